This is an optimization exercise on Yosys and OpenROAD, whose aim is small area, not a production implementation. Function was checked by simulation only, so behaviour that the tests miss may differ from the original. Order is by start time. A run may have started before the one above it ended, and the first run may already hold edits. Not every run is shown, and edits may drop behaviour that the tests do not exercise. Power figures rest on the tool's default switching activity, not on a simulated workload.

===== flow/design.v =====
`timescale 1ps/1ps
module LUT6 #(parameter [63:0] INIT = 64'h0) (
  output O,
  input  I0, I1, I2, I3, I4, I5
);
  assign O = INIT[{I5, I4, I3, I2, I1, I0}];
endmodule
module LUT6_2 #(parameter [63:0] INIT = 64'h0) (
  output O6,
  output O5,
  input  I0, I1, I2, I3, I4, I5
);
  assign O6 = INIT[{I5, I4, I3, I2, I1, I0}];
  assign O5 = INIT[{1'b0, I4, I3, I2, I1, I0}];
endmodule
module FD #(parameter [0:0] INIT = 1'b0) (
  output reg Q,
  input  C, D
);
  always @(posedge C) Q <= D;
endmodule
module FDR #(parameter [0:0] INIT = 1'b0) (
  output reg Q,
  input  C, D, R
);
  always @(posedge C)
    if (R) Q <= 1'b0;
    else   Q <= D;
endmodule
module FDS #(parameter [0:0] INIT = 1'b1) (
  output reg Q,
  input  C, D, S
);
  always @(posedge C)
    if (S) Q <= 1'b1;
    else   Q <= D;
endmodule
module FDRE #(parameter [0:0] INIT = 1'b0) (
  output reg Q,
  input  C, CE, D, R
);
  always @(posedge C)
    if (R)       Q <= 1'b0;
    else if (CE) Q <= D;
endmodule
module MUXCY (
  output O,
  input  CI, DI, S
);
  assign O = S ? CI : DI;
endmodule
module XORCY (
  output O,
  input  CI, LI
);
  assign O = CI ^ LI;
endmodule
module RAM32M #(
  parameter [63:0] INIT_A = 64'h0,
  parameter [63:0] INIT_B = 64'h0,
  parameter [63:0] INIT_C = 64'h0,
  parameter [63:0] INIT_D = 64'h0
) (
  output [1:0] DOA, DOB, DOC, DOD,
  input  [4:0] ADDRA, ADDRB, ADDRC, ADDRD,
  input  [1:0] DIA, DIB, DIC, DID,
  input        WE, WCLK
);
  reg [1:0] mem_a [0:31];
  reg [1:0] mem_b [0:31];
  reg [1:0] mem_c [0:31];
  reg [1:0] mem_d [0:31];
  always @(posedge WCLK)
    if (WE) begin
      mem_a[ADDRD] <= DIA;
      mem_b[ADDRD] <= DIB;
      mem_c[ADDRD] <= DIC;
      mem_d[ADDRD] <= DID;
    end
  assign DOA = mem_a[ADDRA];
  assign DOB = mem_b[ADDRB];
  assign DOC = mem_c[ADDRC];
  assign DOD = mem_d[ADDRD];
endmodule
module RAM64M #(
  parameter [63:0] INIT_A = 64'h0,
  parameter [63:0] INIT_B = 64'h0,
  parameter [63:0] INIT_C = 64'h0,
  parameter [63:0] INIT_D = 64'h0
) (
  output       DOA, DOB, DOC, DOD,
  input  [5:0] ADDRA, ADDRB, ADDRC, ADDRD,
  input        DIA, DIB, DIC, DID,
  input        WE, WCLK
);
  reg mem_a [0:63];
  reg mem_b [0:63];
  reg mem_c [0:63];
  reg mem_d [0:63];
  always @(posedge WCLK)
    if (WE) begin
      mem_a[ADDRD] <= DIA;
      mem_b[ADDRD] <= DIB;
      mem_c[ADDRD] <= DIC;
      mem_d[ADDRD] <= DID;
    end
  assign DOA = mem_a[ADDRA];
  assign DOB = mem_b[ADDRB];
  assign DOC = mem_c[ADDRC];
  assign DOD = mem_d[ADDRD];
endmodule
module RAM128X1S #(parameter [127:0] INIT = 128'h0) (
  output O,
  input  A0, A1, A2, A3, A4, A5, A6,
  input  D, WE, WCLK
);
  reg mem [0:127];
  wire [6:0] a = {A6, A5, A4, A3, A2, A1, A0};
  always @(posedge WCLK)
    if (WE) mem[a] <= D;
  assign O = mem[a];
endmodule
module RAM256X1S #(parameter [255:0] INIT = 256'h0) (
  output       O,
  input  [7:0] A,
  input        D, WE, WCLK
);
  reg mem [0:255];
  always @(posedge WCLK)
    if (WE) mem[A] <= D;
  assign O = mem[A];
endmodule
`timescale 1ps/1ps
module kcpsm6 (address, instruction, bram_enable, in_port, out_port, port_id, write_strobe, k_write_strobe, read_strobe, interrupt, interrupt_ack, sleep, reset, clk) ;
parameter [7:0] 	hwbuild = 8'h00 ;
parameter [11:0] 	interrupt_vector = 12'h3FF ;
parameter integer scratch_pad_memory_size = 64 ;   
output [11:0]	address ;
input	 [17:0]    	instruction ;
output		bram_enable ;
input	 [7:0]	in_port ;
output [7:0]	out_port ;
output [7:0]	port_id ;
output		write_strobe ;
output		k_write_strobe ;
output		read_strobe ;
input			interrupt ;
output		interrupt_ack ;
input			sleep ;
input			reset ;
input			clk ;
wire	[2:1]		t_state_value ;
wire	[2:1]		t_state ;
wire 			run_value ;
wire              run ;
wire  		internal_reset_value ;
wire 			internal_reset ;
wire 			sync_sleep ;
wire 			int_enable_type ;
wire 			interrupt_enable_value ;
wire			interrupt_enable ;
wire			sync_interrupt ;
wire 			active_interrupt_value ;
wire 			active_interrupt ;
wire	[2:0]		arith_logical_sel ;
wire			arith_carry_in ;
wire			arith_carry_value ;
wire			arith_carry ;
wire 	[7:0]		half_arith_logical ;
wire 	[7:0]		logical_carry_mask ;
wire 	[7:0]		carry_arith_logical ;
wire 	[7:0]		arith_logical_value ;
wire 	[7:0]		arith_logical_result ;
wire 	[7:0]		shift_rotate_value ;
wire 	[7:0]		shift_rotate_result ;
wire			shift_in_bit ;
wire 	[7:0]		alu_result ;
wire 	[1:0]		alu_mux_sel_value ;
wire 	[1:0]		alu_mux_sel ;
wire			strobe_type ;
wire 			write_strobe_value ;
wire 			k_write_strobe_value ;
wire			read_strobe_value ;
wire			flag_enable_type ;
wire			flag_enable_value ;
wire			flag_enable ; 
wire			lower_parity ;
wire			lower_parity_sel ;
wire			carry_lower_parity ;
wire 			upper_parity ;
wire			parity ;
wire			shift_carry_value ;
wire			shift_carry ;
wire			carry_flag_value ;
wire			carry_flag ;
wire 			use_zero_flag_value ;
wire			use_zero_flag ;
wire 			drive_carry_in_zero ;
wire          	carry_in_zero ;
wire             	lower_zero ;
wire         	lower_zero_sel ;
wire       		carry_lower_zero ;
wire           	middle_zero ;
wire        	middle_zero_sel ;
wire      		carry_middle_zero ;
wire         	upper_zero_sel ;
wire        	zero_flag_value ;
wire              zero_flag ;
wire       		spm_enable_value ;
wire             	spm_enable ;
wire 	[7:0]		spm_ram_data ;
wire 	[7:0]		spm_data  ;
wire           	regbank_type ;
wire             	bank_value ;
wire              bank ;
wire          	loadstar_type ;
wire         	sx_addr4_value ;
wire   		register_enable_type ;
wire  		register_enable_value ;
wire        	register_enable ;
wire 	[4:0]		sx_addr ;
wire 	[4:0]		sy_addr ;
wire 	[7:0]		sx ;
wire 	[7:0]		sy ;
wire 	[7:0]		sy_or_kk ;
wire       		pc_move_is_valid ;
wire              move_type ;
wire           	returni_type ;
wire 	[2:0]		pc_mode ;
wire 	[11:0]	register_vector ;
wire 	[11:0]	half_pc ;
wire 	[10:0]	carry_pc ;
wire 	[11:0]	pc_value ;
wire 	[11:0]	pc ;
wire 	[11:0]	pc_vector ;
wire             	push_stack ;
wire              pop_stack ;
wire 	[11:0]	stack_memory ;
wire 	[11:0]	return_vector ;
wire       		stack_carry_flag ;
wire      		shadow_carry_flag ;
wire        	stack_zero_flag ;
wire      		shadow_zero_value ;
wire       		shadow_zero_flag ;
wire             	stack_bank ;
wire            	shadow_bank ;
wire              stack_bit ;
wire            	special_bit ;
wire 	[4:0]		half_pointer_value ;
wire 	[4:0]		feed_pointer_value ;
wire 	[4:0]		stack_pointer_carry ;
wire 	[4:0]		stack_pointer_value ;
wire 	[4:0]		stack_pointer ;
LUT6_2 #(
	.INIT	(64'hFFFFF55500000EEE))
reset_lut( 
	.I0 	(run),
	.I1 	(internal_reset),
	.I2 	(stack_pointer_carry[4]),
	.I3 	(t_state[2]),
	.I4 	(reset),
	.I5 	(1'b1),
	.O5 	(run_value),
	.O6 	(internal_reset_value));
FD run_flop (  
	.D 	(run_value),
	.Q 	(run),
	.C 	(clk));
FD internal_reset_flop(
	.D	(internal_reset_value),
	.Q	(internal_reset),
	.C	(clk));
FD sync_sleep_flop(
	.D 	(sleep),
	.Q 	(sync_sleep),
	.C 	(clk));
LUT6_2 #(
	.INIT    (64'h0083000B00C4004C))
t_state_lut( 
	.I0     (t_state[1]),
	.I1     (t_state[2]),
	.I2     (sync_sleep),
	.I3     (internal_reset),
	.I4     (special_bit),
	.I5     (1'b1),
	.O5     (t_state_value[1]),
	.O6     (t_state_value[2]));
FD t_state1_flop (  
	.D      (t_state_value[1]),
	.Q      (t_state[1]),
	.C      (clk));
FD t_state2_flop (  
	.D      (t_state_value[2]),
	.Q      (t_state[2]),
	.C      (clk));
LUT6_2 #(
	.INIT	(64'h0010000000000800))
int_enable_type_lut( 
	.I0     (instruction[13]),
	.I1     (instruction[14]),
	.I2     (instruction[15]),
	.I3     (instruction[16]),
	.I4     (instruction[17]),
	.I5     (1'b1),
	.O5     (loadstar_type),
	.O6     (int_enable_type)) ;
LUT6 #(
	.INIT    (64'h000000000000CAAA))
interrupt_enable_lut( 
	.I0     (interrupt_enable),
	.I1     (instruction[0]),
	.I2     (int_enable_type),
	.I3     (t_state[1]),
	.I4     (active_interrupt),
	.I5     (internal_reset),
	.O      (interrupt_enable_value));                     
FD interrupt_enable_flop (  
	.D      (interrupt_enable_value),
	.Q      (interrupt_enable),
	.C      (clk));
FD sync_interrupt_flop (  
	.D      (interrupt),
	.Q      (sync_interrupt),
	.C      (clk));
LUT6_2 # (
	.INIT    (64'hCC33FF0080808080))
active_interrupt_lut( 
	.I0     (interrupt_enable),
	.I1     (t_state[2]),
	.I2     (sync_interrupt),
	.I3     (bank),
	.I4     (loadstar_type),
	.I5     (1'b1),
	.O5     (active_interrupt_value), 
	.O6     (sx_addr4_value));
FD active_interrupt_flop (  
	.D      (active_interrupt_value),
	.Q      (active_interrupt),
	.C      (clk));
FD interrupt_ack_flop (  
	.D      (active_interrupt),
	.Q      (interrupt_ack),
	.C      (clk));
LUT6 #(
	.INIT    (64'h5A3CFFFF00000000))
pc_move_is_valid_lut( 
	.I0     (carry_flag),
	.I1     (zero_flag),
	.I2     (instruction[14]),
	.I3     (instruction[15]),
	.I4     (instruction[16]),
	.I5     (instruction[17]),
	.O      (pc_move_is_valid)) ;
LUT6_2 # (
	.INIT    (64'h7777027700000200))
move_type_lut( 
	.I0     (instruction[12]),
	.I1     (instruction[13]),
	.I2     (instruction[14]),
	.I3     (instruction[15]),
	.I4     (instruction[16]),
	.I5     (1'b1),
	.O5     (returni_type),
	.O6     (move_type)) ;
LUT6_2 # (
	.INIT    (64'h0000F000000023FF))
pc_mode1_lut( 
	.I0     (instruction[12]),
	.I1     (returni_type),
	.I2     (move_type),
	.I3     (pc_move_is_valid),
	.I4     (active_interrupt),
	.I5     (1'b1),
	.O5     (pc_mode[0]),
	.O6     (pc_mode[1])) ;
LUT6 # (
	.INIT    (64'hFFFFFFFF00040000))
pc_mode2_lut( 
	.I0     (instruction[12]),
	.I1     (instruction[14]),
	.I2     (instruction[15]),
	.I3     (instruction[16]),
	.I4     (instruction[17]),
	.I5     (active_interrupt),
	.O      (pc_mode[2])) ;
LUT6_2 # (
	.INIT    (64'hFFFF100000002000))
push_pop_lut( 
	.I0     (instruction[12]),
	.I1     (instruction[13]),
	.I2     (move_type),
	.I3     (pc_move_is_valid),
	.I4     (active_interrupt),
	.I5     (1'b1),
	.O5     (pop_stack),
	.O6     (push_stack)) ;
LUT6_2 #(
	.INIT    (64'h03CA000004200000))
alu_decode0_lut( 
	.I0     (instruction[13]),
	.I1     (instruction[14]),
	.I2     (instruction[15]),
	.I3     (instruction[16]),
	.I4     (1'b1),
	.I5     (1'b1),
	.O5     (alu_mux_sel_value[0]),
	.O6     (arith_logical_sel[0])) ;
FD alu_mux_sel0_flop(  
	.D      (alu_mux_sel_value[0]),
	.Q      (alu_mux_sel[0]),
	.C      (clk)) ;
LUT6_2 #(
	.INIT    (64'h7708000000000F00))
alu_decode1_lut( 
	.I0     (carry_flag),
	.I1     (instruction[13]),
	.I2     (instruction[14]),
	.I3     (instruction[15]),
	.I4     (instruction[16]),
	.I5     (1'b1),
	.O5     (alu_mux_sel_value[1]),
	.O6     (arith_carry_in)) ;                     
FD alu_mux_sel1_flop (  
	.D      (alu_mux_sel_value[1]),
	.Q      (alu_mux_sel[1]),
	.C      (clk)) ;
LUT6_2 # (
	.INIT    (64'hD000000002000000))
alu_decode2_lut( 
	.I0     (instruction[14]),
	.I1     (instruction[15]),
	.I2     (instruction[16]),
	.I3     (1'b1),
	.I4     (1'b1),
	.I5     (1'b1),
	.O5     (arith_logical_sel[1]),
	.O6     (arith_logical_sel[2])) ;
LUT6_2 # (
	.INIT    (64'h00013F3F0010F7CE))
register_enable_type_lut( 
	.I0     (instruction[13]),
	.I1     (instruction[14]),
	.I2     (instruction[15]),
	.I3     (instruction[16]),
	.I4     (instruction[17]),
	.I5     (1'b1),
	.O5     (flag_enable_type),
	.O6     (register_enable_type)) ;
LUT6_2 # (
	.INIT    (64'hC0CC0000A0AA0000))
register_enable_lut( 
	.I0     (flag_enable_type),
	.I1     (register_enable_type),
	.I2     (instruction[12]),
	.I3     (instruction[17]),
	.I4     (t_state[1]),
	.I5     (1'b1),
	.O5     (flag_enable_value),
	.O6     (register_enable_value)) ;
FDR flag_enable_flop (  
	.D      (flag_enable_value),
	.Q      (flag_enable),
	.R      (active_interrupt),
	.C      (clk)) ;
FDR register_enable_flop (  
	.D      (register_enable_value),
	.Q      (register_enable),
	.R      (active_interrupt),
	.C      (clk)) ;
LUT6_2 # (
	.INIT    (64'h8000000020000000))
spm_enable_lut( 
	.I0     (instruction[13]),
	.I1     (instruction[14]),
	.I2     (instruction[17]),
	.I3     (strobe_type),
	.I4     (t_state[1]),
	.I5     (1'b1),
	.O5     (k_write_strobe_value),
	.O6     (spm_enable_value)) ;
FDR k_write_strobe_flop (  
	.D      (k_write_strobe_value),
	.Q      (k_write_strobe),
	.R      (active_interrupt),
	.C      (clk)) ;
FDR spm_enable_flop (  
	.D      (spm_enable_value),
	.Q      (spm_enable),
	.R      (active_interrupt),
	.C      (clk)) ;
LUT6_2 # (
	.INIT    (64'h4000000001000000))
read_strobe_lut( 
	.I0     (instruction[13]),
	.I1     (instruction[14]),
	.I2     (instruction[17]),
	.I3     (strobe_type),
	.I4     (t_state[1]),
	.I5     (1'b1),
	.O5     (read_strobe_value),
	.O6     (write_strobe_value)) ;
FDR write_strobe_flop (  
	.D      (write_strobe_value),
	.Q      (write_strobe),
	.R      (active_interrupt),
	.C      (clk)) ;
FDR read_strobe_flop (  
	.D      (read_strobe_value),
	.Q      (read_strobe),
	.R      (active_interrupt),
	.C      (clk)) ;
LUT6 # (
	.INIT    (64'h0080020000000000))
regbank_type_lut( 
	.I0     (instruction[12]),
	.I1     (instruction[13]),
	.I2     (instruction[14]),
	.I3     (instruction[15]),
	.I4     (instruction[16]),
	.I5     (instruction[17]),
	.O      (regbank_type)) ;
LUT6 # (
	.INIT    (64'hACACFF00FF00FF00))
bank_lut( 
	.I0     (instruction[0]),
	.I1     (shadow_bank),
	.I2     (instruction[16]),
	.I3     (bank),
	.I4     (regbank_type),
	.I5     (t_state[1]),
	.O      (bank_value)) ;                     
FDR bank_flop (  
	.D      (bank_value),
	.Q      (bank),
	.R      (internal_reset),
	.C      (clk)) ;
FD sx_addr4_flop (  
	.D      (sx_addr4_value),
	.Q      (sx_addr[4]),
	.C      (clk)) ;
assign sx_addr[3:0] = instruction[11:8] ;
assign sy_addr = {bank, instruction[7:4]} ;
XORCY arith_carry_xorcy ( 
	.LI 	(1'b0),
	.CI 	(carry_arith_logical[7]),
	.O      (arith_carry_value)) ;
FD arith_carry_flop (  
	.D      (arith_carry_value),
	.Q      (arith_carry),
	.C      (clk)) ;
LUT6_2 # (
	.INIT    (64'h0000000087780000))
lower_parity_lut( 
	.I0     (instruction[13]),
	.I1     (carry_flag),
	.I2     (arith_logical_result[0]),
	.I3     (arith_logical_result[1]),
	.I4     (1'b1),
	.I5     (1'b1),
	.O5     (lower_parity),
	.O6     (lower_parity_sel)) ;  
MUXCY parity_muxcy ( 
	.DI	(lower_parity),
	.CI	(1'b0),                     
	.S	(lower_parity_sel),
	.O      (carry_lower_parity)) ;
LUT6 #(
	.INIT    (64'h6996966996696996))
upper_parity_lut( 
	.I0     (arith_logical_result[2]),
	.I1     (arith_logical_result[3]),
	.I2     (arith_logical_result[4]),
	.I3     (arith_logical_result[5]),
	.I4     (arith_logical_result[6]),
	.I5     (arith_logical_result[7]),
	.O      (upper_parity)) ;                     
XORCY parity_xorcy( 
	.LI	(upper_parity),
        .CI	(carry_lower_parity),
	.O      (parity)) ;
LUT6 #(
	.INIT    (64'hFFFFAACCF0F0F0F0))
shift_carry_lut( 
	.I0     (sx[0]),
	.I1     (sx[7]),
	.I2     (shadow_carry_flag),
	.I3     (instruction[3]),
	.I4     (instruction[7]),
	.I5     (instruction[16]),
	.O      (shift_carry_value)) ;                     
FD shift_carry_flop(  
	.D      (shift_carry_value),
	.Q      (shift_carry),
	.C      (clk)) ;
LUT6_2 #(
	.INIT    (64'h3333AACCF0AA0000))
carry_flag_lut( 
	.I0     (shift_carry),
	.I1     (arith_carry),
	.I2     (parity),
	.I3     (instruction[14]),
	.I4     (instruction[15]),
	.I5     (instruction[16]),
	.O5     (drive_carry_in_zero),
	.O6     (carry_flag_value)) ;  
FDRE carry_flag_flop(  
	.D      (carry_flag_value),
	.Q      (carry_flag),
       	.CE     (flag_enable),
	.R      (internal_reset),
	.C      (clk)) ;
MUXCY init_zero_muxcy( 
	.DI	(drive_carry_in_zero),
	.CI	(1'b0),
	.S	(carry_flag_value),
	.O      (carry_in_zero)) ;
LUT6_2 # (
	.INIT    (64'hA280000000F000F0))
use_zero_flag_lut( 
	.I0     (instruction[13]),
	.I1     (instruction[14]),
	.I2     (instruction[15]),
	.I3     (instruction[16]),
	.I4     (1'b1),
	.I5     (1'b1),
	.O5     (strobe_type),
	.O6     (use_zero_flag_value)) ;                     
FD use_zero_flag_flop(  
	.D      (use_zero_flag_value),
	.Q      (use_zero_flag),
	.C      (clk)) ;
LUT6_2 #(
	.INIT    (64'h0000000000000001))
lower_zero_lut( 
	.I0     (alu_result[0]),
	.I1     (alu_result[1]),
	.I2     (alu_result[2]),
	.I3     (alu_result[3]),
	.I4     (alu_result[4]),
	.I5     (1'b1),
	.O5     (lower_zero),
	.O6     (lower_zero_sel)) ;                     
MUXCY lower_zero_muxcy( 
	.DI	(lower_zero),
	.CI	(carry_in_zero),
	.S	(lower_zero_sel),
	.O      (carry_lower_zero)) ;
LUT6_2 # (
	.INIT    (64'h0000000D00000000))
middle_zero_lut( 
	.I0     (use_zero_flag),
	.I1     (zero_flag),
	.I2     (alu_result[5]),
	.I3     (alu_result[6]),
	.I4     (alu_result[7]),
	.I5     (1'b1),
	.O5     (middle_zero),
	.O6     (middle_zero_sel)) ;                     
MUXCY middle_zero_muxcy( 
	.DI	(middle_zero),
	.CI	(carry_lower_zero),                     
	.S 	(middle_zero_sel),
  	.O      (carry_middle_zero)) ;
LUT6 #(
	.INIT    (64'hFBFF000000000000))
upper_zero_lut( 
	.I0     (instruction[14]),
	.I1     (instruction[15]),
	.I2     (instruction[16]),
	.I3     (1'b1),
	.I4     (1'b1),
	.I5     (1'b1),
	.O      (upper_zero_sel)) ;                     
MUXCY upper_zero_muxcy( 
	.DI	(shadow_zero_flag),
	.CI	(carry_middle_zero),                    
	.S	(upper_zero_sel),
	.O      (zero_flag_value)) ;
FDRE zero_flag_flop(  
	.D      (zero_flag_value),
	.Q      (zero_flag),
	.CE     (flag_enable),
	.R      (internal_reset),
	.C      (clk)) ;
assign register_vector = {sx[3:0], sy} ;
genvar i ;
generate
for (i = 0 ; i <= 11 ; i = i+1)
begin : address_loop
FD return_vector_flop(  
	.D      (stack_memory[i]),
	.Q      (return_vector[i]),
	.C      (clk));
if (i % 2 == 0) begin: output_data
LUT6_2 #(
	.INIT   (64'hFF00F0F0CCCCAAAA))
pc_vector_mux_lut( 
	.I0     (instruction[i]),
	.I1     (return_vector[i]),
	.I2     (instruction[i+1]),
	.I3     (return_vector[i+1]),
	.I4     (instruction[12]),
	.I5     (1'b1),
	.O5     (pc_vector[i]),
	.O6     (pc_vector[i+1]));
end  
FDRE pc_flop(  
	.D      (pc_value[i]),
	.Q      (pc[i]),
	.R      (internal_reset),
	.CE     (t_state[1]),
	.C      (clk));
if (i == 0) begin: lsb_pc
if (interrupt_vector[i] == 1'b0) begin: low_int_vector
LUT6 #(
	.INIT    (64'h00AA000033CC0F00))
pc_lut( 
	.I0     (register_vector[i]),
	.I1     (pc_vector[i]),
	.I2     (pc[i]),
	.I3     (pc_mode[0]),
	.I4     (pc_mode[1]),
	.I5     (pc_mode[2]), 
	.O      (half_pc[i]));
end  
if (interrupt_vector[i] == 1'b1) begin: high_int_vector
LUT6 #(
	.INIT    (64'h00AA00FF33CC0F00))
pc_lut( 
	.I0     (register_vector[i]),
	.I1     (pc_vector[i]),
	.I2     (pc[i]),
	.I3     (pc_mode[0]),
	.I4     (pc_mode[1]),
	.I5     (pc_mode[2]), 
	.O      (half_pc[i]));
end  
XORCY pc_xorcy( 
	.LI	(half_pc[i]),
	.CI	(1'b0),
	.O      (pc_value[i]));
MUXCY pc_muxcy( 
	.DI 	(pc_mode[0]),
	.CI 	(1'b0),
	.S	(half_pc[i]),
        .O      (carry_pc[i]));
end  
if (i > 0) begin : upper_pc
if (interrupt_vector[i] == 1'b0) begin: low_int_vector
LUT6 #(
	.INIT    (64'h00AA0000CCCCF000))
pc_lut( 
	.I0     (register_vector[i]),
	.I1     (pc_vector[i]),
	.I2     (pc[i]),
	.I3     (pc_mode[0]),
	.I4     (pc_mode[1]),
	.I5     (pc_mode[2]), 
	.O      (half_pc[i]));
end  
if (interrupt_vector[i] == 1'b1) begin: high_int_vector
LUT6 #(
	.INIT    (64'h00AA00FFCCCCF000))
pc_lut( 
	.I0     (register_vector[i]),
	.I1     (pc_vector[i]),
	.I2     (pc[i]),
	.I3     (pc_mode[0]),
	.I4     (pc_mode[1]),
	.I5     (pc_mode[2]), 
	.O      (half_pc[i]));
end  
XORCY pc_xorcy( 
	.LI	(half_pc[i]),
	.CI	(carry_pc[i-1]),
	.O      (pc_value[i]));
if (i < 11) begin: mid_pc
MUXCY pc_muxcy( 
	.DI 	(1'b0),
	.CI 	(carry_pc[i-1]),
	.S 	(half_pc[i]),
	.O     	(carry_pc[i]));
end  
end  
end  
endgenerate
FD shadow_carry_flag_flop(  
	.D      (stack_carry_flag),
	.Q      (shadow_carry_flag),
	.C      (clk)) ;
FD stack_zero_flop(  
	.D      (stack_zero_flag),
	.Q      (shadow_zero_value),
	.C      (clk)) ;
FD shadow_zero_flag_flop(  
	.D      (shadow_zero_value),
	.Q      (shadow_zero_flag),
	.C      (clk)) ;
FD shadow_bank_flop(  
	.D      (stack_bank),
	.Q      (shadow_bank),
	.C      (clk)) ;
FD stack_bit_flop(  
	.D      (stack_bit),
	.Q      (special_bit),
	.C      (clk)) ;
RAM32M #(
	.INIT_A	(64'h0000000000000000), 
	.INIT_B	(64'h0000000000000000), 
	.INIT_C (64'h0000000000000000), 
	.INIT_D (64'h0000000000000000)) 
stack_ram_low ( 
	.DOA	({stack_zero_flag, stack_carry_flag}), 
	.DOB	({stack_bit, stack_bank}),
	.DOC    (stack_memory[1:0]), 
	.DOD    (stack_memory[3:2]),
	.ADDRA	(stack_pointer[4:0]), 
	.ADDRB	(stack_pointer[4:0]), 
	.ADDRC  (stack_pointer[4:0]), 
	.ADDRD  (stack_pointer[4:0]),
	.DIA	({zero_flag, carry_flag}), 
	.DIB	({run, bank}),
	.DIC    (pc[1:0]),
	.DID    (pc[3:2]),
	.WE 	(t_state[1]), 
	.WCLK	(clk));
RAM32M #(
	.INIT_A	(64'h0000000000000000), 
	.INIT_B	(64'h0000000000000000), 
	.INIT_C	(64'h0000000000000000), 
	.INIT_D	(64'h0000000000000000)) 
stack_ram_high(    
	.DOA	(stack_memory[5:4]), 
	.DOB	(stack_memory[7:6]),
	.DOC   	(stack_memory[9:8]),
	.DOD   	(stack_memory[11:10]),
	.ADDRA 	(stack_pointer[4:0]), 
	.ADDRB 	(stack_pointer[4:0]), 
	.ADDRC  (stack_pointer[4:0]), 
	.ADDRD  (stack_pointer[4:0]),
	.DIA    (pc[5:4]),
	.DIB    (pc[7:6]),
	.DIC    (pc[9:8]),
	.DID    (pc[11:10]),
	.WE 	(t_state[1]),  
	.WCLK 	(clk));
generate
for (i = 0 ; i <= 4 ; i = i+1)
begin : stack_loop
if (i == 0) begin: lsb_stack
FDR pointer_flop(  
	.D      (stack_pointer_value[i]),
	.Q      (stack_pointer[i]),
	.R      (internal_reset),
	.C      (clk)) ;
LUT6_2 #(
	.INIT    (64'h001529AAAAAAAAAA))
stack_pointer_lut( 
	.I0     (stack_pointer[i]),
	.I1     (pop_stack),
	.I2     (push_stack),
	.I3     (t_state[1]),
	.I4     (t_state[2]),
	.I5     (1'b1), 
	.O5     (feed_pointer_value[i]),
	.O6     (half_pointer_value[i]));
XORCY stack_xorcy( 
	.LI 	(half_pointer_value[i]),
	.CI 	(1'b0),
	.O      (stack_pointer_value[i]));
MUXCY stack_muxcy( 
	.DI	(feed_pointer_value[i]),
	.CI	(1'b0),
	.S 	(half_pointer_value[i]),
	.O      (stack_pointer_carry[i]));
end  
if (i > 0) begin: upper_stack
FDR pointer_flop(  
	.D      (stack_pointer_value[i]),
	.Q      (stack_pointer[i]),
	.R      (internal_reset),
	.C      (clk)) ;
LUT6_2 #(
	.INIT    (64'h002A252AAAAAAAAA))
stack_pointer_lut( 
	.I0     (stack_pointer[i]),
	.I1     (pop_stack),
	.I2     (push_stack),
	.I3     (t_state[1]),
	.I4     (t_state[2]),
	.I5     (1'b1), 
	.O5     (feed_pointer_value[i]),
	.O6     (half_pointer_value[i]));
XORCY stack_xorcy( 
	.LI 	(half_pointer_value[i]),
	.CI 	(stack_pointer_carry[i-1]),
	.O      (stack_pointer_value[i]));
MUXCY stack_muxcy( 
	.DI 	(feed_pointer_value[i]),
	.CI 	(stack_pointer_carry[i-1]),
	.S 	(half_pointer_value[i]),
	.O      (stack_pointer_carry[i]));
end  
end  
endgenerate
generate
for (i = 0 ; i <= 7 ; i = i+1)
begin : data_path_loop
if (i % 2 == 0) begin: output_data
LUT6_2 #(
	.INIT    (64'hFF00F0F0CCCCAAAA))
sy_kk_mux_lut( 
	.I0     (sy[i]),
	.I1     (instruction[i]),
	.I2     (sy[i+1]),
	.I3     (instruction[i+1]),
	.I4     (instruction[12]),
	.I5     (1'b1),
	.O5     (sy_or_kk[i]),
	.O6     (sy_or_kk[i+1]));
end  
if (i % 2 == 0) begin: second_operand
LUT6_2 #(
	.INIT    (64'hFF00F0F0CCCCAAAA))
out_port_lut( 
	.I0     (sx[i]),
	.I1     (instruction[i+4]),
	.I2     (sx[i+1]),
	.I3     (instruction[i+5]),
	.I4     (instruction[13]),
	.I5     (1'b1),
	.O5     (out_port[i]),
	.O6     (out_port[i+1]));
end  
LUT6_2 #(
	.INIT    (64'h69696E8ACCCC0000))
arith_logical_lut( 
	.I0     (sy_or_kk[i]),
	.I1     (sx[i]),
	.I2     (arith_logical_sel[0]),
	.I3     (arith_logical_sel[1]),
	.I4     (arith_logical_sel[2]),
	.I5     (1'b1),
	.O5     (logical_carry_mask[i]),
	.O6     (half_arith_logical[i]));
FD arith_logical_flop( 
	.D      (arith_logical_value[i]),
	.Q      (arith_logical_result[i]),
	.C      (clk)) ;
if (i == 0) begin: lsb_arith_logical
MUXCY arith_logical_muxcy( 
	.DI 	(logical_carry_mask[i]),
	.CI 	(arith_carry_in),
	.S 	(half_arith_logical[i]),
	.O      (carry_arith_logical[i]));
XORCY arith_logical_xorcy( 
	.LI 	(half_arith_logical[i]),
	.CI 	(arith_carry_in),
	.O      (arith_logical_value[i]));
end  
if (i > 0) begin: upper_arith_logical
MUXCY arith_logical_muxcy( 
	.DI 	(logical_carry_mask[i]),
	.CI 	(carry_arith_logical[i-1]),
	.S 	(half_arith_logical[i]),
	.O      (carry_arith_logical[i]));
XORCY arith_logical_xorcy( 
	.LI 	(half_arith_logical[i]),
	.CI 	(carry_arith_logical[i-1]),
	.O      (arith_logical_value[i]));
end  
if (hwbuild[i] == 1'b0) begin: low_hwbuild 
FDR shift_rotate_flop( 
	.D      (shift_rotate_value[i]),
	.Q      (shift_rotate_result[i]),
	.R      (instruction[7]),
	.C      (clk)) ;
end  
if (hwbuild[i] == 1'b1) begin: high_hwbuild 
FDS shift_rotate_flop( 
	.D      (shift_rotate_value[i]),
	.Q      (shift_rotate_result[i]),
	.S 	(instruction[7]),
	.C      (clk)) ;
end  
if (i == 0) begin: lsb_shift_rotate
LUT6 #(
	.INIT    (64'hBFBC8F8CB3B08380))
shift_bit_lut( 
	.I0     (instruction[0]),
	.I1     (instruction[1]),
	.I2     (instruction[2]),
	.I3     (carry_flag),
	.I4     (sx[0]),
	.I5     (sx[7]),
	.O      (shift_in_bit));
LUT6_2 #(
	.INIT    (64'hFF00F0F0CCCCAAAA))
shift_rotate_lut( 
	.I0     (shift_in_bit),
	.I1     (sx[i+1]),
	.I2     (sx[i]),
	.I3     (sx[i+2]),
	.I4     (instruction[3]),
	.I5     (1'b1),
	.O5     (shift_rotate_value[i]),
	.O6     (shift_rotate_value[i+1]));
end  
if (i == 2 || i == 4) begin: mid_shift_rotate
LUT6_2 #(
	.INIT    (64'hFF00F0F0CCCCAAAA))
shift_rotate_lut( 
	.I0     (sx[i-1]),
	.I1     (sx[i+1]),
	.I2     (sx[i]),
	.I3     (sx[i+2]),
	.I4     (instruction[3]),
	.I5     (1'b1),
	.O5     (shift_rotate_value[i]),
	.O6     (shift_rotate_value[i+1]));
end  
if (i == 6) begin: msb_shift_rotate
LUT6_2 #(
	.INIT    (64'hFF00F0F0CCCCAAAA))
shift_rotate_lut( 
	.I0     (sx[i-1]),
	.I1     (sx[i+1]),
	.I2     (sx[i]),
	.I3     (shift_in_bit),
	.I4     (instruction[3]),
	.I5     (1'b1),
	.O5     (shift_rotate_value[i]),
	.O6     (shift_rotate_value[i+1]));
end  
LUT6 #(
	.INIT    (64'hFF00F0F0CCCCAAAA))
alu_mux_lut( 
	.I0     (arith_logical_result[i]),
	.I1     (shift_rotate_result[i]),
	.I2     (in_port[i]),
	.I3     (spm_data[i]),
	.I4     (alu_mux_sel[0]),
	.I5     (alu_mux_sel[1]),
	.O      (alu_result[i]));
if (scratch_pad_memory_size == 64) begin : small_spm
FD spm_flop( 
	.D      (spm_ram_data[i]),
	.Q      (spm_data[i]),
	.C      (clk)) ;
if (i == 0 || i == 4) begin: small_spm_ram
RAM64M #( 
	.INIT_A	(64'h0000000000000000),
	.INIT_B	(64'h0000000000000000),
	.INIT_C	(64'h0000000000000000),
	.INIT_D	(64'h0000000000000000)) 
spm_ram(   
	.DOA 	(spm_ram_data[i]),
	.DOB 	(spm_ram_data[i+1]),
	.DOC    (spm_ram_data[i+2]),
	.DOD    (spm_ram_data[i+3]),
	.ADDRA 	(sy_or_kk[5:0]),
	.ADDRB 	(sy_or_kk[5:0]),
	.ADDRC  (sy_or_kk[5:0]),
	.ADDRD  (sy_or_kk[5:0]),
	.DIA 	(sx[i]),
	.DIB 	(sx[i+1]),
	.DIC    (sx[i+2]),
	.DID    (sx[i+3]),
	.WE 	(spm_enable),
	.WCLK 	(clk));
end  
end  
if (scratch_pad_memory_size == 128) begin : medium_spm
RAM128X1S  #(
	.INIT	(128'h00000000000000000000000000000000))
spm_ram(       
	.D      (sx[i]),
	.WE 	(spm_enable),
	.WCLK 	(clk),
	.A0 	(sy_or_kk[0]),
	.A1 	(sy_or_kk[1]),
	.A2 	(sy_or_kk[2]),
	.A3 	(sy_or_kk[3]),
	.A4 	(sy_or_kk[4]),
	.A5 	(sy_or_kk[5]),
	.A6 	(sy_or_kk[6]),
	.O      (spm_ram_data[i]));
FD spm_flop( 
	.D      (spm_ram_data[i]),
	.Q      (spm_data[i]),
	.C      (clk)) ;
end  
if (scratch_pad_memory_size == 256) begin : large_spm
RAM256X1S #(
	.INIT	(256'h0000000000000000000000000000000000000000000000000000000000000000))
spm_ram (       
	.D      (sx[i]),
	.WE 	(spm_enable),
	.WCLK 	(clk),
	.A 	(sy_or_kk),
	.O      (spm_ram_data[i]));
FD spm_flop( 
	.D      (spm_ram_data[i]),
	.Q      (spm_data[i]),
	.C      (clk)) ;
end  
end  
endgenerate
RAM32M #(
	.INIT_A	(64'h0000000000000000), 
	.INIT_B	(64'h0000000000000000), 
	.INIT_C (64'h0000000000000000), 
	.INIT_D (64'h0000000000000000)) 
lower_reg_banks(    
	.DOA 	(sy[1:0]), 
	.DOB 	(sx[1:0]),
	.DOC    (sy[3:2]),
	.DOD    (sx[3:2]),
	.ADDRA 	(sy_addr), 
	.ADDRB 	(sx_addr), 
	.ADDRC  (sy_addr), 
	.ADDRD  (sx_addr), 
	.DIA 	(alu_result[1:0]),
	.DIB 	(alu_result[1:0]),
	.DIC    (alu_result[3:2]),
	.DID    (alu_result[3:2]),
	.WE 	(register_enable), 
	.WCLK	(clk));
RAM32M #(
	.INIT_A	(64'h0000000000000000), 
	.INIT_B	(64'h0000000000000000), 
	.INIT_C (64'h0000000000000000),  
	.INIT_D (64'h0000000000000000)) 
upper_reg_banks(    
	.DOA 	(sy[5:4]), 
	.DOB 	(sx[5:4]),
	.DOC    (sy[7:6]),
	.DOD    (sx[7:6]),
	.ADDRA 	(sy_addr),
	.ADDRB 	(sx_addr),
	.ADDRC  (sy_addr), 
	.ADDRD  (sx_addr), 
	.DIA 	(alu_result[5:4]),
	.DIB 	(alu_result[5:4]),
	.DIC    (alu_result[7:6]),
	.DID    (alu_result[7:6]),
	.WE 	(register_enable), 
	.WCLK	(clk));
assign address = pc;
assign bram_enable = t_state[2];
assign port_id = sy_or_kk;
endmodule

===== flow/constraint.sdc =====
create_clock -name core_clock -period 10.0 [get_ports {clk}]
set_input_delay 2.0000 -clock core_clock [delete_from_list [all_inputs] [get_ports {clk}]]
set_output_delay 2.0000 -clock core_clock [all_outputs]
set_load 0.01 [all_outputs]

===== flow/run.sh =====
#!/bin/bash
# synth_recipe.tcl (not shown) runs the flow's synth.tcl, then flattens the netlist and writes it again
# the make line also repeats each setting of config.mk as NAME=value (left out here)
make -C /OpenROAD-flow-scripts/flow DESIGN_CONFIG=/design/flow/config.mk WORK_HOME=/design/flow/orfs CLKGATE_MAP_FILE= SYNTH_SCRIPT=/design/flow/synth_recipe.tcl finish

===== flow/config.mk =====
export PLATFORM = sky130hd
export DESIGN_NAME = kcpsm6
export DESIGN_NICKNAME = kcpsm6
export VERILOG_FILES = /design/flow/design.v
export SDC_FILE = /design/flow/constraint.sdc
export NUM_CORES = 4
export LEC_CHECK = 0
export CAP_MARGIN = 20
export CORE_MARGIN = 2
export CORE_UTILIZATION = 45
export SLEW_MARGIN = 20

==> results of run 1 <==
worst max-delay path, stage by stage:
cell	delay, ns
sky130_fd_sc_hd__buf_6	0.64
sky130_fd_sc_hd__buf_4	0.47
sky130_fd_sc_hd__mux2i_1	0.13
sky130_fd_sc_hd__a22oi_1	0.23
sky130_fd_sc_hd__a21oi_1	0.14
sky130_fd_sc_hd__nor4_1	0.71
sky130_fd_sc_hd__mux2_2	0.86
sky130_fd_sc_hd__clkdlybuf4s50_1	0.68
synthesized netlist by cell type, types with 27 or more instances:
cell                       instances
sky130_fd_sc_hd__a21oi_1          70
sky130_fd_sc_hd__a22oi_1         228
sky130_fd_sc_hd__buf_1            27
sky130_fd_sc_hd__buf_2            47
sky130_fd_sc_hd__buf_4            39
sky130_fd_sc_hd__clkbuf_1        106
sky130_fd_sc_hd__dfxtp_1          82
sky130_fd_sc_hd__edfxtp_1       1280
sky130_fd_sc_hd__ha_1             30
sky130_fd_sc_hd__mux2i_1         153
sky130_fd_sc_hd__mux4_2          249
sky130_fd_sc_hd__nand2_1         123
sky130_fd_sc_hd__nand3_1          38
sky130_fd_sc_hd__nand4_1          56
sky130_fd_sc_hd__nor2_1          233
sky130_fd_sc_hd__o21ai_0          42
final cells by class:
cell class	count	area, sq um	share of cell area [%]
well taps	1637	2050	3.26
clock buffers	190	3940	6.27
diodes	1	2.50	0.00398
inverters	24	100	0.159
flip-flops and latches	1362	40100	63.7
multi-input cells	1582	14800	23.5
clock inverters	73	679	1.08
repair buffers	147	1290	2.05
cell families after synthesis:
group           after synthesis  synth area share, %
simple gates                569                 4.80
mux                         425                 13.2
compound gates              533                 6.89
flops                      1362                 71.6
xor+xnor                     25                0.391
fa+ha+maj                    30                0.671
buf+inv                     262                 2.38
cells in the final DEF (no fill, tap or decap), types with 13 or more instances in the layout:
master	instances
sky130_fd_sc_hd__clkinv_1	26
sky130_fd_sc_hd__mux2_2	23
sky130_fd_sc_hd__a21oi_1	69
sky130_fd_sc_hd__ha_1	30
sky130_fd_sc_hd__o21ai_0	42
sky130_fd_sc_hd__clkinv_2	23
sky130_fd_sc_hd__nand3_1	38
sky130_fd_sc_hd__a31oi_1	14
sky130_fd_sc_hd__mux4_2	249
sky130_fd_sc_hd__dfxtp_1	79
sky130_fd_sc_hd__clkbuf_16	148
sky130_fd_sc_hd__mux2i_1	153
sky130_fd_sc_hd__nor3_1	15
sky130_fd_sc_hd__o22ai_1	26
sky130_fd_sc_hd__nand4_1	56
sky130_fd_sc_hd__a22oi_1	228
sky130_fd_sc_hd__nor2_1	210
sky130_fd_sc_hd__a211oi_1	21
sky130_fd_sc_hd__nand2_1	123
sky130_fd_sc_hd__clkdlybuf4s50_1	57
sky130_fd_sc_hd__edfxtp_1	1280
sky130_fd_sc_hd__inv_1	15
sky130_fd_sc_hd__xnor2_1	13
sky130_fd_sc_hd__buf_4	80
sky130_fd_sc_hd__a41oi_1	13
sky130_fd_sc_hd__clkbuf_1	34
worst paths after layout:
path                     startpoint                      end  slack [ns]  cells past startpoint
hold reg to reg   stack_zero_flop.Q  shadow_zero_flag_flop.Q        0.32                      0
hold / removal    stack_zero_flop.Q  shadow_zero_flag_flop.Q        0.32                      0
setup reg to reg        bank_flop.Q                     flop        4.22                     10
setup / recovery     instruction[4]               port_id[1]        2.04                      8
per-layer routing:
| metal | routed length [um] | global-route usage (%) | part of all wire (%) |
|---|---|---|---|
| met5 | 106 | 0.370 | 0.067 |
| met4 | 4450 | 7.43 | 2.8 |
| met3 | 15600 | 6.08 | 9.9 |
| met2 | 73000 | 38.2 | 46 |
| met1 | 64900 | 35.6 | 41 |
through the flow:
step / std cells / utilization, % / hold WS (ns) / power [mW] / worst slack (ns)
after CTS: 5014 / 50.9 / 0.326 / 12.7 / 2.06
after detailed placement: 4751 / 47.2 / 0.315 / 7.52 / 1.83
after global routing: 5015 / 50.9 / 0.343 / 13.0 / 1.81
final: 5016 / 50.9 / 0.319 / 12.6 / 2.04
after floorplan: 3206 / - / 0.310 / 7.11 / 0.443
after global placement: 4745 / 47.1 / 0.319 / 7.51 / 1.87
power by group:
group	switching (mW)	total (mW)	internal (mW)
logic	0.706	0.999	0.293
clock network	2.20	5.22	3.02
registers	0.0365	6.41	6.37
==> impl_metrics.ini, run 1 <==
[global_route]
grt_max_degree = 72
grt_overflow = 0
antenna_violations_before_repair = 5
globalRouteTotalUtil_pct = 25.0
grt_pass1_vias = 31454
grt_first_pass_wirelength_um = 228000

[cts]
worstSkewPairLatency_ns = 0.77
cts_buffer_depth = 3
cts.sink_count = 1362
clockRootBuffer = sky130_fd_sc_hd__clkbuf_16
postCtsResizedCells = 0
numCtsBuffers = 143
postCtsSetupBuffers = 0
clkSlewWorstSetupHoldPaths_ns = 0.06
clock_tree_from_tritoncts = done
htree_levels = 4
holdBufCountCts = 0

[routing]
post_route_drc = 0
post_drt_via_cell_ratio = 6.32
detail_route.iter0.violations = 4255
wirelength_per_cell_um = 31.5
wirelength_um = 158000
dr.pass1.iters = 8
routed-via-count = 31709
antenna_violating_nets_post_route = 0

[sta]
max_freq_ghz = 0.126
final-max-slew-violation-count = 0
fin_crit_ns = 7.96
finalHoldViolations = 0
setup_violations = 0
fin_tns_setup_ns = 0
timing_worst_slew_pin_value_ns = 1.11
final_min_period_over_clock_period_pct = 79.6
worst_clock_skew_ns = 0.0267
slew_headroom_pct = 25.8
rsz_0062_raised_after_global_routing = false

[floorplan]
chipHeight_um = 357
dieWidth_um = 357
full_die_area_sq_um = 127000
core_area_sq_um = 123000
initial_utilization_pct = 45.3
std_cell_rows = 129
i_o_pin_cnt = 63

[finish]
final_layout_size_suffix_gt1_share_pct = 18.8
design_area_sq_um = 62900
n_fill_cell = 9889
area_growth_syn_to_layout_pct = 12.4
num-nets-final = 3320

[synthesis]
post_syn_nets = 3266
synthFlopType = sky130_fd_sc_hd__edfxtp_1
synth_cell_types = 79
mappedNetlistArea_sq_um = 55900
count_of_mapped_cells_out_of_synthesis = 3206
netlist.area_leader.share_pct = 68.7
postSynthRegisterBits = 1362
synth.avg_cell_area_sq_um = 17.4
synth_top_area_cell = sky130_fd_sc_hd__edfxtp_1
largest_cells_by_area_after_synthesis = sky130_fd_sc_hd__edfxtp_1, sky130_fd_sc_hd__mux4_2, sky130_fd_sc_hd__a22oi_1, sky130_fd_sc_hd__dfxtp_1, sky130_fd_sc_hd__mux2i_1
synth.yosys.seq_area_share_pct = 71.6
synth_warnings = 5
postSynth.asyncResetShare_pct = 0
synth_enable_flop_cells = 1280

[placed_design]
port-buffer-count = 62
gp_routability_congestion = 0.913
dpl-instance-area_sq_um = 58200
dpl.hpwl_um = 98500

[worst_setup_path]
worst_ep_arrival_time_ns = 5.96
largest_fanout_of_any_net_on_the_critical_path = 66
worst-endpoint-required_ns = 8.00
critical_path_class = primary input to output pin
sort_of_element_at_the_end_of_the_critical_path = output pin
startpoint_type = primary input

[min_path]
hp_class = flop to flop

[power_and_ir_drop]
power-per-cell-area_nw_per_um2 = 201
power.ir.vdd_worst_mv = 0.182
cellLeakagePower_nw = 20.6

[job]
drv_cap = 0

[status]
run_status = timing/DRC/antenna clean
==> inputs of run 2 (changes only) <==
==> flow/design.v (replaced) <==
`timescale 1ps/1ps
module kcpsm6 (address, instruction, bram_enable, in_port, out_port, port_id,
               write_strobe, k_write_strobe, read_strobe, interrupt,
               interrupt_ack, sleep, reset, clk);
parameter [7:0]  hwbuild = 8'h00;
parameter [11:0] interrupt_vector = 12'h3FF;
parameter integer scratch_pad_memory_size = 64;
output [11:0] address;
input  [17:0] instruction;
output        bram_enable;
input  [7:0]  in_port;
output [7:0]  out_port;
output [7:0]  port_id;
output reg    write_strobe;
output reg    k_write_strobe;
output reg    read_strobe;
input         interrupt;
output reg    interrupt_ack;
input         sleep;
input         reset;
input         clk;
wire [17:0] in = instruction;
reg  [2:1] t_state;
reg        run, internal_reset, sync_sleep;
reg        interrupt_enable, sync_interrupt, active_interrupt;
reg  [1:0] alu_mux_sel;
reg        flag_enable, register_enable, spm_enable;
reg        bank, sx_addr4;
reg        arith_carry, shift_carry, use_zero_flag;
reg        carry_flag, zero_flag;
reg  [11:0] pc, return_vector;
reg        shadow_carry_flag, shadow_zero_value, shadow_zero_flag, shadow_bank;
reg  [4:0] stack_pointer;
reg  [7:0] arith_logical_result, shift_rotate_result, spm_data;
wire [7:0] sx, sy, sy_or_kk, alu_result;
function lut6(input [63:0] init, input [5:0] a);
  lut6 = init[a];
endfunction
wire [4:0] stack_pointer_carry;
wire run_value            = lut6(64'hFFFFF55500000EEE, {1'b0, reset, t_state[2], stack_pointer_carry[4], internal_reset, run});
wire internal_reset_value = lut6(64'hFFFFF55500000EEE, {1'b1, reset, t_state[2], stack_pointer_carry[4], internal_reset, run});
wire t1_value = lut6(64'h0083000B00C4004C, {1'b0, 1'b0, internal_reset, sync_sleep, t_state[2], t_state[1]});
wire t2_value = lut6(64'h0083000B00C4004C, {1'b1, 1'b0, internal_reset, sync_sleep, t_state[2], t_state[1]});
always @(posedge clk) begin
  run <= run_value;
  internal_reset <= internal_reset_value;
  sync_sleep <= sleep;
  t_state <= {t2_value, t1_value};
end
wire loadstar_type   = lut6(64'h0010000000000800, {1'b0, in[17:13]});
wire int_enable_type = lut6(64'h0010000000000800, {1'b1, in[17:13]});
wire interrupt_enable_value = lut6(64'h000000000000CAAA,
    {internal_reset, active_interrupt, t_state[1], int_enable_type, in[0], interrupt_enable});
wire active_interrupt_value = lut6(64'hCC33FF0080808080, {1'b0, loadstar_type, bank, sync_interrupt, t_state[2], interrupt_enable});
wire sx_addr4_value         = lut6(64'hCC33FF0080808080, {1'b1, loadstar_type, bank, sync_interrupt, t_state[2], interrupt_enable});
always @(posedge clk) begin
  interrupt_enable <= interrupt_enable_value;
  sync_interrupt <= interrupt;
  active_interrupt <= active_interrupt_value;
  interrupt_ack <= active_interrupt;
  sx_addr4 <= sx_addr4_value;
end
wire pc_move_is_valid = lut6(64'h5A3CFFFF00000000, {in[17:14], zero_flag, carry_flag});
wire returni_type = lut6(64'h7777027700000200, {1'b0, in[16:12]});
wire move_type    = lut6(64'h7777027700000200, {1'b1, in[16:12]});
wire [2:0] pc_mode;
assign pc_mode[0] = lut6(64'h0000F000000023FF, {1'b0, active_interrupt, pc_move_is_valid, move_type, returni_type, in[12]});
assign pc_mode[1] = lut6(64'h0000F000000023FF, {1'b1, active_interrupt, pc_move_is_valid, move_type, returni_type, in[12]});
assign pc_mode[2] = lut6(64'hFFFFFFFF00040000, {active_interrupt, in[17:14], in[12]});
wire pop_stack  = lut6(64'hFFFF100000002000, {1'b0, active_interrupt, pc_move_is_valid, move_type, in[13], in[12]});
wire push_stack = lut6(64'hFFFF100000002000, {1'b1, active_interrupt, pc_move_is_valid, move_type, in[13], in[12]});
wire [2:0] arith_logical_sel;
wire [1:0] alu_mux_sel_value;
assign alu_mux_sel_value[0] = lut6(64'h03CA000004200000, {2'b01, in[16:13]});
assign arith_logical_sel[0] = lut6(64'h03CA000004200000, {2'b11, in[16:13]});
assign alu_mux_sel_value[1] = lut6(64'h7708000000000F00, {1'b0, in[16:13], carry_flag});
wire arith_carry_in         = lut6(64'h7708000000000F00, {1'b1, in[16:13], carry_flag});
assign arith_logical_sel[1] = lut6(64'hD000000002000000, {3'b011, in[16:14]});
assign arith_logical_sel[2] = lut6(64'hD000000002000000, {3'b111, in[16:14]});
wire flag_enable_type     = lut6(64'h00013F3F0010F7CE, {1'b0, in[17:13]});
wire register_enable_type = lut6(64'h00013F3F0010F7CE, {1'b1, in[17:13]});
wire flag_enable_value     = lut6(64'hC0CC0000A0AA0000, {1'b0, t_state[1], in[17], in[12], register_enable_type, flag_enable_type});
wire register_enable_value = lut6(64'hC0CC0000A0AA0000, {1'b1, t_state[1], in[17], in[12], register_enable_type, flag_enable_type});
wire strobe_type        = lut6(64'hA280000000F000F0, {2'b01, in[16:13]});
wire use_zero_flag_value = lut6(64'hA280000000F000F0, {2'b11, in[16:13]});
wire k_write_strobe_value = lut6(64'h8000000020000000, {1'b0, t_state[1], strobe_type, in[17], in[14], in[13]});
wire spm_enable_value     = lut6(64'h8000000020000000, {1'b1, t_state[1], strobe_type, in[17], in[14], in[13]});
wire read_strobe_value    = lut6(64'h4000000001000000, {1'b0, t_state[1], strobe_type, in[17], in[14], in[13]});
wire write_strobe_value   = lut6(64'h4000000001000000, {1'b1, t_state[1], strobe_type, in[17], in[14], in[13]});
always @(posedge clk) begin
  alu_mux_sel <= alu_mux_sel_value;
  if (active_interrupt) begin
    flag_enable <= 1'b0;
    register_enable <= 1'b0;
    k_write_strobe <= 1'b0;
    spm_enable <= 1'b0;
    write_strobe <= 1'b0;
    read_strobe <= 1'b0;
  end else begin
    flag_enable <= flag_enable_value;
    register_enable <= register_enable_value;
    k_write_strobe <= k_write_strobe_value;
    spm_enable <= spm_enable_value;
    write_strobe <= write_strobe_value;
    read_strobe <= read_strobe_value;
  end
  use_zero_flag <= use_zero_flag_value;
end
wire regbank_type = lut6(64'h0080020000000000, in[17:12]);
wire bank_value = lut6(64'hACACFF00FF00FF00, {t_state[1], regbank_type, bank, in[16], shadow_bank, in[0]});
always @(posedge clk)
  if (internal_reset) bank <= 1'b0;
  else bank <= bank_value;
wire [4:0] sx_addr = {sx_addr4, in[11:8]};
wire [4:0] sy_addr = {bank, in[7:4]};
wire [7:0] half_arith_logical, logical_carry_mask, carry_arith_logical, arith_logical_value;
wire [7:0] shift_rotate_value;
genvar i;
generate for (i = 0; i < 8; i = i + 1) begin : dp
  assign sy_or_kk[i] = in[12] ? in[i] : sy[i];
  assign out_port[i] = in[13] ? in[i+4] : sx[i];
  assign logical_carry_mask[i] = lut6(64'h69696E8ACCCC0000, {1'b0, arith_logical_sel, sx[i], sy_or_kk[i]});
  assign half_arith_logical[i] = lut6(64'h69696E8ACCCC0000, {1'b1, arith_logical_sel, sx[i], sy_or_kk[i]});
  if (i == 0) begin : lsb
    assign carry_arith_logical[i] = half_arith_logical[i] ? arith_carry_in : logical_carry_mask[i];
    assign arith_logical_value[i] = half_arith_logical[i] ^ arith_carry_in;
  end else begin : msb
    assign carry_arith_logical[i] = half_arith_logical[i] ? carry_arith_logical[i-1] : logical_carry_mask[i];
    assign arith_logical_value[i] = half_arith_logical[i] ^ carry_arith_logical[i-1];
  end
  assign alu_result[i] = lut6(64'hFF00F0F0CCCCAAAA, {alu_mux_sel, spm_data[i], in_port[i], shift_rotate_result[i], arith_logical_result[i]});
end endgenerate
wire shift_in_bit = lut6(64'hBFBC8F8CB3B08380, {sx[7], sx[0], carry_flag, in[2:0]});
assign shift_rotate_value = in[3] ? {shift_in_bit, sx[7:1]} : {sx[6:0], shift_in_bit};
always @(posedge clk) begin
  arith_logical_result <= arith_logical_value;
  arith_carry <= carry_arith_logical[7];
  if (in[7]) shift_rotate_result <= hwbuild;
  else shift_rotate_result <= shift_rotate_value;
end
wire lower_parity     = lut6(64'h0000000087780000, {2'b01, arith_logical_result[1:0], carry_flag, in[13]});
wire lower_parity_sel = lut6(64'h0000000087780000, {2'b11, arith_logical_result[1:0], carry_flag, in[13]});
wire carry_lower_parity = lower_parity_sel ? 1'b0 : lower_parity;
wire upper_parity = ^arith_logical_result[7:2];
wire parity = upper_parity ^ carry_lower_parity;
wire shift_carry_value = lut6(64'hFFFFAACCF0F0F0F0, {in[16], in[7], in[3], shadow_carry_flag, sx[7], sx[0]});
wire drive_carry_in_zero = lut6(64'h3333AACCF0AA0000, {1'b0, in[15:14], parity, arith_carry, shift_carry});
wire carry_flag_value    = lut6(64'h3333AACCF0AA0000, {in[16:14], parity, arith_carry, shift_carry});
wire carry_in_zero = carry_flag_value ? 1'b0 : drive_carry_in_zero;
wire lower_zero     = lut6(64'h0000000000000001, {1'b0, alu_result[4:0]});
wire lower_zero_sel = lut6(64'h0000000000000001, {1'b1, alu_result[4:0]});
wire carry_lower_zero = lower_zero_sel ? carry_in_zero : lower_zero;
wire middle_zero     = lut6(64'h0000000D00000000, {1'b0, alu_result[7:5], zero_flag, use_zero_flag});
wire middle_zero_sel = lut6(64'h0000000D00000000, {1'b1, alu_result[7:5], zero_flag, use_zero_flag});
wire carry_middle_zero = middle_zero_sel ? carry_lower_zero : middle_zero;
wire upper_zero_sel = lut6(64'hFBFF000000000000, {3'b111, in[16:14]});
wire zero_flag_value = upper_zero_sel ? carry_middle_zero : shadow_zero_flag;
always @(posedge clk) begin
  shift_carry <= shift_carry_value;
  if (internal_reset) begin
    carry_flag <= 1'b0;
    zero_flag <= 1'b0;
  end else if (flag_enable) begin
    carry_flag <= carry_flag_value;
    zero_flag <= zero_flag_value;
  end
end
wire [11:0] register_vector = {sx[3:0], sy};
wire [11:0] pc_vector = in[12] ? return_vector : in[11:0];
wire [11:0] half_pc, pc_value;
wire [10:0] carry_pc;
generate for (i = 0; i < 12; i = i + 1) begin : pcl
  if (i == 0) begin : lsb
    assign half_pc[i] = lut6(interrupt_vector[i] ? 64'h00AA00FF33CC0F00 : 64'h00AA000033CC0F00,
                             {pc_mode, pc[i], pc_vector[i], register_vector[i]});
    assign pc_value[i] = half_pc[i];
    assign carry_pc[i] = half_pc[i] ? 1'b0 : pc_mode[0];
  end else begin : msb
    assign half_pc[i] = lut6(interrupt_vector[i] ? 64'h00AA00FFCCCCF000 : 64'h00AA0000CCCCF000,
                             {pc_mode, pc[i], pc_vector[i], register_vector[i]});
    assign pc_value[i] = half_pc[i] ^ carry_pc[i-1];
    if (i < 11) begin : mid
      assign carry_pc[i] = half_pc[i] ? carry_pc[i-1] : 1'b0;
    end
  end
end endgenerate
always @(posedge clk)
  if (internal_reset) pc <= 12'd0;
  else if (t_state[1]) pc <= pc_value;
wire [4:0] half_pointer_value, feed_pointer_value, stack_pointer_value;
generate for (i = 0; i < 5; i = i + 1) begin : spl
  assign feed_pointer_value[i] = stack_pointer[i];
  if (i == 0) begin : lsb
    assign half_pointer_value[i] = lut6(64'h001529AAAAAAAAAA, {1'b1, t_state, push_stack, pop_stack, stack_pointer[i]});
    assign stack_pointer_value[i] = half_pointer_value[i];
    assign stack_pointer_carry[i] = half_pointer_value[i] ? 1'b0 : feed_pointer_value[i];
  end else begin : msb
    assign half_pointer_value[i] = lut6(64'h002A252AAAAAAAAA, {1'b1, t_state, push_stack, pop_stack, stack_pointer[i]});
    assign stack_pointer_value[i] = half_pointer_value[i] ^ stack_pointer_carry[i-1];
    assign stack_pointer_carry[i] = half_pointer_value[i] ? stack_pointer_carry[i-1] : feed_pointer_value[i];
  end
end endgenerate
always @(posedge clk)
  if (internal_reset) stack_pointer <= 5'd0;
  else stack_pointer <= stack_pointer_value;
reg  [14:0] stack_ram [0:31];
always @(posedge clk)
  if (t_state[1]) stack_ram[stack_pointer] <= {zero_flag, carry_flag, bank, pc};
wire [14:0] stack_word = stack_ram[stack_pointer];
always @(posedge clk) begin
  return_vector <= stack_word[11:0];
  shadow_bank <= stack_word[12];
  shadow_carry_flag <= stack_word[13];
  shadow_zero_value <= stack_word[14];
  shadow_zero_flag <= shadow_zero_value;
end
reg [7:0] spm_ram [0:63];
always @(posedge clk) begin
  if (spm_enable) spm_ram[sy_or_kk[5:0]] <= sx;
  spm_data <= spm_ram[sy_or_kk[5:0]];
end
reg [7:0] reg_ram [0:31];
always @(posedge clk)
  if (register_enable) reg_ram[sx_addr] <= alu_result;
assign sx = reg_ram[sx_addr];
assign sy = reg_ram[sy_addr];
assign address = pc;
assign bram_enable = t_state[2];
assign port_id = sy_or_kk;
endmodule
==> impl_metrics.ini, run 2 <==
[status]
run_status = timing/DRC/antenna clean

[routing]
post_route_drc = 0
wirelength_um = 152000
dr.pass1.iters = 6
detail_route.iter0.violations = 4436
post_drt_via_cell_ratio = 6.27
wirelength_per_cell_um = 30.3
antenna_violating_nets_post_route = 0
routed-via-count = 31391

[cts]
clockRootBuffer = sky130_fd_sc_hd__clkbuf_16
holdBufCountCts = 0
worstSkewPairLatency_ns = 0.77
numCtsBuffers = 138
cts.sink_count = 1329
clkSlewWorstSetupHoldPaths_ns = 0.06
postCtsSetupBuffers = 0
clock_tree_from_tritoncts = done
postCtsResizedCells = 0
htree_levels = 4
cts_buffer_depth = 3

[placed_design]
dpl.hpwl_um = 94200
dp.cells = 4754
gp_routability_congestion = 0.938
dpl-instance-area_sq_um = 57000
port-buffer-count = 62

[floorplan]
std_cell_rows = 127
core_area_sq_um = 120000
i_o_pin_cnt = 63
initial_utilization_pct = 45.4
chipHeight_um = 352
full_die_area_sq_um = 124000
dieWidth_um = 352

[synthesis]
synth_warnings = 1
postSynth.asyncResetShare_pct = 0
synth_cell_types = 83
synth.avg_cell_area_sq_um = 17.1
largest_cells_by_area_after_synthesis = sky130_fd_sc_hd__edfxtp_1, sky130_fd_sc_hd__mux4_2, sky130_fd_sc_hd__dfxtp_1, sky130_fd_sc_hd__mux2i_1, sky130_fd_sc_hd__a22oi_1
synth_most_common_cell = sky130_fd_sc_hd__edfxtp_1
netlist.area_leader.share_pct = 68.9
postSynthRegisterBits = 1329
synthFlopType = sky130_fd_sc_hd__edfxtp_1
post_syn_nets = 3233
ys_top_cells_by_count = sky130_fd_sc_hd__edfxtp_1, sky130_fd_sc_hd__mux4_2, sky130_fd_sc_hd__nor2_1, sky130_fd_sc_hd__nand2_1, sky130_fd_sc_hd__mux2i_1
synth_enable_flop_cells = 1248
mappedNetlistArea_sq_um = 54400
count_of_mapped_cells_out_of_synthesis = 3174
synth.yosys.seq_area_share_pct = 71.8
synth_top_area_cell = sky130_fd_sc_hd__edfxtp_1

[sta]
rsz_0062_raised_after_global_routing = false
timing_worst_slew_pin_value_ns = 1.16
max_freq_ghz = 0.128
final-max-slew-violation-count = 0
slew_headroom_pct = 22.2
worst_clock_skew_ns = 0.0333
final_min_period_over_clock_period_pct = 78.1
finalHoldViolations = 0
fin_crit_ns = 7.81
fin_tns_setup_ns = 0
setup_violations = 0

[power_and_ir_drop]
power-per-cell-area_nw_per_um2 = 202
p_total_mw = 12.4
cellLeakagePower_nw = 18.9
power.ir.vdd_worst_mv = 0.160

[finish]
final_layout_size_suffix_gt1_share_pct = 18.5
area.sequential_sq_um = 39100
num-nets-final = 3341
layoutNonFillerInstCount = 5008
largest_register_ffs = 512
final_common_cell = sky130_fd_sc_hd__edfxtp_1
area_growth_syn_to_layout_pct = 13.2
multi_input_area_sq_um = 14400
design_area_sq_um = 61600
n_fill_cell = 9669
most-common-layout-cells = sky130_fd_sc_hd__edfxtp_1, sky130_fd_sc_hd__mux4_2, sky130_fd_sc_hd__nor2_1

[global_route]
antenna_violations_before_repair = 6
grt_max_degree = 70
grt_pass1_vias = 30919
globalRouteTotalUtil_pct = 24.6
grt_first_pass_wirelength_um = 219000
grt_overflow = 0

[worst_setup_path]
startpoint_type = primary input
critical_path_class = primary input to output pin
sort_of_element_at_the_end_of_the_critical_path = output pin
worst_ep_arrival_time_ns = 5.81
worst-r2r-cell-count = 14
largest_fanout_of_any_net_on_the_critical_path = 69
worst-endpoint-required_ns = 8.00

[min_path]
hold_depth = 0
hp_class = flop to flop

[job]
drv_cap = 0
[run 2: power by group]
group / switching, mW / internal, mW / leakage, nW
Clock: 2.17 / 3.04 / 2.23
Combinational: 0.685 / 0.285 / 5.35
Sequential: 0.0282 / 6.21 / 11.3
Total: 2.88 / 9.54 / 18.9
[run 2: critical path, cell delays in order]
cell,delay [ns]
sky130_fd_sc_hd__clkdlybuf4s50_1,0.74
sky130_fd_sc_hd__nand3b_1,0.65
sky130_fd_sc_hd__o22ai_1,0.30
sky130_fd_sc_hd__nor4_2,0.27
sky130_fd_sc_hd__buf_4,0.63
sky130_fd_sc_hd__inv_1,0.18
sky130_fd_sc_hd__o21ai_0,0.38
sky130_fd_sc_hd__clkdlybuf4s50_1,0.62
[run 2: path summary, 6_finish.rpt]
check,start,to,slack (ns)
max,instruction[10],out_port[7],2.19
min,shadow_zero_value,shadow_zero_flag,0.36
max reg2reg,bank,spm_data[3],4.87
min reg2reg,shadow_zero_value,shadow_zero_flag,0.36
[run 2: per-stage QoR]
step           util [%]  hold WS, ns  worst slack, ns
2_1_floorplan         -        0.310           0.0244
6_report           51.3        0.365             2.19
3_3_place_gp       47.5        0.325             2.12
5_1_grt            51.3        0.361             2.06
3_5_place_dp       47.5        0.342             2.20
4_1_cts            51.3        0.358             2.25
[run 2: area by class of cell]
class,instances,share of cell area (%)
multi-input cells,1621,23.3
clock buffers,175,6.05
flip-flops and latches,1329,63.5
diodes,4,0.0163
inverters,25,0.160
clock inverters,75,1.40
repair buffers,167,2.29
well taps,1612,3.27
[run 2: logic make-up (layout without fill, tap and decap cells)]
kind of cell,Yosys count,after routing,synth area share (%)
fa+ha+maj,29,29,0.667
buf+inv,224,442,2.01
compound gates,543,543,6.74
simple gates,623,623,5.18
xor+xnor,19,19,0.306
other cells,0,4,0
flops,1329,1329,71.8
mux,407,407,13.3
[run 2: per-layer routing]
metal  vias up  GRT usage [%]  part of all wire, %
met5         -              0                    0
met1     16254           34.7                   41
li1      13095              -                    -
met4         0           8.73                  3.5
met2      1734           38.1                   46
met3       308           5.14                  9.1
==> inputs of run 3 (changes only) <==
--- a/flow/config.mk
+++ b/flow/config.mk
@@ -7,5 +7,7 @@
 export LEC_CHECK = 0
+export ABC_AREA = 1
 export CAP_MARGIN = 20
 export CORE_MARGIN = 2
-export CORE_UTILIZATION = 45
+export CORE_UTILIZATION = 70
+export CTS_BUF_LIST = sky130_fd_sc_hd__clkbuf_4 sky130_fd_sc_hd__clkbuf_8
 export SLEW_MARGIN = 20
==> impl_metrics.ini, run 3 <==
[status]
run_status = timing/DRC/antenna clean

[routing]
dr.pass1.iters = 13
wirelength_per_cell_um = 25.8
post_route_drc = 0
post_drt_via_cell_ratio = 6.56
routed-via-count = 38804
wirelength_um = 152000
detail_route.iter0.violations = 5524
antenna_violating_nets_post_route = 0

[sta]
rsz_0062_raised_after_global_routing = false
finalHoldViolations = 0
final-max-slew-violation-count = 0
fin_crit_ns = 8.03
worst_clock_skew_ns = 0.0573
fin_tns_setup_ns = 0
timing_worst_slew_pin_value_ns = 1.18
final_min_period_over_clock_period_pct = 80.3
slew_headroom_pct = 20.9
max_freq_ghz = 0.125
setup_violations = 0

[worst_setup_path]
crit_path_frequent_cell = sky130_fd_sc_hd__nand2_1
critical-path-max-stage-delay_ns = 0.85
worst_ep_arrival_time_ns = 6.03
worstReg2RegEnd = pc[11]
path_cells = buf_4 > inv_4 > buf_12 > nand2_1 > nand3_1 > nand3_1 > nand2_1 > nand2_1 > nand3_1 > nand2_1 > nand2_1 > nand2_4 > inv_8 > clkdlybuf4s50_1
startpoint_type = primary input
worst-endpoint-required_ns = 8.00
critical_path_class = primary input to output pin
reg2reg_from = zero_flag
worst-r2r-setup-slack_ns = 4.79
worst-r2r-cell-count = 23
sort_of_element_at_the_end_of_the_critical_path = output pin
largest_fanout_of_any_net_on_the_critical_path = 104
timing.critical_path.slowest_stage_cell = sky130_fd_sc_hd__inv_4

[cts]
clkSlewWorstSetupHoldPaths_ns = 0.06
postCtsResizedCells = 0
worstSkewPairLatency_ns = 0.90
cts_buffer_depth = 3
clockRootBuffer = sky130_fd_sc_hd__clkbuf_8
numCtsBuffers = 201
postCtsSetupBuffers = 0
htree_levels = 4
cts.sink_count = 1329
clock_tree_from_tritoncts = done
holdBufCountCts = 0

[finish]
largest_register_ffs = 512
area_growth_syn_to_layout_pct = 10.2
design_area_sq_um = 61000
num-nets-final = 4756
final_common_cell = sky130_fd_sc_hd__edfxtp_1
most-common-layout-cells = sky130_fd_sc_hd__edfxtp_1, sky130_fd_sc_hd__nand2_1, sky130_fd_sc_hd__a21oi_1
final_layout_size_suffix_gt1_share_pct = 10.8

[floorplan]
core_area_sq_um = 78600
i_o_pin_cnt = 63
full_die_area_sq_um = 81400
std_cell_rows = 103
initial_utilization_pct = 70.4
dieWidth_um = 285
chipHeight_um = 285

[power_and_ir_drop]
power-per-cell-area_nw_per_um2 = 195
power.ir.vdd_worst_mv = 0.172
cellLeakagePower_nw = 20.9

[min_path]
hp_class = flop to flop
hold_wc_startpoint = shadow_zero_value
hold_depth = 0
min_to = shadow_zero_flag

[synthesis]
count_of_mapped_cells_out_of_synthesis = 4607
synth_warnings = 1
postSynthRegisterBits = 1329
synth_top_area_cell = sky130_fd_sc_hd__edfxtp_1
synthFlopType = sky130_fd_sc_hd__edfxtp_1
synth.avg_cell_area_sq_um = 12.0
synth.yosys.seq_area_share_pct = 70.6
synth_most_common_cell = sky130_fd_sc_hd__edfxtp_1
postSynth.asyncResetShare_pct = 0
post_syn_nets = 4666
largest_cells_by_area_after_synthesis = sky130_fd_sc_hd__edfxtp_1, sky130_fd_sc_hd__nand2_1, sky130_fd_sc_hd__a21oi_1, sky130_fd_sc_hd__a22oi_1, sky130_fd_sc_hd__dfxtp_1
synth_enable_flop_cells = 1248
netlist.area_leader.share_pct = 67.7
mappedNetlistArea_sq_um = 55400
ys_top_cells_by_count = sky130_fd_sc_hd__edfxtp_1, sky130_fd_sc_hd__nand2_1, sky130_fd_sc_hd__a21oi_1, sky130_fd_sc_hd__a22oi_1, sky130_fd_sc_hd__nor2_1
synth_cell_types = 58

[placed_design]
dpl-instance-area_sq_um = 56900
dpl.hpwl_um = 91200
gp_routability_congestion = 1.01
port-buffer-count = 62

[global_route]
grt_busiest_layer = met2
grt_max_degree = 105
grt_overflow = 0
antenna_violations_before_repair = 6
globalRouteTotalUtil_pct = 37.4
grt_pass1_vias = 36751
global_route.usage.met3_pct = 8.90
grt_first_pass_wirelength_um = 226000
grt.met1_usage_pct = 51.4
met2_usage_pct = 57.5

[job]
drv_cap = 0
==> run 3: cells by family (layout without fill, tap and decap cells) <==
family | after synthesis | after routing | share of synthesized area, %
adders and majority gates | 29 | 29 | 0.655
other | 0 | 4 | 0
and+or+nand+nor | 1569 | 1569 | 11.9
AOI/OAI and AO/OA | 1203 | 1203 | 12.9
xor gates and xnor gates | 16 | 16 | 0.253
buffers and inverters | 461 | 713 | 3.63
DFF | 1329 | 1329 | 70.6
==> run 3: how the worst max path moves through the flow <==
| stage | slack (ns) | startpoint | end | depth (start not counted) |
|---|---|---|---|---|
| after floorplan | 2.32 | instruction[8] | out_port[6] | 10 |
| after global placement | 2.21 | instruction[4] | port_id[0] | 14 |
| after detailed placement | 2.19 | instruction[4] | port_id[0] | 14 |
| after CTS | 2.18 | instruction[4] | port_id[0] | 14 |
| after global routing | 1.87 | instruction[4] | port_id[0] | 14 |
| final | 1.97 | instruction[4] | port_id[0] | 14 |
==> run 3: metal layers <==
layer  wire, um  up-vias
li1           -    17127
met1      56000    18543
met2      70800     2654
met3      18200      470
met4       7380       10
met5         92        -
==> run 3: layout make-up <==
type | count | area, sq um
repair buffers | 169 | 1440
clock buffers | 279 | 3410
clock inverters | 86 | 652
diodes | 4 | 10.0
fillers | 4902 | 17600
multi-input cells | 2817 | 14400
flip-flops and latches | 1329 | 39100
inverters | 179 | 687
well taps | 1050 | 1310
==> run 3: metrics by stage <==
stage | total power, mW | hold slack, ns | util (%) | setup WS (ns) | cells
global route | 12.2 | 0.333 | 77.6 | 1.87 | 5910
detailed placement | 7.44 | 0.313 | 72.4 | 2.19 | 5543
CTS | 11.9 | 0.328 | 77.5 | 2.18 | 5908
floorplan | 7.02 | 0.310 | - | 2.32 | 4607
global placement | 7.43 | 0.312 | 72.4 | 2.21 | 5543
finish | 11.9 | 0.328 | 77.6 | 1.97 | 5913
==> run 3: worst max-delay path: cells and delay by family <==
family / cells / cell delay, ns
and+or+nand+nor: 9 / 1.23
buffers and inverters: 5 / 2.66
==> run 3: power by group <==
group / switching, mW / internal (mW)
logic: 0.832 / 0.276
registers: 0.0241 / 6.24
clock network: 2.13 / 2.38
total: 2.98 / 8.89
==> inputs of run 4 (changes only) <==
--- a/flow/design.v
+++ b/flow/design.v
@@ -25,12 +25,19 @@
 reg        interrupt_enable, sync_interrupt, active_interrupt;
-reg  [1:0] alu_mux_sel;
 reg        flag_enable, register_enable, spm_enable;
 reg        bank, sx_addr4;
-reg        arith_carry, shift_carry, use_zero_flag;
+reg        shift_carry;
 reg        carry_flag, zero_flag;
-reg  [11:0] pc, return_vector;
-reg        shadow_carry_flag, shadow_zero_value, shadow_zero_flag, shadow_bank;
+reg  [11:0] pc;
+reg        shadow_zero_flag;
+wire [11:0] return_vector;
+wire       shadow_carry_flag, shadow_bank;
 reg  [4:0] stack_pointer;
-reg  [7:0] arith_logical_result, shift_rotate_result, spm_data;
-wire [7:0] sx, sy, sy_or_kk, alu_result;
+reg  [7:0] sx_t1;
+reg        carry_t1;
+reg  [4:0] sy_addr;
+reg        pc_from_reg;
+wire [7:0] rf_read, sx, sy, sy_or_kk, alu_result;
+wire [7:0] arith_logical_result, shift_rotate_result, spm_data;
+wire [1:0] alu_mux_sel;
+wire       arith_carry, use_zero_flag;
 function lut6(input [63:0] init, input [5:0] a);
@@ -75,4 +82,4 @@
 assign arith_logical_sel[0] = lut6(64'h03CA000004200000, {2'b11, in[16:13]});
-assign alu_mux_sel_value[1] = lut6(64'h7708000000000F00, {1'b0, in[16:13], carry_flag});
-wire arith_carry_in         = lut6(64'h7708000000000F00, {1'b1, in[16:13], carry_flag});
+assign alu_mux_sel_value[1] = lut6(64'h7708000000000F00, {1'b0, in[16:13], carry_t1});
+wire arith_carry_in         = lut6(64'h7708000000000F00, {1'b1, in[16:13], carry_t1});
 assign arith_logical_sel[1] = lut6(64'hD000000002000000, {3'b011, in[16:14]});
@@ -89,4 +96,5 @@
 wire write_strobe_value   = lut6(64'h4000000001000000, {1'b1, t_state[1], strobe_type, in[17], in[14], in[13]});
-always @(posedge clk) begin
-  alu_mux_sel <= alu_mux_sel_value;
+assign alu_mux_sel = alu_mux_sel_value;
+assign use_zero_flag = use_zero_flag_value;
+always @(posedge clk) begin
   if (active_interrupt) begin
@@ -106,3 +114,2 @@
   end
-  use_zero_flag <= use_zero_flag_value;
 end
@@ -111,6 +118,15 @@
 always @(posedge clk)
-  if (internal_reset) bank <= 1'b0;
-  else bank <= bank_value;
+  bank <= bank_next;
 wire [4:0] sx_addr = {sx_addr4, in[11:8]};
-wire [4:0] sy_addr = {bank, in[7:4]};
+wire port_type = (in[17:13] == 5'b00100) | (in[17:14] == 4'b1011);
+wire bank_next = internal_reset ? 1'b0 : bank_value;
+wire [4:0] rf_read_addr = t_state[1] ? sx_addr : sy_addr;
+assign sx = sx_t1;   
+assign sy = rf_read;
+always @(posedge clk)
+  if (t_state[1]) begin
+    sx_t1 <= rf_read;
+    carry_t1 <= carry_flag;
+    sy_addr <= {port_type ? bank_next : bank, in[7:4]};
+  end
 wire [7:0] half_arith_logical, logical_carry_mask, carry_arith_logical, arith_logical_value;
@@ -120,3 +136,3 @@
   assign sy_or_kk[i] = in[12] ? in[i] : sy[i];
-  assign out_port[i] = in[13] ? in[i+4] : sx[i];
+  assign out_port[i] = in[13] ? in[i+4] : sx_t1[i];
   assign logical_carry_mask[i] = lut6(64'h69696E8ACCCC0000, {1'b0, arith_logical_sel, sx[i], sy_or_kk[i]});
@@ -132,10 +148,7 @@
 end endgenerate
-wire shift_in_bit = lut6(64'hBFBC8F8CB3B08380, {sx[7], sx[0], carry_flag, in[2:0]});
+wire shift_in_bit = lut6(64'hBFBC8F8CB3B08380, {sx[7], sx[0], carry_t1, in[2:0]});
 assign shift_rotate_value = in[3] ? {shift_in_bit, sx[7:1]} : {sx[6:0], shift_in_bit};
-always @(posedge clk) begin
-  arith_logical_result <= arith_logical_value;
-  arith_carry <= carry_arith_logical[7];
-  if (in[7]) shift_rotate_result <= hwbuild;
-  else shift_rotate_result <= shift_rotate_value;
-end
+assign arith_logical_result = arith_logical_value;
+assign arith_carry = carry_arith_logical[7];
+assign shift_rotate_result = in[7] ? hwbuild : shift_rotate_value;
 wire lower_parity     = lut6(64'h0000000087780000, {2'b01, arith_logical_result[1:0], carry_flag, in[13]});
@@ -145,3 +158,3 @@
 wire parity = upper_parity ^ carry_lower_parity;
-wire shift_carry_value = lut6(64'hFFFFAACCF0F0F0F0, {in[16], in[7], in[3], shadow_carry_flag, sx[7], sx[0]});
+wire shift_carry_value = lut6(64'hFFFFAACCF0F0F0F0, {in[16], in[7], in[3], shadow_carry_flag, rf_read[7], rf_read[0]});
 wire drive_carry_in_zero = lut6(64'h3333AACCF0AA0000, {1'b0, in[15:14], parity, arith_carry, shift_carry});
@@ -167,3 +180,3 @@
 end
-wire [11:0] register_vector = {sx[3:0], sy};
+wire [11:0] register_vector = 12'd0;   
 wire [11:0] pc_vector = in[12] ? return_vector : in[11:0];
@@ -187,4 +200,12 @@
 always @(posedge clk)
-  if (internal_reset) pc <= 12'd0;
-  else if (t_state[1]) pc <= pc_value;
+  if (internal_reset) begin
+    pc <= 12'd0;
+    pc_from_reg <= 1'b0;
+  end else if (t_state[1]) begin
+    pc <= pc_value;
+    pc_from_reg <= pc_mode == 3'b110;
+  end else if (t_state[2]) begin
+    if (pc_from_reg) pc <= {sx_t1[3:0], sy};
+    pc_from_reg <= 1'b0;
+  end
 wire [4:0] half_pointer_value, feed_pointer_value, stack_pointer_value;
@@ -205,24 +226,45 @@
   else stack_pointer <= stack_pointer_value;
-reg  [14:0] stack_ram [0:31];
-always @(posedge clk)
-  if (t_state[1]) stack_ram[stack_pointer] <= {zero_flag, carry_flag, bank, pc};
-wire [14:0] stack_word = stack_ram[stack_pointer];
-always @(posedge clk) begin
-  return_vector <= stack_word[11:0];
-  shadow_bank <= stack_word[12];
-  shadow_carry_flag <= stack_word[13];
-  shadow_zero_value <= stack_word[14];
-  shadow_zero_flag <= shadow_zero_value;
-end
-reg [7:0] spm_ram [0:63];
-always @(posedge clk) begin
-  if (spm_enable) spm_ram[sy_or_kk[5:0]] <= sx;
-  spm_data <= spm_ram[sy_or_kk[5:0]];
-end
-reg [7:0] reg_ram [0:31];
-always @(posedge clk)
-  if (register_enable) reg_ram[sx_addr] <= alu_result;
-assign sx = reg_ram[sx_addr];
-assign sy = reg_ram[sy_addr];
-assign address = pc;
+wire [31:0] sp_sel = 32'd1 << stack_pointer;
+reg  [14:0] stack_ram [0:30];
+reg  [14:0] stack_word;
+integer k;
+always @(posedge clk)
+  for (k = 0; k <= 30; k = k + 1)
+    if (t_state[1] && sp_sel[k]) stack_ram[k] <= {zero_flag, carry_flag, bank, pc};
+always @* begin
+  stack_word = 15'd0;
+  for (k = 0; k <= 30; k = k + 1)
+    stack_word = stack_word | ({15{sp_sel[k+1]}} & stack_ram[k]);
+end
+assign return_vector = stack_word[11:0];
+assign shadow_bank = stack_word[12];
+assign shadow_carry_flag = stack_word[13];
+always @(posedge clk)
+  shadow_zero_flag <= stack_word[14];
+wire [63:0] spm_sel = 64'd1 << sy_or_kk[5:0];
+reg  [7:0] spm_ram [0:63];
+reg  [7:0] spm_ram_data;
+always @(posedge clk)
+  for (k = 0; k < 64; k = k + 1)
+    if (spm_enable && spm_sel[k]) spm_ram[k] <= sx;
+always @* begin
+  spm_ram_data = 8'd0;
+  for (k = 0; k < 64; k = k + 1)
+    spm_ram_data = spm_ram_data | ({8{spm_sel[k]}} & spm_ram[k]);
+end
+assign spm_data = spm_ram_data;
+wire [31:0] sx_sel = 32'd1 << sx_addr;
+wire [31:0] rd_sel = 32'd1 << rf_read_addr;
+reg  [7:0] reg_ram [0:31];
+reg  [7:0] rd_r;
+always @(posedge clk)
+  for (k = 0; k < 32; k = k + 1)
+    if (register_enable && sx_sel[k]) reg_ram[k] <= alu_result;
+always @* begin
+  rd_r = 8'd0;
+  for (k = 0; k < 32; k = k + 1)
+    rd_r = rd_r | ({8{rd_sel[k]}} & reg_ram[k]);
+end
+assign rf_read = rd_r;
+assign address = pc_from_reg ? {sx_t1[3:0], sy} : pc;
 assign bram_enable = t_state[2];
--- a/flow/config.mk
+++ b/flow/config.mk
@@ -7,7 +7,7 @@
 export LEC_CHECK = 0
-export ABC_AREA = 1
 export CAP_MARGIN = 20
 export CORE_MARGIN = 2
-export CORE_UTILIZATION = 70
-export CTS_BUF_LIST = sky130_fd_sc_hd__clkbuf_4 sky130_fd_sc_hd__clkbuf_8
+export CORE_UTILIZATION = 45
+export CTS_CLUSTER_DIAMETER = 80
+export CTS_CLUSTER_SIZE = 20
 export SLEW_MARGIN = 20
==> impl_metrics.ini, run 4 <==
[synthesis]
netlist.area_leader.share_pct = 71.7
synthFlopType = sky130_fd_sc_hd__edfxtp_1
mappedNetlistArea_sq_um = 52200
synth_most_common_cell = sky130_fd_sc_hd__edfxtp_1
largest_cells_by_area_after_synthesis = sky130_fd_sc_hd__edfxtp_1, sky130_fd_sc_hd__a22oi_1, sky130_fd_sc_hd__a22o_1, sky130_fd_sc_hd__a221oi_1, sky130_fd_sc_hd__dfxtp_1
synth_top_area_cell = sky130_fd_sc_hd__edfxtp_1
count_of_mapped_cells_out_of_synthesis = 3472
synth_cell_types = 101
postSynthRegisterBits = 1286
synth.avg_cell_area_sq_um = 15.0
synth_enable_flop_cells = 1247
synth.yosys.seq_area_share_pct = 73.2
postSynth.asyncResetShare_pct = 0
post_syn_nets = 3532
ys_top_cells_by_count = sky130_fd_sc_hd__edfxtp_1, sky130_fd_sc_hd__nor2_1, sky130_fd_sc_hd__clkbuf_1, sky130_fd_sc_hd__a22oi_1, sky130_fd_sc_hd__nand2_1
synth_warnings = 4

[sta]
slew_headroom_pct = 21.0
final_critical_path_setup_slack_ns = 0.762
finalHoldViolations = 0
max_freq_ghz = 0.108
fin_tns_setup_ns = 0
fin_crit_ns = 9.24
setup_violations = 0
worst_clock_skew_ns = 0.0351
final-max-slew-violation-count = 0
final_min_period_over_clock_period_pct = 92.4
rsz_0062_raised_after_global_routing = false
timing_worst_slew_pin_value_ns = 1.17

[finish]
design_area_sq_um = 58000
largest_register_ffs = 512
final_common_cell = sky130_fd_sc_hd__edfxtp_1
multi_input_area_sq_um = 13300
area_growth_syn_to_layout_pct = 11.1
final_layout_size_suffix_gt1_share_pct = 11.8
layoutNonFillerInstCount = 5148
num-nets-final = 3648
most-common-layout-cells = sky130_fd_sc_hd__edfxtp_1, sky130_fd_sc_hd__buf_4, sky130_fd_sc_hd__nor2_1
n_fill_cell = 9626
area.sequential_sq_um = 38200

[cts]
holdBufCountCts = 0
cts.sink_count = 1286
clockRootBuffer = sky130_fd_sc_hd__clkbuf_16
postCtsSetupBuffers = 0
htree_levels = 3
cts_buffer_depth = 3
postCtsResizedCells = 0
clock_tree_from_tritoncts = done
clkSlewWorstSetupHoldPaths_ns = 0.08
numCtsBuffers = 76
worstSkewPairLatency_ns = 0.70

[min_path]
hp_class = flop to flop
min_to = internal_reset
hold_depth = 1
hold_wc_startpoint = run

[worst_setup_path]
worst-r2r-cell-count = 23
crit_path_frequent_cell = sky130_fd_sc_hd__clkdlybuf4s50_1
critical_path_class = primary input to output pin
worst_ep_arrival_time_ns = 7.24
timing.critical_path.slowest_stage_cell = sky130_fd_sc_hd__clkdlybuf4s50_1
worstReg2RegEnd = zero_flag
worst-endpoint-required_ns = 8.00
startpoint_type = primary input
largest_fanout_of_any_net_on_the_critical_path = 12
worst-r2r-setup-slack_ns = 2.45
sort_of_element_at_the_end_of_the_critical_path = output pin
critical-path-max-stage-delay_ns = 0.94
reg2reg_from = t_state[1]
path_cells = clkdlybuf4s50_1 > and3b_1 > nor2_1 > nor3b_1 > nor4_1 > nand4_1 > o21ai_0 > inv_1 > clkdlybuf4s50_1

[routing]
wirelength_per_cell_um = 35.8
post_drt_via_cell_ratio = 6.79
wirelength_um = 184000
post_route_drc = 0
dr.pass1.iters = 6
routed-via-count = 34936
antenna_violating_nets_post_route = 0
detail_route.iter0.violations = 5735

[global_route]
grt_first_pass_wirelength_um = 255000
grt_overflow = 0
globalRouteTotalUtil_pct = 30.6
antenna_violations_before_repair = 7
grt_pass1_vias = 32325
grt_max_degree = 73

[floorplan]
std_cell_rows = 124
core_area_sq_um = 115000
dieWidth_um = 345
i_o_pin_cnt = 63
full_die_area_sq_um = 119000
initial_utilization_pct = 45.5
chipHeight_um = 345

[status]
run_status = timing/DRC/antenna clean

[placed_design]
pre_cts_slack_ns = 0.806
dpl-instance-area_sq_um = 55700
dpl.hpwl_um = 122000
dp.cells = 5020
gp_routability_congestion = 0.966
port-buffer-count = 62

[power_and_ir_drop]
power.ir.vdd_worst_mv = 0.132
cellInternalPower_mw = 7.57
clock_power_share_pct = 33.9
p_seq_share_pct = 60.4
power.share.switching_pct = 22.6
power.share.combinational_pct = 5.7
cellLeakagePower_nw = 18.9
p_switching_mw = 2.21
power-per-cell-area_nw_per_um2 = 169

[job]
drv_cap = 0
run 4: cell types whose count changed after synthesis, moves of 57 or more:
cell | before | now
sky130_fd_sc_hd__a221oi_1 | 13 | 91
sky130_fd_sc_hd__a21oi_1 | 533 | 100
sky130_fd_sc_hd__and3_1 | 0 | 86
sky130_fd_sc_hd__nand3_1 | 174 | 117
sky130_fd_sc_hd__nand4_1 | 10 | 80
sky130_fd_sc_hd__buf_2 | 116 | 18
sky130_fd_sc_hd__o21ai_1 | 94 | 4
sky130_fd_sc_hd__a22oi_1 | 248 | 152
sky130_fd_sc_hd__clkbuf_1 | 114 | 175
sky130_fd_sc_hd__nand2_1 | 926 | 138
sky130_fd_sc_hd__inv_1 | 144 | 40
sky130_fd_sc_hd__nor2_1 | 237 | 180
sky130_fd_sc_hd__mux2i_1 | 0 | 59
sky130_fd_sc_hd__a22o_1 | 24 | 116
run 4: cells by family (layout without fill, tap and decap cells):
logic type | after synthesis | count (layout) | share of synthesized area (%)
buffers and inverters | 267 | 429 | 2.07
XOR/XNOR | 21 | 21 | 0.352
AO/OA/AOI/OAI | 906 | 906 | 13.1
AND/OR/NAND/NOR | 877 | 877 | 8.85
other | 0 | 2 | 0
flip-flops | 1286 | 1286 | 73.2
multiplexers | 85 | 85 | 1.73
adder cells (fa/ha/maj) | 30 | 30 | 0.719
run 4: per-layer routing:
layer,routed length (um),vias to the layer above,global-route usage (%)
li1,-,14307,-
met1,74500,17910,45.0
met2,80700,2362,45.5
met3,21000,353,5.90
met4,7820,4,11.3
met5,25,-,0
run 4: power by group through the flow:
| stage | combinational [mW] | sequential, mW | clock, mW |
|---|---|---|---|
| after global placement | 0.537 | 6.03 | 0 |
| final | 0.556 | 5.91 | 3.32 |
| after floorplan | 0.276 | 6.03 | 0 |
| after global routing | 0.577 | 5.91 | 3.50 |
| after CTS | 0.541 | 5.90 | 3.34 |
| after detailed placement | 0.540 | 6.03 | 0 |
run 4: layout make-up:
type / count / share of cell area, %
sequential: 1286 / 65.9
clock inverter: 16 / 0.436
antenna: 2 / 0.00863
inverter: 46 / 0.302
multi-input combinational: 1919 / 23.0
tap: 1512 / 3.26
clock buffer: 108 / 3.48
timing repair buffer: 259 / 3.64
run 4: worst max path at each step:
stage               slack, ns            start             to  cells after the start
floorplan                1.52  instruction[10]  reg_ram[0][6]                     22
global placement         0.81   instruction[9]      zero_flag                     16
detailed placement       0.81  instruction[10]      zero_flag                     25
CTS                      1.09   instruction[9]     port_id[5]                      9
global route             0.81   instruction[9]      zero_flag                     24
finish                   0.76   instruction[9]     port_id[5]                      9
run 4: through the flow:
stage / hold WS (ns) / power, mW / utilization [%]
finish: 0.427 / 9.78 / 50.6
CTS: 0.427 / 9.78 / 50.6
detailed placement: 0.401 / 6.57 / 48.6
global placement: 0.395 / 6.57 / 48.6
floorplan: 0.362 / 6.31 / -
global route: 0.438 / 9.99 / 50.6
run 4: critical path: cells and delay by family:
kind | cells | cell delay, ns
and+or+nand+nor | 5 | 2.37
buffers and inverters | 3 | 1.99
AOI/OAI and AO/OA | 1 | 0.85

## re-timing with driven ports
Ports are ideal in the flow. The routed layouts listed here were re-timed in OpenROAD.
Step 1: set_driving_cell puts a clkbuf_16 on clk and a buf_2 on each other input, an assumption about the parent block.
Step 2 moves the port delays by t, midway between the first and last clock arrival at a register: inputs arrive t later, outputs are due t later. That takes back most of the time a late clock gives input paths.
a / b / c = ideal / step 1 / step 2; a / b = the first two.
run	t (ns)	setup WS [ns]	worst data-port slew with drivers (ns)	cell pins on the clock port's net
run 1	0.828	2.043 / 2.004 / 1.658	0.12	1
run 2	0.822	2.189 / 2.112 / 2.112	0.18	1
run 3	0.944	1.968 / 1.948 / 1.948	0.13	1
run 4	0.762	0.762 / 0.735 / 0.461	0.08	1
After both steps every run listed still meets setup and hold. For run 1, which loses most, drivers alone change the setup slack by -0.039 ns; drivers and shift together by -0.385 ns.
